From an optimization exercise on the open Yosys and OpenROAD flow, aimed at small area; shortcuts taken in it are not production practice.
Only simulation tests tie the RTL to the original design; equivalence was not proved.
Order is by start time. A run may have started before the one above it ended, and the first run may already hold edits.
Not every run is shown, and edits may drop behaviour that the tests do not exercise.
The flow treats the clock pin as an ideal source. Dropping or thinning the clock tree relies on that and would not hold on a real chip.

File: design.v
module led_display (
    input wire signed [3:0] x1,    
    input wire signed [3:0] x2,    
    input wire display_select,     
    output reg [6:0] seg1,         
    output reg [6:0] seg2          
);
    reg signed [3:0] value;       
    reg [3:0] abs_value;          
    always @(*) begin
        value = (display_select == 0) ? x1 : x2;
        abs_value = (value < 0) ? -value : value;
    end
    always @(*) begin
        if (value < 0)
            seg1 = 7'b0111111;  
        else
            seg1 = 7'b1000000;  
    end
    always @(*) begin
        case (abs_value)
            4'd0: seg2 = 7'b1000000;  
            4'd1: seg2 = 7'b1111001;  
            4'd2: seg2 = 7'b0100100;  
            4'd3: seg2 = 7'b0110000;  
            4'd4: seg2 = 7'b0011001;  
            4'd5: seg2 = 7'b0010010;  
            4'd6: seg2 = 7'b0000010;  
            4'd7: seg2 = 7'b1111000;  
            4'd8: seg2 = 7'b0000000;  
            4'd9: seg2 = 7'b0010000;  
            4'd10: seg2 = 7'b0001000;  
            4'd11: seg2 = 7'b0000011;  
            4'd12: seg2 = 7'b1000110;  
            4'd13: seg2 = 7'b0100001;  
            4'd14: seg2 = 7'b0000110;  
            4'd15: seg2 = 7'b0001110;  
            default: seg2 = 7'b1111111;  
        endcase
    end
endmodule
module quadratic_sequence (
    input wire i_clk,              
    input wire i_rst_n,            
    input wire i_write_en,         
    input wire i_read_en,          
    input wire signed [4:0] i_data,  
    output reg [1:0] o_result,     
    output wire [6:0] led1_data,   
    output wire [6:0] led2_data,   
    output wire [6:0] led1_A, led2_A, led1_B, led2_B, led1_C, led2_C  
);
    parameter IDLE        = 4'b0000,
              GET_A       = 4'b0001,
              GET_B       = 4'b0010,
              GET_C       = 4'b0011,
              CALC_DELTA  = 4'b0100,
              CALC_SQRT   = 4'b0101,
              CALC_ROOTS  = 4'b0110,
              FINISH      = 4'b0111,
              READ_X      = 4'b1000,
              READ_X1     = 4'b1001,
              READ_X2     = 4'b1010;
    reg signed [3:0] reg_A, reg_B, reg_C;  
    reg signed [3:0] led_reg_A, led_reg_B, led_reg_C;  
    reg signed [15:0] delta;               
    reg signed [3:0] sqrt_delta;           
    reg signed [3:0] reg_X, reg_X1, reg_X2;  
    reg [2:0] CNT;                         
    reg [3:0] current_state;               
    reg i_write_en_prev, i_read_en_prev;   
	reg signed [3:0] o_data;
    reg signed [4:0] temp_value;  
    led_display display_data (
        .x1(o_data),
        .x2(o_data),  
        .display_select(1'b0),
        .seg1(led1_data),
        .seg2(led2_data)
    );
    led_display display_A (
        .x1(led_reg_A),
        .x2(led_reg_A),  
        .display_select(1'b0),
        .seg1(led1_A),
        .seg2(led2_A)
    );
    led_display display_B (
        .x1(led_reg_B),
        .x2(led_reg_B),  
        .display_select(1'b0),
        .seg1(led1_B),
        .seg2(led2_B)
    );
    led_display display_C (
        .x1(led_reg_C),
        .x2(led_reg_C),  
        .display_select(1'b0),
        .seg1(led1_C),
        .seg2(led2_C)
    );
    always @(posedge i_clk or negedge i_rst_n) begin
        if (!i_rst_n) begin
            reg_A <= 0;
            reg_B <= 0;
            reg_C <= 0;
            led_reg_A <= 0;
            led_reg_B <= 0;
            led_reg_C <= 0;
            delta <= 0;
            sqrt_delta <= 0;
            reg_X <= 0;
            reg_X1 <= 0;
            reg_X2 <= 0;
            o_result <= 0;
            o_data <= 0;
            CNT <= 0;
            current_state <= IDLE;
            i_write_en_prev <= 0;
            i_read_en_prev <= 0;
        end else begin
            i_write_en_prev <= !i_write_en;
            i_read_en_prev <= !i_read_en;
            if (!i_write_en && !i_write_en_prev) begin
                CNT <= CNT + 1;
            end
            if (i_data[4] == 1'b0) begin
                temp_value = $signed(i_data[3:0]);  
            end else begin
                temp_value = -$signed(i_data[3:0]);  
            end
            if (temp_value > 7) temp_value = 4'sd7;
            else if (temp_value < -8) temp_value = -4'sd8;
            case (current_state)
                IDLE: begin
                    CNT <= 0;
                    if (!i_read_en && !i_read_en_prev) begin
                        case (o_result)
                            2'b10: begin  
                                current_state <= READ_X;
                            end
                            2'b11: begin  
                                current_state <= READ_X1;
                            end
                            default: current_state <= IDLE;  
                        endcase
                    end else if (!i_write_en && !i_write_en_prev) begin
                        reg_A <= temp_value[3:0];
                        led_reg_A <= temp_value[3:0];
                        current_state <= GET_A;
                    end
                end
                GET_A: begin
                    if (!i_write_en && !i_write_en_prev) begin
                        reg_B <= temp_value[3:0];
                        led_reg_B <= temp_value[3:0];
                        current_state <= GET_B;
                    end
                end
                GET_B: begin
                    if (!i_write_en && !i_write_en_prev) begin
                        reg_C <= temp_value[3:0];
                        led_reg_C <= temp_value[3:0];
                        current_state <= GET_C;
                    end
                end
                GET_C: begin
                    if (CNT == 3'd2) begin
                        current_state <= CALC_DELTA;
                    end
                end
                CALC_DELTA: begin
                    delta <= (reg_B * reg_B) - (4 * reg_A * reg_C);
                    current_state <= CALC_SQRT;
                end
                CALC_SQRT: begin
                    case (delta)
                        16'd0:  sqrt_delta <= 4'd0;
                        16'd1:  sqrt_delta <= 4'd1;
                        16'd4:  sqrt_delta <= 4'd2;
                        16'd9:  sqrt_delta <= 4'd3;
                        16'd16: sqrt_delta <= 4'd4;
                        16'd25: sqrt_delta <= 4'd5;
                        16'd36: sqrt_delta <= 4'd6;
                        16'd49: sqrt_delta <= 4'd7;
                        16'd64: sqrt_delta <= 4'd8;
                        16'd81: sqrt_delta <= 4'd9;
                        16'd100: sqrt_delta <= 4'd10;
                        16'd121: sqrt_delta <= 4'd11;
                        16'd144: sqrt_delta <= 4'd12;
                        16'd169: sqrt_delta <= 4'd13;
                        16'd196: sqrt_delta <= 4'd14;
                        16'd225: sqrt_delta <= 4'd15;
                        default: sqrt_delta <= 4'd0;  
                    endcase
                    current_state <= CALC_ROOTS;
                end
                CALC_ROOTS: begin
                    if (reg_A != 0) begin
                        reg_X  <= (-reg_B) / (2 * reg_A);
                        reg_X1 <= (-reg_B + $signed({4'b0, sqrt_delta})) / (2 * reg_A);
                        reg_X2 <= (-reg_B - $signed({4'b0, sqrt_delta})) / (2 * reg_A);
                    end else begin
                        reg_X <= 0;
                        reg_X1 <= 0;
                        reg_X2 <= 0;
                    end
                    current_state <= FINISH;
                end
                FINISH: begin
                    if (delta < 0)
                        o_result <= 2'b01;  
                    else if (delta == 0)
                        o_result <= 2'b10;  
                    else
                        o_result <= 2'b11;  
                    current_state <= IDLE;
                end
                READ_X: begin
                    o_data <= reg_X;  
                    if (!i_read_en && !i_read_en_prev) begin
                        current_state <= IDLE;
                    end
                end
                READ_X1: begin
                    o_data <= reg_X1;  
                    if (!i_read_en && !i_read_en_prev) begin
                        current_state <= READ_X2;
                    end
                end
                READ_X2: begin
                    o_data <= reg_X2;  
                    if (!i_read_en && !i_read_en_prev) begin
                        current_state <= IDLE;
                    end
                end
                default: current_state <= IDLE;
            endcase
        end
    end
endmodule
File: run.sh
#!/bin/bash
# synth_recipe.tcl (not shown) runs the flow's synth.tcl, then flattens the netlist and writes it again
# the make line also repeats each setting of config.mk as NAME=value (left out here)
make -C /OpenROAD-flow-scripts/flow DESIGN_CONFIG=/design/flow/config.mk WORK_HOME=/design/flow/orfs CLKGATE_MAP_FILE= SYNTH_SCRIPT=/design/flow/synth_recipe.tcl finish
File: config.mk
export PLATFORM = sky130hd
export DESIGN_NAME = quadratic_sequence
export DESIGN_NICKNAME = quadratic_sequence
export VERILOG_FILES = /design/flow/design.v
export SDC_FILE = /design/flow/constraint.sdc
export NUM_CORES = 4
export LEC_CHECK = 0
export CAP_MARGIN = 20
export CORE_MARGIN = 2
export CORE_UTILIZATION = 40
export PLACE_DENSITY = 0.6
export SLEW_MARGIN = 20
File: constraint.sdc
create_clock -name core_clock -period 80.0 [get_ports {i_clk}]
set_input_delay 16.0000 -clock core_clock [delete_from_list [all_inputs] [get_ports {i_clk}]]
set_output_delay 16.0000 -clock core_clock [all_outputs]
set_load 0.01 [all_outputs]
==> results of run 1 <==
[stage by stage]
stage / hold WS [ps] / worst slack, ps
after global placement: 465 / -687
final: 482 / 5230
after global routing: 535 / -59.3
after floorplan: 442 / 7690
after detailed placement: 470 / -660
after CTS: 488 / 256
[layout by cell type, fill, tap and decap left out, types with 65 or more instances in the layout]
master              n
ha_1             1565
nand2_1          1281
conb_1           1139
nor2_1           1125
a21oi_1           960
o21ai_0           732
inv_1             546
xnor2_1           531
a21o_1            486
nor3_1            406
o21a_1            392
xor2_1            340
buf_4             318
nand3_1           299
a31oi_1           214
or3_1             189
nor2b_1           186
mux2_2            170
nand2b_1          143
o211ai_1          140
nand4_1           132
a211oi_1          129
and2_1            127
and3_1            119
or2_2             102
o21bai_1          100
o31ai_1           100
mux2i_1            85
a211o_1            67
clkdlybuf4s50_1    65
[worst max-delay path: cells and delay by family (launching register included)]
family	cells	cell delay [ps]
compound gates	155	39830
xor+xnor	2	380
fa+ha+maj	33	10110
buf+inv	24	5320
flops	1	610
mux	7	2280
simple gates	65	15900
[cell families (layout without fill, tap and decap cells)]
family,count (synthesis),in the layout,share of synthesized area
buffers and inverters,909,956,0.0425
adders and majority gates,1598,1598,0.240
muxes,258,258,0.0335
and+or+nand+nor,4347,4347,0.245
other,2,1139,0.0000892
DFF,53,53,0.0158
AOI/OAI and AO/OA,4163,4164,0.332
xor gates and xnor gates,877,877,0.0917
[final cells by class]
cell class,instances,area [µm²]
well taps,2805,3510
flip-flops and latches,53,1330
clock inverters,3,25.0
clock buffers,5,125
inverters,558,2120
fillers,22200,115000
multi-input cells,12400,84100
repair buffers,390,3150
[worst max path at each step]
stage	to	slack [ps]	cells past startpoint
final	reg_X[2]$_DFFE_PN0P_	5230	286
after global routing	reg_X[2]$_DFFE_PN0P_	-60	284
after CTS	reg_X[2]$_DFFE_PN0P_	260	272
after detailed placement	reg_X[2]$_DFFE_PN0P_	-660	275
after global placement	reg_X[2]$_DFFE_PN0P_	-690	277
after floorplan	reg_X2[1]$_DFFE_PN0P_	7690	311
[flip-flops by register name, summed over array words and instances, names as in the netlist]
| register | count |
|---|---|
| led_reg_C | 4 |
| led_reg_B | 4 |
| led_reg_A | 4 |
| i_read_en_prev | 1 |
| delta | 10 |
| o_data | 4 |
| o_result | 2 |
| CNT | 3 |
| reg_X1 | 4 |
| reg_X2 | 4 |
| i_write_en_prev | 1 |
| sqrt_delta | 4 |
| current_state | 4 |
| reg_X | 4 |
[per-layer routing]
metal,up-vias,part of all wire,global-route usage
met2,2171,0.44,0.414
met4,2,0.032,0.0676
met5,-,0.000046,0
met1,41400,0.48,0.352
li1,46900,-,-
met3,324,0.045,0.0138
[timing repair]
action / CTS / global route
resized for setup: 6 / 90
setup buffers: 0 / 12
gates cloned: 0 / 1
pin swaps: 0 / 6
endpoints found under the setup margin: 4 / 12
==> impl_metrics.yaml, run 1 <==
final_layout:
  syn2layout_area_growth_pct: 12.1
  finalNonFillerCells: 16200
  fin_nets: 15000
  antenna_cells: 0
  drive_above_1_share: 0.0638
  final_area_um2: 94300
  fin_util: 0.451
drt:
  drt_iter0_drc: 6679
  num_vias: 90900
  dr.pass1.iters: 6
  wire_per_inst_um: 17.4
  routed_wl_um: 282000
  drc_errors: 0
  postRouteAntennaNets: 0
  viasPerCell: 5.61
floorplanning:
  die_height_um: 463
  core_um2: 209000
  io_pins: 67
  rows: 168
  die_area_um2: 214000
  start_util: 0.402
  die_x_um: 463
global_route:
  first_global_vias: 83000
  antenna_found_initial: 4
  grt_max_degree: 54
  overflow: 0
  grt_pass1_wl_um: 448000
  grt_usage: 0.251
worst_hold_path:
  min_to: "reg_X[2]$_DFFE_PN0P_"
  min_from: "reg_X[2]$_DFFE_PN0P_"
  hold_path.class: "reg -> reg"
  hold_depth: 2
sta:
  worst_slew_pin_slew_ps: 1140
  fin_crit_sh: 0.935
  final_hold_viol_count: 0
  max_slew_margin: 0.230
  fmax_ghz: 0.0134
  drv_slew: 0
  skew_ps: 19.9
  setup_viol: 0
  post-route-min-period_ps: 74770
  setup_tns_ps: 0
logic_synthesis:
  async_flop_share: 1.00
  ys.flop_type: "dfrtp_1"
  syn_inst: 12200
  ys_seq_area_frac: 0.0158
  synth.area.top_cells: "ha_1, nand2_1, a21oi_1"
  synth_most_common_cell: "ha_1"
  synth_common_cells: "ha_1, nand2_1, nor2_1"
  synth_area_per_cell_um2: 6.89
  synth_area_um2: 84200
  synth_edf_count: 0
  ys_types: 121
  synth-seq-cells: 53
  yosys_warnings: 2
  yosysTopAreaCell: "ha_1"
  synth_top_area_share: 0.233
cts:
  numCtsBuffers: 5
  ctsLongestPathBuffers: 2
  cts.clk_slew.worst_paths_ps: 80
  ctsHoldBuffers: 0
  h-tree-depth: 2
  root_buffer: "clkbuf_16"
  cts_sinks: 53
  clkLatencyLatePin_ps: 340
  cts_tree: "built"
place:
  gp_congestion: 0.989
  place_inst: 16200
  dpl.hpwl_um: 239000
  post_dp_cell_area_um2: 93700
  port_buffers: 66
setup_path:
  r2r_start: "led_reg_B[0]$_DFFE_PN0P_"
  worstSetupPathType: "reg -> reg"
  cp_common_cell: "ha_1"
  critPathLaunchType: "register"
  critPathMaxFanout: 32
  r2r_cells: 286
  cpMaxStageDelayCell: "a2111oi_0"
  r2r-end: "reg_X[2]$_DFFE_PN0P_"
  endpoint_kind: "register"
  rrSetupSlack_ps: 5230
  cp-startpoint: "led_reg_B[0]$_DFFE_PN0P_"
  critPathRequiredTime_ps: 80200
  critical_path_arrival_ps: 74970
  cpPeakStageDelay_ps: 640
run:
  max_cap_violations: 0
run_status:
  status: "complete, no violations"
Power of run 1 is left out: the tool's default activity adds up to more than one toggle a clock period on the data nets, which glitch-free logic cannot reach.
==> run 2, diff against run 1 <==
==> design.v (replaced) <==
module led_display (
    input  wire [3:0] v,
    output wire [6:0] seg1,
    output reg  [6:0] seg2
);
    assign seg1 = v[3] ? 7'b0111111 : 7'b1000000;
    always @(*) begin
        case (v)
            4'd0:  seg2 = 7'b1000000;
            4'd1:  seg2 = 7'b1111001;
            4'd2:  seg2 = 7'b0100100;
            4'd3:  seg2 = 7'b0110000;
            4'd4:  seg2 = 7'b0011001;
            4'd5:  seg2 = 7'b0010010;
            4'd6:  seg2 = 7'b0000010;
            4'd7:  seg2 = 7'b1111000;
            4'd8:  seg2 = 7'b0000000;  
            4'd9:  seg2 = 7'b1111000;  
            4'd10: seg2 = 7'b0000010;  
            4'd11: seg2 = 7'b0010010;  
            4'd12: seg2 = 7'b0011001;  
            4'd13: seg2 = 7'b0110000;  
            4'd14: seg2 = 7'b0100100;  
            default: seg2 = 7'b1111001;  
        endcase
    end
endmodule
module quadratic_sequence (
    input  wire       i_clk,
    input  wire       i_rst_n,
    input  wire       i_write_en,
    input  wire       i_read_en,
    input  wire [4:0] i_data,
    output reg  [1:0] o_result,
    output wire [6:0] led1_data,
    output wire [6:0] led2_data,
    output wire [6:0] led1_A, led2_A, led1_B, led2_B, led1_C, led2_C
);
    localparam IDLE = 4'd0, GET_A = 4'd1, GET_B = 4'd2, GET_C = 4'd3,
               CALC_DELTA = 4'd4, CALC_SQRT = 4'd5, CALC_ROOTS = 4'd6,
               FINISH = 4'd7, READ_1 = 4'd8, READ_2 = 4'd9;
    reg [3:0] reg_A, reg_B, reg_C, o_data, state;
    reg w_prev, r_prev;
    wire w_press = ~i_write_en & ~w_prev;
    wire r_press = ~i_read_en & ~r_prev;
    wire [3:0] m = i_data[3:0];
    wire [3:0] coef = i_data[4] ? ((m == 4'b1000) ? 4'd7 : -m) : m;
    wire signed [3:0] sa = reg_A, sb = reg_B, sc = reg_C;
    wire signed [9:0] delta = sb * sb - 4 * (sa * sc);
    reg [3:0] s;
    always @(*) begin
        case (delta)
            10'd0:   s = 4'd0;
            10'd1:   s = 4'd1;
            10'd4:   s = 4'd2;
            10'd9:   s = 4'd3;
            10'd16:  s = 4'd4;
            10'd25:  s = 4'd5;
            10'd36:  s = 4'd6;
            10'd49:  s = 4'd7;
            10'd64:  s = 4'd8;
            10'd81:  s = 4'd9;
            10'd100: s = 4'd10;
            10'd121: s = 4'd11;
            10'd144: s = 4'd12;
            10'd169: s = 4'd13;
            10'd196: s = 4'd14;
            10'd225: s = 4'd15;
            default: s = 4'd0;
        endcase
    end
    wire sel = state[0];
    wire signed [5:0] num = sel ? (-sb - $signed({1'b0, s})) : (-sb + $signed({1'b0, s}));
    wire [4:0] anum = num[5] ? -num[4:0] : num[4:0];
    wire [3:0] aa = sa[3] ? -sa : sa;
    wire [3:0] q = anum[4:1] / aa;
    wire [3:0] root = (sa == 0) ? 4'd0 : ((num[5] ^ sa[3]) ? -q : q);
    led_display d_data (.v(o_data), .seg1(led1_data), .seg2(led2_data));
    led_display d_a (.v(reg_A), .seg1(led1_A), .seg2(led2_A));
    led_display d_b (.v(reg_B), .seg1(led1_B), .seg2(led2_B));
    led_display d_c (.v(reg_C), .seg1(led1_C), .seg2(led2_C));
    always @(posedge i_clk or negedge i_rst_n) begin
        if (!i_rst_n) begin
            reg_A <= 0; reg_B <= 0; reg_C <= 0; o_data <= 0;
            o_result <= 0; state <= IDLE; w_prev <= 0; r_prev <= 0;
        end else begin
            w_prev <= ~i_write_en;
            r_prev <= ~i_read_en;
            case (state)
                IDLE:
                    if (r_press) begin
                        if (o_result[1]) state <= READ_1;
                    end else if (w_press) begin
                        reg_A <= coef; state <= GET_A;
                    end
                GET_A: if (w_press) begin reg_B <= coef; state <= GET_B; end
                GET_B: if (w_press) begin reg_C <= coef; state <= GET_C; end
                GET_C: state <= CALC_DELTA;
                CALC_DELTA: state <= CALC_SQRT;
                CALC_SQRT: state <= CALC_ROOTS;
                CALC_ROOTS: state <= FINISH;
                FINISH: begin
                    o_result <= {~delta[9], delta != 0};
                    state <= IDLE;
                end
                READ_1: begin
                    o_data <= root;
                    if (r_press) state <= o_result[0] ? READ_2 : IDLE;
                end
                READ_2: begin
                    o_data <= root;
                    if (r_press) state <= IDLE;
                end
                default: state <= IDLE;
            endcase
        end
    end
endmodule
==> run 2 against run 1 <==
Compared with the run above:
- via count is 96% lower
- critical endpoint is now led2_B[0]
- highest routed layer is now met4
- global-route usage is 7.7 points lower
- flip-flop and latch count is 29 lower
- synthesized area is 94% lower
- synthesized cell count is 95% lower
- first-iteration DRC count is 97% lower
==> impl_metrics.yaml, run 2 <==
worst_hold_path:
  hold_path.class: "reg -> reg"
  min_from: "o_result[1]$_DFFE_PN0N_"
logic_synthesis:
  ys_types: 63
  synth_top_area_share: 0.183
  synth.area.top_cells: "ha_1, dfrtp_1, fa_1"
  synth_most_common_cell: "ha_1"
  ys.flop_type: "dfrtp_1"
  async_flop_share: 1.00
  ys_seq_area_frac: 0.128
  yosysTopAreaCell: "ha_1"
  synth_edf_count: 0
  syn_inst: 589
  synth_area_per_cell_um2: 7.99
  synth_area_um2: 4710
  synth-seq-cells: 24
  synth_common_cells: "ha_1, inv_1, nand2_1"
  yosys_warnings: 2
setup_path:
  critPathRequiredTime_ps: 64000
  r2r_start: "reg_A[3]$_DFFE_PN0P_"
  cp-startpoint: "reg_B[0]$_DFFE_PN0P_"
  cp-endpoint: "led2_B[0]"
  r2r_cells: 55
  rrSetupSlack_ps: 65270
  worstSetupPathType: "reg -> out"
  endpoint_kind: "output port"
  critPathLaunchType: "register"
  critPathMaxFanout: 17
  critical_path_arrival_ps: 2620
  r2r-end: "o_data[1]$_DFFE_PN0P_"
run_status:
  status: "complete, no violations"
global_route:
  grt_usage: 0.174
  grt_pass1_wl_um: 18800
  grt_max_degree: 25
  overflow: 0
  first_global_vias: 3961
  antenna_found_initial: 0
cts:
  ctsHoldBuffers: 0
  cts_tree: "built"
  cts_sinks: 24
  h-tree-depth: 1
  post_cts_buffers: 0
  cts.clk_slew.worst_paths_ps: 60
  ctsResizeCount: 0
  clkLatencyLatePin_ps: 260
  ctsLongestPathBuffers: 2
  root_buffer: "clkbuf_16"
  numCtsBuffers: 3
sta:
  max_slew_margin: 0.509
  post-route-min-period_ps: 18620
  setup_tns_ps: 0
  worst_slew_pin_slew_ps: 728
  drv_slew: 0
  skew_ps: 4.26
  fin_crit_sh: 0.233
  setup_viol: 0
  rsz0062_at_grt: "no"
  fmax_ghz: 0.0537
  final_hold_viol_count: 0
run:
  max_cap_violations: 0
floorplanning:
  die_x_um: 112
  io_pins: 67
  die_height_um: 112
  start_util: 0.410
  die_area_um2: 12700
  core_um2: 11500
  rows: 39
drt:
  drt_iter0_drc: 200
  postRouteAntennaNets: 0
  dr.pass1.iters: 4
  routed_wl_um: 10700
  viasPerCell: 5.26
  wire_per_inst_um: 14.1
  drc_errors: 0
  num_vias: 3996
final_layout:
  antenna_cells: 0
  syn2layout_area_growth_pct: 14.1
  fin_nets: 723
  drive_above_1_share: 0.0390
  final_common_cell: "ha_1"
  final_cell_mix: "ha_1, inv_1, clkdlybuf4s50_1"
place:
  port_buffers: 66
  gp_congestion: 0.960
  dpl.hpwl_um: 8690
-- run 2: changes by cell type after synthesis, moves of 483 or more --
cell     delta
xnor2_1   -510
nand2_1  -1229
inv_1     -483
a21oi_1   -934
ha_1     -1499
nor2_1   -1083
o21ai_0   -707
-- run 2: worst max-delay path: stages, from the launching register on --
cell and delay (ps):
dfrtp_1 730, inv_1 310, ha_1 460, o21ai_0 190
a22o_1 140, clkdlybuf4s50_1 530
-- run 2: per-stage QoR --
stage / utilization / std cells / hold WS [ps] / worst slack, ps / area, µm²
6_report: 0.469 / 759 / 560 / 61380 / 5370
5_1_grt: 0.469 / 759 / 567 / 61250 / 5370
4_1_cts: 0.469 / 759 / 559 / 61390 / 5380
3_5_place_dp: 0.462 / 756 / 544 / 61680 / 5300
3_3_place_gp: 0.462 / 756 / 536 / 61720 / 5300
2_1_floorplan: - / 589 / 538 / 62550 / 4710
-- run 2: worst min path at each step --
stage                                         end  depth (start not counted)  slack (ps)
after floorplan             o_data[0]$_DFFE_PN0P_                          2         540
after global placement    o_result[1]$_DFFE_PN0N_                          1         540
after detailed placement  o_result[1]$_DFFE_PN0N_                          1         540
after CTS                 o_result[1]$_DFFE_PN0N_                          1         560
after global routing      o_result[1]$_DFFE_PN0N_                          1         570
final                     o_result[1]$_DFFE_PN0N_                          1         560
-- run 2: cell families after synthesis --
group,share of synthesized area
DFF,0.128
muxes,0.0359
buffers and inverters,0.108
and+or+nand+nor,0.175
adders and majority gates,0.298
xor gates and xnor gates,0.0880
AOI/OAI and AO/OA,0.166
-- run 2: layout make-up --
class                           instances  area, µm²
Fill cell                            1141       6090
Sequential cell                        24        601
Timing Repair Buffer                   67        663
Multi-Input combinational cell        453       3600
Tap cell                              143        179
Inverter                               69        259
Clock buffer                            3       75.1
-- run 2: layer usage --
layer,wire length [µm],global-route usage
met5,0,0
met4,118,0.0260
met3,402,0.0200
met2,5060,0.294
met1,5140,0.247
Power of run 2 is left out for the same reason.
==> run 3, diff against run 2 <==
==> flow/run.sh (new file) <==
#!/bin/bash
bash standard.sh > standard.log 2>&1
==> standard.sh (new file) <==
#!/bin/bash
# synth_recipe.tcl (not shown) runs the flow's synth.tcl, then flattens the netlist and writes it again
# the make line also repeats each setting of config.mk as NAME=value (left out here)
make -C /OpenROAD-flow-scripts/flow DESIGN_CONFIG=/design/flow/config.mk WORK_HOME=/design/flow/orfs CLKGATE_MAP_FILE= SYNTH_SCRIPT=/design/flow/synth_recipe.tcl "${@:-finish}"
removed: run.sh
==> run 3 against run 2 <==
Compared with the run above:
- wire length is the same
- hold slack stayed put
- first-iteration DRC count unchanged
- register-to-register slack barely moved
- cell area unchanged
- flip-flop and latch count is the same
- via count is the same
- sequential share of layout area did not move
- fmax unchanged
==> impl_metrics.yaml, run 3 <==
sta:
  skew_ps: 4.26
  drv_slew: 0
  fin_crit_sh: 0.233
  final_hold_viol_count: 0
  max_slew_margin: 0.509
  setup_tns_ps: 0
  worst_slew_pin_slew_ps: 728
  rsz0062_at_grt: "no"
  worst_hold_slack_ps: 560
  fmax_ghz: 0.0537
  post-route-min-period_ps: 18620
  setup_viol: 0
logic_synthesis:
  ys_seq_area_frac: 0.128
  syn_inst: 589
  synth_most_common_cell: "ha_1"
  synth_area_per_cell_um2: 7.99
  synth.area.top_cells: "ha_1, dfrtp_1, fa_1"
  synth_top_area_share: 0.183
  async_flop_share: 1.00
  synth_common_cells: "ha_1, inv_1, nand2_1"
  synth_area_um2: 4710
  yosys_warnings: 2
  synth_edf_count: 0
  yosysTopAreaCell: "ha_1"
  synth-seq-cells: 24
  ys.flop_type: "dfrtp_1"
  ys_types: 63
setup_path:
  endpoint_kind: "output port"
  critPathLaunchType: "register"
  rrSetupSlack_ps: 65270
  critPathRequiredTime_ps: 64000
  cpPeakStageDelay_ps: 730
  cp-startpoint: "reg_B[0]$_DFFE_PN0P_"
  cpMaxStageDelayCell: "dfrtp_1"
  worstSetupPathType: "reg -> out"
  r2r_start: "reg_A[3]$_DFFE_PN0P_"
  critPathMaxFanout: 17
  critical_path_arrival_ps: 2620
  cp_cell_sequence: "inv_1 > ha_1 > o21ai_0 > a22o_1 > clkdlybuf4s50_1"
cts:
  cts_tree: "built"
  clkLatencyLatePin_ps: 260
  h-tree-depth: 1
  ctsLongestPathBuffers: 2
  root_buffer: "clkbuf_16"
  cts.clk_slew.worst_paths_ps: 60
  ctsHoldBuffers: 0
  cts_sinks: 24
  post_cts_buffers: 0
  numCtsBuffers: 3
  ctsResizeCount: 0
worst_hold_path:
  hold_path.class: "reg -> reg"
  min_from: "o_result[1]$_DFFE_PN0N_"
floorplanning:
  die_area_um2: 12700
  start_util: 0.410
  core_um2: 11500
  die_height_um: 112
  rows: 39
  io_pins: 67
  die_x_um: 112
place:
  dpl.hpwl_um: 8690
  port_buffers: 66
  post_dp_cell_area_um2: 5300
  gp_congestion: 0.960
final_layout:
  drive_above_1_share: 0.0390
  multiInputGateArea_um2: 3600
  antenna_cells: 0
  final_area_um2: 5370
  final_common_cell: "ha_1"
  filler_cell_count: 1141
  seq_area_um2: 601
  syn2layout_area_growth_pct: 14.1
  fin_nets: 723
  final_cell_mix: "ha_1, inv_1, clkdlybuf4s50_1"
run_status:
  status: "complete, no violations"
global_route:
  antenna_found_initial: 0
  grt_usage: 0.174
  first_global_vias: 3961
  overflow: 0
  grt_max_degree: 25
  grt_pass1_wl_um: 18800
drt:
  num_vias: 3996
  routed_wl_um: 10700
  viasPerCell: 5.26
  postRouteAntennaNets: 0
  drc_errors: 0
  wire_per_inst_um: 14.1
  dr.pass1.iters: 4
  drt_iter0_drc: 200
run:
  max_cap_violations: 0
## run 3: routing by layer
metal / GRT usage / share of wire
met4: 0.0260 / 0.011
met3: 0.0200 / 0.038
met1: 0.247 / 0.48
met5: 0 / 0
met2: 0.294 / 0.47
## run 3: cells by family (layout without fill, tap and decap cells)
logic type | Yosys count | count (layout) | synth area share
xor gates and xnor gates | 40 | 40 | 0.0880
AOI/OAI and AO/OA | 123 | 123 | 0.166
buffers and inverters | 112 | 139 | 0.108
DFF | 24 | 24 | 0.128
adders and majority gates | 96 | 96 | 0.298
and+or+nand+nor | 178 | 178 | 0.175
muxes | 16 | 16 | 0.0359
## run 3: final timing paths
check	endpoint	cells after the start
worst max register to register	o_data[1]$_DFFE_PN0P_	55
min in group asynchronous	o_result[0]$_DFFE_PN0N_	1
worst min register to register	o_result[1]$_DFFE_PN0N_	1
max in group asynchronous	state[1]$_DFFE_PN0P_	1
worst min-delay path	o_result[1]$_DFFE_PN0N_	1
worst max-delay path	led2_B[0]	5
## run 3: cell type report
class | count | share of cell area
Clock buffer | 3 | 0.0140
Multi-Input combinational cell | 453 | 0.669
Inverter | 69 | 0.0482
Timing Repair Buffer | 67 | 0.123
Sequential cell | 24 | 0.112
Tap cell | 143 | 0.0333
## run 3: worst max-delay path: cells and delay by family, from the launching register on
family,cells,cell delay [ps]
adder cells (fa/ha/maj),1,460
flip-flops,1,730
buffers and inverters,2,840
AO/OA/AOI/OAI,2,330
## run 3: stage by stage
step	setup WS, ps	instances	util
2_1_floorplan	62550	589	-
3_3_place_gp	61720	756	0.462
3_5_place_dp	61680	756	0.462
4_1_cts	61390	759	0.469
5_1_grt	61250	759	0.469
6_report	61380	759	0.469
Power of run 3 is left out for the same reason.
==> run 4, diff against run 3 <==
==> flow/run.sh (replaced) <==
#!/bin/bash
set -euo pipefail
WORK=$PWD
export MY_ABC_SCRIPT=$WORK/flow/abc.script
export FLOW_SYNTH_TCL=$WORK/synth_recipe.tcl
bash standard.sh ADDER_MAP_FILE= SYNTH_SCRIPT=$WORK/flow/synth.tcl \
  "BUFFER_PORTS_ARGS=-buffer_cell sky130_fd_sc_hd__buf_1" finish > $WORK/standard.log 2>&1
==> flow/abc.script (new file) <==
strash
&get -n
&deepsyn -T 60
&put
dch
map -a
topo
==> flow/synth.tcl (new file) <==
# The standard flow's synthesis script (synth_recipe.tcl) unchanged, except that every abc call
# runs flow/abc.script instead of ORFS's abc script.
proc abc {args} {
  set i [lsearch -exact $args -script]
  if {$i >= 0} { set args [lreplace $args $i [expr {$i + 1}] -script $::env(MY_ABC_SCRIPT)] }
  yosys abc {*}$args
}
source $::env(FLOW_SYNTH_TCL)
==> run 4 against run 3 <==
Compared with the run above:
- global-route usage grew 3.0 points
- hold slack lost 5.8 ps
- utilization shrank 2.4 points
- critical path type unchanged
- worst setup slack gained 280 ps
- die area shrank 40%
- fmax grew 1.5%
- critical endpoint is now led2_B[5]
- sequential share of layout area grew 8.8 points
- still clean on timing, DRC and antenna
- wire length shrank 28%
==> impl_metrics.yaml, run 4 <==
place:
  dpl.hpwl_um: 6200
  post_dp_cell_area_um2: 2950
  port_buffers: 66
  place_ws_ps: 62000
  gp_congestion: 0.949
final_layout:
  fin_nets: 534
  multiInputGateArea_um2: 1730
  final_common_cell: "nor2_1"
  seq_area_um2: 601
  filler_cell_count: 758
  final_cell_mix: "nor2_1, nand2_1, clkinv_1"
  final_area_um2: 3000
  drive_above_1_share: 0.0248
  syn2layout_area_growth_pct: 8.31
  antenna_cells: 0
logic_synthesis:
  synth_area_per_cell_um2: 5.81
  synth-seq-cells: 24
  ys_seq_area_frac: 0.217
  yosysTopAreaCell: "dfrtp_1"
  async_flop_share: 1.00
  syn_inst: 477
  synth_common_cells: "nor2_1, nand2_1, clkinv_1"
  ys_types: 31
  synth_most_common_cell: "nor2_1"
  ys.flop_type: "dfrtp_1"
  synth_edf_count: 0
  synth_top_area_share: 0.217
  yosys_warnings: 2
  synth.area.top_cells: "dfrtp_1, nor2_1, nand2_1"
  synth_area_um2: 2770
sta:
  setup_ws_ps: 61660
  rsz0062_at_grt: "no"
  worst_slew_pin_slew_ps: 1020
  drv_slew: 0
  setup_tns_ps: 0
  setup_viol: 0
  post-route-min-period_ps: 18340
  fin_crit_sh: 0.229
  final_hold_viol_count: 0
  fmax_ghz: 0.0545
  max_slew_margin: 0.313
  skew_ps: 6.77
setup_path:
  critPathRequiredTime_ps: 64000
  worstSetupPathType: "reg -> out"
  r2r_cells: 50
  r2r-end: "o_data[2]$_DFFE_PN0P_"
  critPathLaunchType: "register"
  critical_path_arrival_ps: 2340
  critPathMaxFanout: 9
  r2r_start: "reg_A[0]$_DFFE_PN0P_"
  rrSetupSlack_ps: 70850
  cp_common_cell: "clkinv_1"
  cpLargestDelayFamily: "buffers and inverters"
  path_buf_inv: 5
  endpoint_kind: "output port"
  cp_cell_sequence: "clkinv_1 > nor2_1 > clkinv_1 > a21oi_1 > clkinv_1 > o21ai_0 > clkinv_1 > a21oi_1 > buf_1"
  cpMaxStageDelayCell: "dfrtp_1"
  cpPeakStageDelay_ps: 530
global_route:
  grt_pass1_wl_um: 12700
  grt_max_degree: 25
  grt_usage: 0.205
  overflow: 0
  met3_usage: 0.0180
  grtUsageMet1: 0.296
  grt-busiest-layer: "met2"
  antenna_found_initial: 0
  grt_util_met2: 0.324
  first_global_vias: 2714
cts:
  ctsHoldBuffers: 0
  ctsResizeCount: 0
  numCtsBuffers: 3
  post_cts_buffers: 0
  cts_sinks: 24
  clkLatencyLatePin_ps: 270
  cts.clk_slew.worst_paths_ps: 90
  h-tree-depth: 1
  cts_tree: "built"
  ctsLongestPathBuffers: 2
  root_buffer: "clkbuf_8"
drt:
  wire_per_inst_um: 12.7
  num_vias: 3186
  postRouteAntennaNets: 0
  dr.pass1.iters: 7
  routed_wl_um: 7700
  drt_iter0_drc: 219
  drc_errors: 0
  viasPerCell: 5.27
worst_hold_path:
  min_from: "o_result[1]$_DFFE_PN0N_"
  min_to: "o_result[1]$_DFFE_PN0N_"
  hold_depth: 1
  hold_path.class: "reg -> reg"
floorplanning:
  io_pins: 67
  die_area_um2: 7610
  start_util: 0.410
  core_um2: 6760
  die_height_um: 87.2
  rows: 30
  die_x_um: 87.2
run:
  max_cap_violations: 0
run_status:
  status: "complete, no violations"
[run 4: layout make-up]
cell class / count / area share
Clock buffer: 4 / 0.0183
Inverter: 69 / 0.0863
Tap cell: 80 / 0.0334
Timing Repair Buffer: 67 / 0.0851
Multi-Input combinational cell: 360 / 0.577
Sequential cell: 24 / 0.200
[run 4: cells by family (layout without fill, tap and decap cells)]
| family | after synthesis | count (layout) | share of synthesized area |
|---|---|---|---|
| flops | 24 | 24 | 0.217 |
| compound gates | 118 | 118 | 0.248 |
| xor+xnor | 16 | 16 | 0.0506 |
| simple gates | 225 | 225 | 0.322 |
| mux | 1 | 1 | 0.00406 |
| buf+inv | 93 | 140 | 0.159 |
[run 4: metrics by stage]
step / std cells / hold WS, ps / util
6_report: 604 / 554 / 0.444
3_5_place_dp: 600 / 532 / 0.436
3_3_place_gp: 600 / 533 / 0.436
4_1_cts: 604 / 555 / 0.444
5_1_grt: 604 / 571 / 0.444
2_1_floorplan: 477 / 485 / -
[run 4: worst max path at each step]
stage,start,end,depth (start not counted)
2_1_floorplan,reg_B[1]$_DFFE_PN0P_,led2_B[5],8
3_3_place_gp,reg_B[1]$_DFFE_PN0P_,led2_B[5],9
3_5_place_dp,reg_B[1]$_DFFE_PN0P_,led2_B[5],9
4_1_cts,reg_B[1]$_DFFE_PN0P_,led2_B[5],9
5_1_grt,reg_B[1]$_DFFE_PN0P_,led2_B[5],9
6_report,reg_B[1]$_DFFE_PN0P_,led2_B[5],9
[run 4: routing by layer]
layer  up-vias  part of all wire
li1       1655                 -
met1      1412              0.48
met2       108              0.44
met3        11             0.057
met4         0             0.020
met5         -                 0
Power of run 4 is left out for the same reason.
==> run 5, diff against run 4 <==
==> design.v (replaced) <==
module led_display (
    input  wire [3:0] v,
    output wire [6:0] seg1,    
    output reg  [6:0] seg2     
);
    assign seg1 = v[3] ? 7'b0111111 : 7'b1000000;
    always @(*) begin
        case (v[2:0])
            3'd0:    seg2 = v[3] ? 7'b0000000 : 7'b1000000;  
            3'd1:    seg2 = 7'b1111001;
            3'd2:    seg2 = 7'b0100100;
            3'd3:    seg2 = 7'b0110000;
            3'd4:    seg2 = 7'b0011001;
            3'd5:    seg2 = 7'b0010010;
            3'd6:    seg2 = 7'b0000010;
            default: seg2 = 7'b1111000;
        endcase
    end
endmodule
module quadratic_sequence (
    input  wire       i_clk,
    input  wire       i_rst_n,
    input  wire       i_write_en,
    input  wire       i_read_en,
    input  wire [4:0] i_data,
    output reg  [1:0] o_result,
    output wire [6:0] led1_data,
    output wire [6:0] led2_data,
    output wire [6:0] led1_A, led2_A, led1_B, led2_B, led1_C, led2_C
);
    localparam IDLE = 4'd0, GET_A = 4'd1, GET_B = 4'd2, GET_C = 4'd3,
               CALC_DELTA = 4'd4, CALC_SQRT = 4'd5, CALC_ROOTS = 4'd6,
               FINISH = 4'd7, READ_1 = 4'd8, READ_2 = 4'd9;
    reg [3:0] reg_A, reg_B, reg_C, o_data, state;
    reg w_prev, r_prev;
    wire w_press = ~i_write_en & ~w_prev;
    wire r_press = ~i_read_en & ~r_prev;
    wire [3:0] m = i_data[3:0];
    wire [2:0] m_mag = m[3] ? 3'd0 - m[2:0] : m[2:0];
    wire [3:0] coef = {i_data[4] ? (~m[3] & (m[2:0] != 3'd0)) : m[3],
                       m_mag | {3{i_data[4] & (m == 4'b1000)}}};
    wire a8 = reg_A[3] & (reg_A[2:0] == 3'd0);
    wire b8 = reg_B[3] & (reg_B[2:0] == 3'd0);
    wire c8 = reg_C[3] & (reg_C[2:0] == 3'd0);
    wire [3:0] ma = {a8, reg_A[2:0]}, mb = {b8, reg_B[2:0]}, mc = {c8, reg_C[2:0]};
    wire e = reg_B[0];
    reg [4:0] u;
    always @(*) begin
        case (reg_B[2:0])
            3'd0:    u = b8 ? 5'd16 : 5'd0;
            3'd1:    u = 5'd0;
            3'd2:    u = 5'd1;
            3'd3:    u = 5'd2;
            3'd4:    u = 5'd4;
            3'd5:    u = 5'd6;
            3'd6:    u = 5'd9;
            default: u = 5'd12;
        endcase
    end
    wire [6:0] p = ma * mc;
    wire ac_neg = reg_A[3] ^ reg_C[3];
    wire [7:0] dp = ac_neg ? {3'b0, u} + {1'b0, p} : {3'b0, u} - {1'b0, p};
    wire delta_neg = dp[7];
    wire delta_nz = (dp != 8'd0) | e;
    reg [2:0] j;
    reg ok;
    always @(*) begin
        ok = 1'b1;
        j = 3'd0;
        case ({e, dp[6:0]})
            {1'b0, 7'd0}:  j = 3'd0;
            {1'b0, 7'd1}:  j = 3'd1;
            {1'b0, 7'd4}:  j = 3'd2;
            {1'b0, 7'd9}:  j = 3'd3;
            {1'b0, 7'd16}: j = 3'd4;
            {1'b0, 7'd25}: j = 3'd5;
            {1'b0, 7'd36}: j = 3'd6;
            {1'b0, 7'd49}: j = 3'd7;
            {1'b1, 7'd0}:  j = 3'd0;
            {1'b1, 7'd2}:  j = 3'd1;
            {1'b1, 7'd6}:  j = 3'd2;
            {1'b1, 7'd12}: j = 3'd3;
            {1'b1, 7'd20}: j = 3'd4;
            {1'b1, 7'd30}: j = 3'd5;
            {1'b1, 7'd42}: j = 3'd6;
            {1'b1, 7'd56}: j = 3'd7;
            default:       ok = 1'b0;
        endcase
    end
    wire [3:0] s = ok ? {j, e} : 4'd0;
    wire sel = state[0];
    wire t = sel ^ reg_B[3];
    wire signed [5:0] mm = t ? $signed({2'b0, s}) + $signed({2'b0, mb})
                             : $signed({2'b0, s}) - $signed({2'b0, mb});
    wire [4:0] am = mm[5] ? 5'd0 - mm[4:0] : mm[4:0];
    wire [3:0] q = am[4:1] / ma;
    wire rneg = reg_A[3] ^ sel ^ mm[5];
    wire [2:0] wq = q[3] ? 3'd0 - q[2:0] : q[2:0];
    wire rs = (q == 4'd0) ? 1'b0 : (rneg ? ~(q[3] & (q[2:0] != 3'd0)) : q[3]);
    wire [3:0] root = (ma == 4'd0) ? 4'd0 : {rs, wq};
    led_display d_data (.v(o_data), .seg1(led1_data), .seg2(led2_data));
    led_display d_a    (.v(reg_A),  .seg1(led1_A),    .seg2(led2_A));
    led_display d_b    (.v(reg_B),  .seg1(led1_B),    .seg2(led2_B));
    led_display d_c    (.v(reg_C),  .seg1(led1_C),    .seg2(led2_C));
    always @(posedge i_clk or negedge i_rst_n) begin
        if (!i_rst_n) begin
            reg_A <= 0; reg_B <= 0; reg_C <= 0; o_data <= 0;
            o_result <= 0; state <= IDLE; w_prev <= 0; r_prev <= 0;
        end else begin
            w_prev <= ~i_write_en;
            r_prev <= ~i_read_en;
            case (state)
                IDLE:
                    if (r_press) begin
                        if (o_result[1]) state <= READ_1;
                    end else if (w_press) begin
                        reg_A <= coef; state <= GET_A;
                    end
                GET_A: if (w_press) begin reg_B <= coef; state <= GET_B; end
                GET_B: if (w_press) begin reg_C <= coef; state <= GET_C; end
                GET_C: state <= CALC_DELTA;
                CALC_DELTA: state <= CALC_SQRT;
                CALC_SQRT: state <= CALC_ROOTS;
                CALC_ROOTS: state <= FINISH;
                FINISH: begin
                    o_result <= {~delta_neg, delta_nz};
                    state <= IDLE;
                end
                READ_1: begin
                    o_data <= root;
                    if (r_press) state <= o_result[0] ? READ_2 : IDLE;
                end
                READ_2: begin
                    o_data <= root;
                    if (r_press) state <= IDLE;
                end
                default: state <= IDLE;
            endcase
        end
    end
endmodule
==> flow/abc.script (replaced) <==
strash
&get -n
&deepsyn -J 200
&put
dch
amap
topo
==> run 5 against run 4 <==
Compared with the run above:
- cell count down 22%
- flip-flop and latch count unchanged
- die area down 18%
- first-iteration DRC count down 28%
- critical path depth down 2
- via count down 21%
- sequential share of layout area up 4.3 points
- wire length down 21%
- register-to-register slack better by 670 ps
- worst setup slack better by 540 ps
- fmax up 3.1%
- largest cell class unchanged
==> impl_metrics.yaml, run 5 <==
global_route:
  overflow: 0
  grt_pass1_wl_um: 10200
  first_global_vias: 2166
  antenna_found_initial: 0
  grt_usage: 0.201
  grt_max_degree: 25
logic_synthesis:
  synth_top_area_share: 0.269
  yosys_warnings: 2
  synth_compound_area_frac: 0.305
  synth-simple-area-share: 0.258
  synth-seq-cells: 24
  synth_area_um2: 2240
  synth_adder_area_share: 0
  synth_edf_count: 0
  async_flop_share: 1.00
  synth_most_common_cell: "nor2_1"
  syn_inst: 350
  synth.area.top_cells: "dfrtp_1, nor2_1, clkinv_1"
  ys_seq_area_frac: 0.269
  ys.flop_type: "dfrtp_1"
  synth_common_cells: "nor2_1, clkinv_1, nand2_1, o21ai_0, a21oi_1"
  yosysTopAreaCell: "dfrtp_1"
  synth_area_per_cell_um2: 6.39
  synth-xor-area-share: 0.00392
  ys_types: 34
  muxShareOfSynthArea: 0
  synth_top_family_by_area: "compound AO/OA/AOI/OAI gates"
cts:
  numCtsBuffers: 3
  ctsHoldBuffers: 0
  ctsResizeCount: 0
  root_buffer: "clkbuf_8"
  cts.clk_slew.worst_paths_ps: 90
  post_cts_buffers: 0
  clkLatencyLatePin_ps: 270
  ctsLongestPathBuffers: 2
  cts_sinks: 24
  cts_tree: "built"
  h-tree-depth: 1
floorplanning:
  die_x_um: 78.8
  rows: 27
  die_height_um: 78.8
  core_um2: 5440
  io_pins: 67
  die_area_um2: 6200
  start_util: 0.411
setup_path:
  critical_path_arrival_ps: 1790
  worstSetupPathType: "reg -> out"
  critPathLaunchType: "register"
  cp_common_cell: "nor2_1"
  critPathMaxFanout: 7
  critPathRequiredTime_ps: 64000
  r2r_start: "reg_A[3]$_DFFE_PN0P_"
  r2r_cells: 38
  endpoint_kind: "output port"
  cpMaxStageDelayCell: "dfrtp_1"
  r2r-end: "o_data[3]$_DFFE_PN0P_"
  cpPeakStageDelay_ps: 470
  cp_cell_sequence: "clkinv_1 > nor2_1 > a22oi_1 > nand2_1 > o21ai_0 > nor2_1 > buf_1"
  rrSetupSlack_ps: 71520
final_layout:
  finalNonFillerCells: 469
  fin_nets: 407
  drive_above_1_share: 0.0126
  antenna_cells: 0
  syn2layout_area_growth_pct: 10.6
  final_common_cell: "nor2_1"
  final_cell_mix: "nor2_1, buf_1, clkinv_1"
sta:
  skew_ps: 4.32
  drv_slew: 0
  fmax_ghz: 0.0562
  fin_crit_sh: 0.222
  setup_tns_ps: 0
  rsz0062_at_grt: "no"
  worst_slew_pin_slew_ps: 907
  setup_ws_ps: 62210
  setup_viol: 0
  final_hold_viol_count: 0
  post-route-min-period_ps: 17790
  max_slew_margin: 0.380
worst_hold_path:
  hold_depth: 1
  hold_path.class: "reg -> reg"
  min_from: "state[3]$_DFFE_PN0P_"
  min_to: "state[2]$_DFFE_PN0P_"
place:
  port_buffers: 66
  dpl.hpwl_um: 4900
  gp_congestion: 0.954
  place_ws_ps: 62410
  place_inst: 465
drt:
  wire_per_inst_um: 13.0
  drt_iter0_drc: 158
  postRouteAntennaNets: 0
  viasPerCell: 5.39
  num_vias: 2526
  drc_errors: 0
  dr.pass1.iters: 5
  routed_wl_um: 6090
run:
  max_cap_violations: 0
run_status:
  status: "complete, no violations"
-- run 5: cell count changes after synthesis, sizes merged, moves of 5 or more --
cell,change
nand3,-7
o21ai,-10
nor2,-27
clkinv,-19
o22ai,+15
a21oi,-10
nand2,-58
xor2,-12
nor3,-5
-- run 5: cell type report --
cell class	instances	area [µm²]
Tap cell	72	90.1
Timing Repair Buffer	67	255
Inverter	50	188
Fill cell	606	2970
Clock buffer	3	41.3
Sequential cell	24	601
Multi-Input combinational cell	252	1270
Clock inverter	1	30.0
-- run 5: how the worst max path moves through the flow --
stage	startpoint	end	slack [ps]	cells after the start
finish	reg_A[1]$_DFFE_PN0P_	led2_A[1]	62210	7
global route	reg_A[1]$_DFFE_PN0P_	led2_A[1]	61970	7
CTS	reg_A[1]$_DFFE_PN0P_	led2_A[1]	62190	7
detailed placement	i_read_en	reg_A[2]$_DFFE_PN0P_	62410	8
global placement	i_read_en	reg_A[2]$_DFFE_PN0P_	62460	8
floorplan	reg_C[2]$_DFFE_PN0P_	led2_C[5]	62490	7
-- run 5: routing by layer --
metal | GRT usage | routed length, µm | part of all wire | vias up
met1 | 0.296 | 2960 | 0.49 | 1137
li1 | - | - | - | 1300
met2 | 0.321 | 2670 | 0.44 | 87
met4 | 0.0316 | 35 | 0.0058 | 0
met3 | 0.0261 | 421 | 0.069 | 2
met5 | 0 | 0 | 0 | -
-- run 5: cells by family after synthesis --
| group | count (synthesis) |
|---|---|
| flops | 24 |
| xor+xnor | 1 |
| compound gates | 113 |
| simple gates | 138 |
| buf+inv | 74 |
-- run 5: metrics by stage --
| stage | hold slack, ps | util | area, µm² |
|---|---|---|---|
| 2_1_floorplan | 420 | - | 2240 |
| 3_3_place_gp | 440 | 0.441 | 2400 |
| 3_5_place_dp | 447 | 0.441 | 2400 |
| 4_1_cts | 461 | 0.455 | 2470 |
| 5_1_grt | 469 | 0.455 | 2470 |
| 6_report | 459 | 0.455 | 2470 |
-- run 5: worst max-delay path, delay by kind of cell, from the launching register on --
kind	cells	cell delay (ps)
flops	1	470
simple gates	3	430
buf+inv	2	400
compound gates	2	220
Power of run 5 is left out for the same reason.
==> run 6, diff against run 5 <==
--- a/design.v
+++ b/design.v
@@ -44,15 +44,17 @@
     wire c8 = reg_C[3] & (reg_C[2:0] == 3'd0);
-    wire [3:0] ma = {a8, reg_A[2:0]}, mb = {b8, reg_B[2:0]}, mc = {c8, reg_C[2:0]};
+    wire [3:0] ma = {a8, reg_A[2:0]}, mc = {c8, reg_C[2:0]};
     wire e = reg_B[0];
+    wire [2:0] kap = {b8, reg_B[2:1]};
     reg [4:0] u;
     always @(*) begin
-        case (reg_B[2:0])
-            3'd0:    u = b8 ? 5'd16 : 5'd0;
-            3'd1:    u = 5'd0;
-            3'd2:    u = 5'd1;
-            3'd3:    u = 5'd2;
-            3'd4:    u = 5'd4;
-            3'd5:    u = 5'd6;
-            3'd6:    u = 5'd9;
-            default: u = 5'd12;
+        case ({kap, e})
+            4'b0000: u = 5'd0;
+            4'b0001: u = 5'd0;
+            4'b0010: u = 5'd1;
+            4'b0011: u = 5'd2;
+            4'b0100: u = 5'd4;
+            4'b0101: u = 5'd6;
+            4'b0110: u = 5'd9;
+            4'b0111: u = 5'd12;
+            default: u = 5'd16;
         endcase
@@ -89,10 +91,10 @@
     end
-    wire [3:0] s = ok ? {j, e} : 4'd0;
     wire sel = state[0];
     wire t = sel ^ reg_B[3];
-    wire signed [5:0] mm = t ? $signed({2'b0, s}) + $signed({2'b0, mb})
-                             : $signed({2'b0, s}) - $signed({2'b0, mb});
-    wire [4:0] am = mm[5] ? 5'd0 - mm[4:0] : mm[4:0];
-    wire [3:0] q = am[4:1] / ma;
-    wire rneg = reg_A[3] ^ sel ^ mm[5];
+    wire jlt = j < kap;
+    wire [2:0] jmk = jlt ? kap - j : j - kap;
+    wire [3:0] h = ok ? (t ? j + kap + e : {1'b0, jmk}) : {1'b0, kap};
+    wire m_neg = ok ? (~t & jlt) : ~t;
+    wire [3:0] q = h / ma;
+    wire rneg = reg_A[3] ^ sel ^ m_neg;
     wire [2:0] wq = q[3] ? 3'd0 - q[2:0] : q[2:0];
==> flow/run.sh (replaced) <==
#!/bin/bash
set -euo pipefail
WORK=$PWD
export MY_ABC_SCRIPT=$WORK/flow/abc.script
export FLOW_SYNTH_TCL=$WORK/synth_recipe.tcl
CTS="-sink_clustering_enable -repair_clock_nets -dont_use_dummy_load"
if [[ -f $WORK/flow/cts_args ]]; then CTS=$(cat $WORK/flow/cts_args); fi
bash standard.sh ADDER_MAP_FILE= SYNTH_SCRIPT=$WORK/flow/synth.tcl \
  "BUFFER_PORTS_ARGS=-buffer_cell sky130_fd_sc_hd__buf_1" \
  "CTS_ARGS=$CTS" finish > $WORK/standard.log 2>&1
==> run 6 against run 5 <==
Compared with the run above:
- hold slack improved by 130 ps
- worst setup slack got worse by 180 ps
- synthesized cell count increased by 2.0%
- utilization decreased by 0.29 points
- critical path type unchanged
- critical endpoint is now led2_A[0]
- largest cell class unchanged
==> impl_metrics.yaml, run 6 <==
worst_hold_path:
  hold_depth: 1
  hold_path.class: "reg -> reg"
logic_synthesis:
  async_flop_share: 1.00
  ys.flop_type: "dfrtp_1"
  ys_types: 32
  synth_edf_count: 0
  synth.area.top_cells: "dfrtp_1, nor2_1, clkinv_1"
  yosysTopAreaCell: "dfrtp_1"
  synth_area_um2: 2280
  synth_top_area_share: 0.263
  ys_seq_area_frac: 0.263
  synth_most_common_cell: "nor2_1"
  synth_common_cells: "nor2_1, clkinv_1, o21ai_0"
  syn_inst: 357
  synth-seq-cells: 24
  yosys_warnings: 2
  synth_area_per_cell_um2: 6.39
run:
  max_cap_violations: 0
run_status:
  status: "complete, no violations"
place:
  port_buffers: 66
  dpl.hpwl_um: 4960
  gp_congestion: 0.882
drt:
  drt_iter0_drc: 267
  routed_wl_um: 6340
  postRouteAntennaNets: 0
  dr.pass1.iters: 5
  wire_per_inst_um: 13.3
  viasPerCell: 5.49
  drc_errors: 0
  num_vias: 2610
setup_path:
  rrSetupSlack_ps: 69590
  endpoint_kind: "output port"
  critPathLaunchType: "register"
  critPathRequiredTime_ps: 64000
  worstSetupPathType: "reg -> out"
  critical_path_arrival_ps: 1970
  r2r_cells: 50
  critPathMaxFanout: 8
sta:
  setup_viol: 0
  final_hold_viol_count: 0
  drv_slew: 0
  skew_ps: 14.2
  setup_tns_ps: 0
  worst_slew_pin_slew_ps: 755
  post-route-min-period_ps: 17970
  rsz0062_at_grt: "no"
  fin_crit_sh: 0.225
  max_slew_margin: 0.495
  fmax_ghz: 0.0556
floorplanning:
  die_x_um: 79.5
  io_pins: 67
  start_util: 0.414
  die_area_um2: 6320
  core_um2: 5510
  die_height_um: 79.5
  rows: 27
final_layout:
  antenna_cells: 0
  final_common_cell: "nor2_1"
  final_cell_mix: "nor2_1, buf_1, clkinv_1"
  drive_above_1_share: 0.00993
  fin_nets: 414
  syn2layout_area_growth_pct: 9.05
  filler_cell_count: 597
cts:
  ctsLongestPathBuffers: 2
  cts.clk_slew.worst_paths_ps: 90
  ctsResizeCount: 0
  cts_sinks: 24
  numCtsBuffers: 3
  cts_tree: "built"
  clkLatencyLatePin_ps: 270
  ctsHoldBuffers: 0
  post_cts_buffers: 0
  h-tree-depth: 1
  root_buffer: "clkbuf_8"
global_route:
  overflow: 0
  met3_usage: 0.0238
  grt_usage: 0.203
  antenna_found_initial: 0
  grt_util_met2: 0.334
  grt_pass1_wl_um: 10400
  grt_max_degree: 25
  first_global_vias: 2195
  grt-busiest-layer: "met2"
  grtUsageMet1: 0.290
==> run 6: changes by cell type after synthesis, sizes merged, moves of 3 or more <==
cell / change
clkinv: +6
nand2: -6
nor2: +5
o21ai: -5
or2: +4
nor3: +3
==> run 6: critical path, cell delays in order, from the launching register on <==
cell and delay (ps):
dfrtp_1 480, clkinv_1 280, nor2_1 210, clkinv_1 160
nand3_1 140, o21ai_0 140, nor2b_1 170, buf_1 130
==> run 6: kinds of logic (layout without fill, tap and decap cells) <==
family / after synthesis / in the layout / share of synthesized area
buf+inv: 80 / 126 / 0.171
flops: 24 / 24 / 0.263
xor+xnor: 1 / 1 / 0.00384
simple gates: 140 / 140 / 0.259
compound gates: 112 / 112 / 0.302
==> run 6: through the flow <==
stage | worst slack [ps] | instance area [µm²] | util | std cells | hold slack (ps)
finish | 62030 | 2490 | 0.452 | 475 | 584
global route | 61770 | 2490 | 0.452 | 475 | 622
CTS | 62050 | 2490 | 0.452 | 475 | 583
detailed placement | 62350 | 2450 | 0.444 | 472 | 549
global placement | 62420 | 2450 | 0.444 | 472 | 564
floorplan | 62400 | 2280 | - | 357 | 533
==> run 6: layer usage <==
metal / vias up / routed length (µm)
li1: 1310 / -
met1: 1161 / 2930
met2: 131 / 2860
met3: 8 / 496
met4: 0 / 47
met5: - / 0
==> run 6: path summary, 6_finish.rpt <==
check / start / end
max: reg_A[1]$_DFFE_PN0P_ / led2_A[0]
min: o_result[1]$_DFFE_PN0N_ / o_result[1]$_DFFE_PN0N_
max reg2reg: reg_A[0]$_DFFE_PN0P_ / o_data[3]$_DFFE_PN0P_
min reg2reg: o_result[1]$_DFFE_PN0N_ / o_result[1]$_DFFE_PN0N_
max in group asynchronous: i_rst_n / state[2]$_DFFE_PN0P_
min in group asynchronous: i_rst_n / o_result[1]$_DFFE_PN0N_
==> run 6: layout make-up <==
cell class	instances	area, µm²	share of cell area
inverters	56	210	0.0845
multi-input cells	253	1290	0.519
flip-flops and latches	24	601	0.241
clock buffers	3	41.3	0.0166
well taps	72	90.1	0.0362
repair buffers	67	255	0.103
Power of run 6 is left out for the same reason.
==> run 7, diff against run 6 <==
==> flow/cts_args (new file) <==
-repair_clock_nets -dont_use_dummy_load -buf_list sky130_fd_sc_hd__clkbuf_8 -root_buf sky130_fd_sc_hd__clkbuf_8
==> run 7 against run 6 <==
Compared with the run above:
- still clean on timing, DRC and antenna
- sequential share of layout area stayed put
- synthesized area stayed put
- hold slack stayed put
- fmax stayed put
- non-clock buffer count stayed put
- global-route usage stayed put
==> impl_metrics.yaml, run 7 <==
run_status:
  status: "complete, no violations"
logic_synthesis:
  ys.flop_type: "dfrtp_1"
  ys_seq_area_frac: 0.263
  synth_common_cells: "nor2_1, clkinv_1, o21ai_0"
  yosys_warnings: 2
  synth-seq-cells: 24
  ys_types: 32
  yosysTopAreaCell: "dfrtp_1"
  synth_area_per_cell_um2: 6.39
  syn_inst: 357
  synth.area.top_cells: "dfrtp_1, nor2_1, clkinv_1"
  synth_edf_count: 0
  synth_area_um2: 2280
  synth_top_area_share: 0.263
  async_flop_share: 1.00
  synth_most_common_cell: "nor2_1"
final_layout:
  final_common_cell: "nor2_1"
  finalNonFillerCells: 475
  final_area_um2: 2490
  drive_above_1_share: 0.00993
  filler_cell_count: 597
  final_cell_mix: "nor2_1, buf_1, clkinv_1"
  fin_nets: 414
  antenna_cells: 0
  syn2layout_area_growth_pct: 9.05
setup_path:
  cpLargestDelayFamily: "buffers and inverters"
  endpoint_kind: "output port"
  worstSetupPathType: "reg -> out"
  cpMaxStageDelayCell: "dfrtp_1"
  critPathRequiredTime_ps: 64000
  cp-startpoint: "reg_A[1]$_DFFE_PN0P_"
  cp_common_cell: "clkinv_1"
  critPathLaunchType: "register"
  critical_path_arrival_ps: 1970
  critPathMaxFanout: 8
  path_buf_inv: 3
  cp_cell_sequence: "clkinv_1 > nor2_1 > clkinv_1 > nand3_1 > o21ai_0 > nor2b_1 > buf_1"
  cpPeakStageDelay_ps: 480
  r2r_start: "reg_A[0]$_DFFE_PN0P_"
global_route:
  grt_pass1_wl_um: 10400
  first_global_vias: 2195
  antenna_found_initial: 0
  grt_max_degree: 25
  overflow: 0
  grt_usage: 0.203
drt:
  dr.pass1.iters: 5
  drt_iter0_drc: 267
  drc_errors: 0
  num_vias: 2610
  routed_wl_um: 6340
  wire_per_inst_um: 13.3
  viasPerCell: 5.49
  postRouteAntennaNets: 0
cts:
  h-tree-depth: 1
  ctsResizeCount: 0
  root_buffer: "clkbuf_8"
  clkLatencyLatePin_ps: 270
  cts_tree: "built"
  ctsLongestPathBuffers: 2
  cts.clk_slew.worst_paths_ps: 90
  post_cts_buffers: 0
  cts_sinks: 24
  numCtsBuffers: 3
  ctsHoldBuffers: 0
place:
  place_inst: 472
  dpl.hpwl_um: 4960
  post_dp_cell_area_um2: 2450
  port_buffers: 66
  gp_congestion: 0.882
floorplanning:
  die_area_um2: 6320
  io_pins: 67
  start_util: 0.414
  die_height_um: 79.5
  core_um2: 5510
  die_x_um: 79.5
  rows: 27
sta:
  drv_slew: 0
  setup_tns_ps: 0
  worst_hold_slack_ps: 584
  rsz0062_at_grt: "no"
  post-route-min-period_ps: 17970
  max_slew_margin: 0.495
  worst_slew_pin_slew_ps: 755
  final_hold_viol_count: 0
  setup_viol: 0
  skew_ps: 14.2
  fmax_ghz: 0.0556
  fin_crit_sh: 0.225
worst_hold_path:
  hold_path.class: "reg -> reg"
  min_from: "o_result[1]$_DFFE_PN0N_"
run:
  max_cap_violations: 0
-- run 7: cell counts after synthesis --
No cell type changed its count.
-- run 7: layout make-up --
type | instances | area, µm² | share of cell area
sequential | 24 | 601 | 0.241
inverter | 56 | 210 | 0.0845
tap | 72 | 90.1 | 0.0362
multi-input combinational | 253 | 1290 | 0.519
timing repair buffer | 67 | 255 | 0.103
clock buffer | 3 | 41.3 | 0.0166
-- run 7: through the flow --
stage | utilization | worst slack [ps]
6_report | 0.452 | 62030
4_1_cts | 0.452 | 62050
3_5_place_dp | 0.444 | 62350
5_1_grt | 0.452 | 61770
2_1_floorplan | - | 62400
3_3_place_gp | 0.444 | 62420
-- run 7: worst paths after layout --
check                                     endpoint  slack, ps  cells after the start
hold / removal             o_result[1]$_DFFE_PN0N_        580                      1
setup reg to reg             o_data[3]$_DFFE_PN0P_      69590                     50
max in group asynchronous     state[2]$_DFFE_PN0P_      64050                      2
hold reg to reg            o_result[1]$_DFFE_PN0N_        580                      1
setup / recovery                         led2_A[0]      62030                      7
min in group asynchronous  o_result[1]$_DFFE_PN0N_      15700                      2
-- run 7: metal layers --
layer,part of all wire,vias up,global-route usage
met2,0.45,131,0.334
met5,0,-,0
met3,0.078,8,0.0238
li1,-,1310,-
met1,0.46,1161,0.290
met4,0.0074,0,0.0310
-- run 7: cells by family after synthesis --
logic type	count (synthesis)	share of synthesized area
simple gates	140	0.259
xor+xnor	1	0.00384
buf+inv	80	0.171
flops	24	0.263
compound gates	112	0.302
-- run 7: worst reg2reg max path: cells and delay by family, from the launching register on --
kind            cells  cell delay, ps
buf+inv             6            1450
compound gates     21            4400
simple gates       23            3920
flops               1             570
Power of run 7 is left out for the same reason.
==> run 8, diff against run 7 <==
==> flow/cts_args (replaced) <==
-sink_clustering_enable -sink_clustering_size 30 -sink_clustering_max_diameter 200 -repair_clock_nets -dont_use_dummy_load -buf_list sky130_fd_sc_hd__clkbuf_8 -root_buf sky130_fd_sc_hd__clkbuf_8
==> run 8 against run 7 <==
Compared with the run above:
- flip-flop and latch count is the same
- sequential share of layout area is the same
- critical endpoint unchanged
- largest cell class unchanged
- highest routed layer unchanged
- hold slack unchanged
- critical path type unchanged
- still clean
- die area stayed put
- cell area unchanged
==> impl_metrics.yaml, run 8 <==
logic_synthesis:
  synth.area.top_cells: "dfrtp_1, nor2_1, clkinv_1"
  ys.flop_type: "dfrtp_1"
  synth_area_per_cell_um2: 6.39
  synth_top_area_share: 0.263
  async_flop_share: 1.00
  ys_types: 32
  yosys_warnings: 2
  synth_area_um2: 2280
  ys_seq_area_frac: 0.263
  synth_most_common_cell: "nor2_1"
  yosysTopAreaCell: "dfrtp_1"
  synth_common_cells: "nor2_1, clkinv_1, o21ai_0"
  syn_inst: 357
  synth-seq-cells: 24
  synth_edf_count: 0
drt:
  postRouteAntennaNets: 0
  met3_length_um: 496
  wl_met2_um: 2860
  wire_per_inst_um: 13.3
  viasPerCell: 5.49
  drt_iter0_drc: 267
  drc_errors: 0
  routed_wl_um: 6340
  met1_length_um: 2930
  num_vias: 2610
  routed.top_layer: "met4"
  dr.pass1.iters: 5
final_layout:
  final_cell_mix: "nor2_1, buf_1, clkinv_1"
  drive_above_1_share: 0.00993
  filler_cell_count: 597
  final_common_cell: "nor2_1"
  syn2layout_area_growth_pct: 9.05
  antenna_cells: 0
  fin_nets: 414
  fin_util: 0.452
setup_path:
  critPathMaxFanout: 8
  critPathLaunchType: "register"
  cp-startpoint: "reg_A[1]$_DFFE_PN0P_"
  critical_path_arrival_ps: 1970
  endpoint_kind: "output port"
  worstSetupPathType: "reg -> out"
  r2r_start: "reg_A[0]$_DFFE_PN0P_"
  critPathRequiredTime_ps: 64000
sta:
  setup_viol: 0
  worst_slew_pin_slew_ps: 755
  drv_slew: 0
  skew_ps: 14.2
  rsz0062_at_grt: "no"
  post-route-min-period_ps: 17970
  max_slew_margin: 0.495
  fin_crit_sh: 0.225
  setup_tns_ps: 0
  fmax_ghz: 0.0556
  final_hold_viol_count: 0
global_route:
  first_global_vias: 2195
  grt_usage: 0.203
  grt_max_degree: 25
  antenna_found_initial: 0
  overflow: 0
  grt_pass1_wl_um: 10400
cts:
  numCtsBuffers: 3
  cts_sinks: 24
  h-tree-depth: 1
  cts_tree: "built"
  cts.clk_slew.worst_paths_ps: 90
  root_buffer: "clkbuf_8"
  clkLatencyLatePin_ps: 270
  ctsLongestPathBuffers: 2
  ctsHoldBuffers: 0
  ctsResizeCount: 0
  post_cts_buffers: 0
floorplanning:
  rows: 27
  die_height_um: 79.5
  die_area_um2: 6320
  start_util: 0.414
  core_um2: 5510
  die_x_um: 79.5
  io_pins: 67
place:
  dpl.hpwl_um: 4960
  port_buffers: 66
  gp_congestion: 0.882
worst_hold_path:
  hold_path.class: "reg -> reg"
  min_from: "o_result[1]$_DFFE_PN0N_"
run:
  max_cap_violations: 0
run_status:
  status: "complete, no violations"
[run 8: cell counts in the layout (fill, tap and decap cells not counted)]
No cell type changed its count.
[run 8: final timing paths]
check	endpoint	slack (ps)	cells after the start
setup / recovery	led2_A[0]	62030	7
hold / removal	o_result[1]$_DFFE_PN0N_	580	1
setup reg to reg	o_data[3]$_DFFE_PN0P_	69590	50
hold reg to reg	o_result[1]$_DFFE_PN0N_	580	1
max in group asynchronous	state[2]$_DFFE_PN0P_	64050	2
min in group asynchronous	o_result[1]$_DFFE_PN0N_	15700	2
[run 8: through the flow]
stage | hold WS [ps] | std cells | setup slack (ps) | area, µm²
finish | 584 | 475 | 62030 | 2490
global route | 622 | 475 | 61770 | 2490
CTS | 583 | 475 | 62050 | 2490
detailed placement | 549 | 472 | 62350 | 2450
global placement | 564 | 472 | 62420 | 2450
floorplan | 533 | 357 | 62400 | 2280
[run 8: cell type report]
cell class	count	area (µm²)	area share
repair buffers	67	255	0.103
clock buffers	3	41.3	0.0166
well taps	72	90.1	0.0362
flip-flops and latches	24	601	0.241
multi-input cells	253	1290	0.519
inverters	56	210	0.0845
[run 8: per-layer routing]
metal,up-vias,track usage
met5,-,0
met4,0,0.0310
met3,8,0.0238
met2,131,0.334
met1,1161,0.290
li1,1310,-
[run 8: cell families (layout without fill, tap and decap cells)]
group	Yosys count	count (layout)	synth area share
AOI/OAI and AO/OA	112	112	0.302
buffers and inverters	80	126	0.171
xor gates and xnor gates	1	1	0.00384
DFF	24	24	0.263
and+or+nand+nor	140	140	0.259
[run 8: critical path, cell delays in order (launching register included)]
cell and delay [ps]:
dfrtp_1 480, clkinv_1 280, nor2_1 210, clkinv_1 160, nand3_1 140, o21ai_0 140, nor2b_1 170, buf_1 130
Power of run 8 is left out for the same reason.
==> run 9, diff against run 8 <==
--- a/flow/run.sh
+++ b/flow/run.sh
@@ -3,3 +3,3 @@
 WORK=$PWD
-export MY_ABC_SCRIPT=$WORK/flow/abc.script
+export MY_ABC_DIR=$WORK/flow
 export FLOW_SYNTH_TCL=$WORK/synth_recipe.tcl
==> flow/abc_0.script (new file) <==
strash
&get -n
&deepsyn -J 200 -S 0
&put
dch
amap
topo
==> flow/abc_1.script (new file) <==
strash
&get -n
&deepsyn -J 200 -S 1
&put
dch
amap
topo
==> flow/abc_2.script (new file) <==
strash
&get -n
&deepsyn -J 200 -S 2
&put
dch
amap
topo
==> flow/abc_3.script (new file) <==
strash
&get -n
&deepsyn -J 200 -S 3
&put
dch
amap
topo
==> flow/abc_4.script (new file) <==
strash
&get -n
&deepsyn -J 200 -S 4
&put
dch
amap
topo
==> flow/abc_5.script (new file) <==
strash
&get -n
&deepsyn -J 200 -S 5
&put
dch
amap
topo
==> flow/synth.tcl (replaced) <==
# The standard flow's synthesis script (synth_recipe.tcl) unchanged, except for the abc calls:
# each abc call maps the combinational logic with every script flow/abc_*.script in turn,
# starting from the same netlist, and keeps the result with the smallest cell area.
proc abc {args} {
  set i [lsearch -exact $args -script]
  if {$i >= 0} { set args [lreplace $args $i [expr {$i + 1}]] }
  set lib ""
  set j [lsearch -exact $args -liberty]
  if {$j >= 0} { set lib [lindex $args [expr {$j + 1}]] }
  design -save my_pre_abc
  set best ""
  set best_area 0
  foreach scr [lsort [glob $::env(MY_ABC_DIR)/abc_*.script]] {
    design -load my_pre_abc
    yosys abc -script $scr {*}$args
    set report [tee -q -s result.string stat -liberty $lib]
    if {![regexp {Chip area for module '[^']*': ([0-9.]+)} $report -> area]} { error "no area for $scr" }
    puts "abc script [file tail $scr]: cell area $area"
    if {$best eq "" || $area < $best_area} {
      set best $scr
      set best_area $area
      design -save my_best_abc
    }
  }
  puts "abc: kept [file tail $best], cell area $best_area"
  design -load my_best_abc
}
source $::env(FLOW_SYNTH_TCL)
removed: flow/abc.script
removed: flow/cts_args
==> run 9 against run 8 <==
Compared with the run above:
- still clean
- hold slack got worse by 48 ps
- register-to-register slack improved by 4000 ps
- die area decreased by 3.2%
- wire length decreased by 3.6%
- via count decreased by 2.2%
- clock-buffer cell count unchanged
- flip-flop and latch count unchanged
- synthesized cell count decreased by 4.2%
- global-route usage decreased by 0.44 points
==> impl_metrics.yaml, run 9 <==
drt:
  drc_errors: 0
  routed_wl_um: 6110
  num_vias: 2553
  wire_per_inst_um: 13.3
  drt_iter0_drc: 128
  postRouteAntennaNets: 0
  viasPerCell: 5.55
  dr.pass1.iters: 5
sta:
  setup_tns_ps: 0
  rsz0062_at_grt: "no"
  skew_ps: 15.6
  drv_slew: 0
  post-route-min-period_ps: 17980
  final_hold_viol_count: 0
  fin_crit_sh: 0.225
  max_slew_margin: 0.393
  setup_viol: 0
  worst_slew_pin_slew_ps: 901
  fmax_ghz: 0.0556
logic_synthesis:
  synth_area_per_cell_um2: 6.44
  synth-seq-cells: 24
  synth_common_cells: "nor2_1, clkinv_1, a21oi_1"
  synth.area.top_cells: "dfrtp_1, nor2_1, buf_4"
  yosys_warnings: 2
  async_flop_share: 1.00
  yosysTopAreaCell: "dfrtp_1"
  synth_edf_count: 0
  synth_top_area_share: 0.273
  ys.flop_type: "dfrtp_1"
  ys_seq_area_frac: 0.273
  synth_area_um2: 2200
  synth_most_common_cell: "nor2_1"
  syn_inst: 342
  ys_types: 30
final_layout:
  syn2layout_area_growth_pct: 9.37
  filler_cell_count: 587
  final_area_um2: 2410
  drive_above_1_share: 0.0103
  fin_util: 0.446
  antenna_cells: 0
  finalNonFillerCells: 460
  final_common_cell: "nor2_1"
  fin_nets: 399
  final_cell_mix: "nor2_1, buf_1, clkinv_1"
floorplanning:
  core_um2: 5410
  start_util: 0.408
  die_area_um2: 6120
  die_height_um: 78.2
  rows: 27
  die_x_um: 78.2
  io_pins: 67
global_route:
  grt_max_degree: 25
  grt_usage: 0.199
  first_global_vias: 2143
  overflow: 0
  antenna_found_initial: 0
  grt_pass1_wl_um: 9960
setup_path:
  rrSetupSlack_ps: 73620
  critPathRequiredTime_ps: 64000
  critPathLaunchType: "register"
  critPathMaxFanout: 10
  worstSetupPathType: "reg -> out"
  critical_path_arrival_ps: 1980
  endpoint_kind: "output port"
cts:
  cts_sinks: 24
  numCtsBuffers: 3
  cts_tree: "built"
  ctsResizeCount: 0
  root_buffer: "clkbuf_8"
  h-tree-depth: 1
  clkLatencyLatePin_ps: 270
  post_cts_buffers: 0
  ctsLongestPathBuffers: 2
  cts.clk_slew.worst_paths_ps: 90
  ctsHoldBuffers: 0
worst_hold_path:
  hold_path.class: "reg -> reg"
run_status:
  status: "complete, no violations"
run:
  max_cap_violations: 0
place:
  post_dp_cell_area_um2: 2370
  place_inst: 457
  port_buffers: 66
  gp_congestion: 0.942
  dpl.hpwl_um: 4940
[run 9: cell count changes after synthesis, moves of 3 or more]
cell	delta
clkinv_1	-13
nand3_1	+5
nor2_1	+5
or2_0	-5
a21oi_1	+4
nand2_1	-4
o21ai_0	-3
[run 9: logic make-up after synthesis]
group	synth area share
buffers and inverters	0.155
AND/OR/NAND/NOR	0.265
flip-flops	0.273
AO/OA/AOI/OAI	0.308
[run 9: cell type report]
type                    count  area, µm²  share of cell area
clock buffers               3       41.3              0.0171
multi-input cells         251       1260               0.523
flip-flops and latches     24        601               0.249
well taps                  72       90.1              0.0374
repair buffers             67        255               0.106
inverters                  43        161              0.0670
[run 9: through the flow]
| step | hold slack, ps | worst slack (ps) |
|---|---|---|
| global placement | 544 | 62420 |
| floorplan | 517 | 62520 |
| finish | 536 | 62020 |
| global route | 580 | 61770 |
| detailed placement | 555 | 62360 |
| CTS | 542 | 62040 |
[run 9: worst max-delay path: stages (launching register included)]
cell      delay, ps
dfrtp_1         540
clkinv_1        300
nor2_1          290
nor2_1          100
a21o_1          220
nor2_1           90
nor2_1           50
buf_1           130
[run 9: path summary, 6_finish.rpt]
path | from | to | depth (start not counted)
worst max-delay path | reg_A[2]$_DFFE_PN0P_ | led2_A[6] | 7
worst min-delay path | r_prev$_DFF_PN0_ | state[3]$_DFFE_PN0P_ | 3
worst max register to register | reg_A[3]$_DFFE_PN0P_ | o_data[3]$_DFFE_PN0P_ | 25
worst min register to register | r_prev$_DFF_PN0_ | state[3]$_DFFE_PN0P_ | 3
max in group asynchronous | i_rst_n | o_result[0]$_DFFE_PN0N_ | 2
min in group asynchronous | i_rst_n | state[3]$_DFFE_PN0P_ | 2
[run 9: routing by layer]
| layer | global-route usage | up-vias | wire length, µm |
|---|---|---|---|
| li1 | - | 1274 | - |
| met1 | 0.276 | 1172 | 2810 |
| met2 | 0.317 | 97 | 2780 |
| met3 | 0.0483 | 10 | 442 |
| met4 | 0.0351 | 0 | 71 |
| met5 | 0 | - | 0 |
Power of run 9 is left out for the same reason.
==> run 10, diff against run 9 <==
--- a/design.v
+++ b/design.v
@@ -61,3 +61,5 @@
     end
-    wire [6:0] p = ma * mc;
+    wire [5:0] p3 = reg_A[2:0] * reg_C[2:0];
+    wire [6:0] p = a8 ? (c8 ? 7'd64 : {1'b0, reg_C[2:0], 3'b0})
+                      : (c8 ? {1'b0, reg_A[2:0], 3'b0} : {1'b0, p3});
     wire ac_neg = reg_A[3] ^ reg_C[3];
@@ -93,3 +95,3 @@
     wire t = sel ^ reg_B[3];
-    wire jlt = j < kap;
+    wire jlt = ~ac_neg;
     wire [2:0] jmk = jlt ? kap - j : j - kap;
@@ -97,3 +99,264 @@
     wire m_neg = ok ? (~t & jlt) : ~t;
-    wire [3:0] q = h / ma;
+    reg [3:0] q;
+    always @(*) begin
+        case ({ma, h})
+            {4'd0, 4'd0}: q = 4'd0;
+            {4'd0, 4'd1}: q = 4'd0;
+            {4'd0, 4'd2}: q = 4'd0;
+            {4'd0, 4'd3}: q = 4'd0;
+            {4'd0, 4'd4}: q = 4'd0;
+            {4'd0, 4'd5}: q = 4'd0;
+            {4'd0, 4'd6}: q = 4'd0;
+            {4'd0, 4'd7}: q = 4'd0;
+            {4'd0, 4'd8}: q = 4'd0;
+            {4'd0, 4'd9}: q = 4'd0;
+            {4'd0, 4'd10}: q = 4'd0;
+            {4'd0, 4'd11}: q = 4'd0;
+            {4'd0, 4'd12}: q = 4'd0;
+            {4'd0, 4'd13}: q = 4'd0;
+            {4'd0, 4'd14}: q = 4'd0;
+            {4'd0, 4'd15}: q = 4'd0;
+            {4'd1, 4'd0}: q = 4'd0;
+            {4'd1, 4'd1}: q = 4'd1;
+            {4'd1, 4'd2}: q = 4'd2;
+            {4'd1, 4'd3}: q = 4'd3;
+            {4'd1, 4'd4}: q = 4'd4;
+            {4'd1, 4'd5}: q = 4'd5;
+            {4'd1, 4'd6}: q = 4'd6;
+            {4'd1, 4'd7}: q = 4'd7;
+            {4'd1, 4'd8}: q = 4'd8;
+            {4'd1, 4'd9}: q = 4'd9;
+            {4'd1, 4'd10}: q = 4'd10;
+            {4'd1, 4'd11}: q = 4'd11;
+            {4'd1, 4'd12}: q = 4'd12;
+            {4'd1, 4'd13}: q = 4'd13;
+            {4'd1, 4'd14}: q = 4'd14;
+            {4'd1, 4'd15}: q = 4'd15;
+            {4'd2, 4'd0}: q = 4'd0;
+            {4'd2, 4'd1}: q = 4'd0;
+            {4'd2, 4'd2}: q = 4'd1;
+            {4'd2, 4'd3}: q = 4'd1;
+            {4'd2, 4'd4}: q = 4'd2;
+            {4'd2, 4'd5}: q = 4'd2;
+            {4'd2, 4'd6}: q = 4'd3;
+            {4'd2, 4'd7}: q = 4'd3;
+            {4'd2, 4'd8}: q = 4'd4;
+            {4'd2, 4'd9}: q = 4'd4;
+            {4'd2, 4'd10}: q = 4'd5;
+            {4'd2, 4'd11}: q = 4'd5;
+            {4'd2, 4'd12}: q = 4'd6;
+            {4'd2, 4'd13}: q = 4'd6;
+            {4'd2, 4'd14}: q = 4'd7;
+            {4'd2, 4'd15}: q = 4'd7;
+            {4'd3, 4'd0}: q = 4'd0;
+            {4'd3, 4'd1}: q = 4'd0;
+            {4'd3, 4'd2}: q = 4'd0;
+            {4'd3, 4'd3}: q = 4'd1;
+            {4'd3, 4'd4}: q = 4'd1;
+            {4'd3, 4'd5}: q = 4'd1;
+            {4'd3, 4'd6}: q = 4'd2;
+            {4'd3, 4'd7}: q = 4'd2;
+            {4'd3, 4'd8}: q = 4'd2;
+            {4'd3, 4'd9}: q = 4'd3;
+            {4'd3, 4'd10}: q = 4'd3;
+            {4'd3, 4'd11}: q = 4'd3;
+            {4'd3, 4'd12}: q = 4'd4;
+            {4'd3, 4'd13}: q = 4'd4;
+            {4'd3, 4'd14}: q = 4'd4;
+            {4'd3, 4'd15}: q = 4'd5;
+            {4'd4, 4'd0}: q = 4'd0;
+            {4'd4, 4'd1}: q = 4'd0;
+            {4'd4, 4'd2}: q = 4'd0;
+            {4'd4, 4'd3}: q = 4'd0;
+            {4'd4, 4'd4}: q = 4'd1;
+            {4'd4, 4'd5}: q = 4'd1;
+            {4'd4, 4'd6}: q = 4'd1;
+            {4'd4, 4'd7}: q = 4'd1;
+            {4'd4, 4'd8}: q = 4'd2;
+            {4'd4, 4'd9}: q = 4'd2;
+            {4'd4, 4'd10}: q = 4'd2;
+            {4'd4, 4'd11}: q = 4'd2;
+            {4'd4, 4'd12}: q = 4'd3;
+            {4'd4, 4'd13}: q = 4'd3;
+            {4'd4, 4'd14}: q = 4'd3;
+            {4'd4, 4'd15}: q = 4'd3;
+            {4'd5, 4'd0}: q = 4'd0;
+            {4'd5, 4'd1}: q = 4'd0;
+            {4'd5, 4'd2}: q = 4'd0;
+            {4'd5, 4'd3}: q = 4'd0;
+            {4'd5, 4'd4}: q = 4'd0;
+            {4'd5, 4'd5}: q = 4'd1;
+            {4'd5, 4'd6}: q = 4'd1;
+            {4'd5, 4'd7}: q = 4'd1;
+            {4'd5, 4'd8}: q = 4'd1;
+            {4'd5, 4'd9}: q = 4'd1;
+            {4'd5, 4'd10}: q = 4'd2;
+            {4'd5, 4'd11}: q = 4'd2;
+            {4'd5, 4'd12}: q = 4'd2;
+            {4'd5, 4'd13}: q = 4'd2;
+            {4'd5, 4'd14}: q = 4'd2;
+            {4'd5, 4'd15}: q = 4'd3;
+            {4'd6, 4'd0}: q = 4'd0;
+            {4'd6, 4'd1}: q = 4'd0;
+            {4'd6, 4'd2}: q = 4'd0;
+            {4'd6, 4'd3}: q = 4'd0;
+            {4'd6, 4'd4}: q = 4'd0;
+            {4'd6, 4'd5}: q = 4'd0;
+            {4'd6, 4'd6}: q = 4'd1;
+            {4'd6, 4'd7}: q = 4'd1;
+            {4'd6, 4'd8}: q = 4'd1;
+            {4'd6, 4'd9}: q = 4'd1;
+            {4'd6, 4'd10}: q = 4'd1;
+            {4'd6, 4'd11}: q = 4'd1;
+            {4'd6, 4'd12}: q = 4'd2;
+            {4'd6, 4'd13}: q = 4'd2;
+            {4'd6, 4'd14}: q = 4'd2;
+            {4'd6, 4'd15}: q = 4'd2;
+            {4'd7, 4'd0}: q = 4'd0;
+            {4'd7, 4'd1}: q = 4'd0;
+            {4'd7, 4'd2}: q = 4'd0;
+            {4'd7, 4'd3}: q = 4'd0;
+            {4'd7, 4'd4}: q = 4'd0;
+            {4'd7, 4'd5}: q = 4'd0;
+            {4'd7, 4'd6}: q = 4'd0;
+            {4'd7, 4'd7}: q = 4'd1;
+            {4'd7, 4'd8}: q = 4'd1;
+            {4'd7, 4'd9}: q = 4'd1;
+            {4'd7, 4'd10}: q = 4'd1;
+            {4'd7, 4'd11}: q = 4'd1;
+            {4'd7, 4'd12}: q = 4'd1;
+            {4'd7, 4'd13}: q = 4'd1;
+            {4'd7, 4'd14}: q = 4'd2;
+            {4'd7, 4'd15}: q = 4'd2;
+            {4'd8, 4'd0}: q = 4'd0;
+            {4'd8, 4'd1}: q = 4'd0;
+            {4'd8, 4'd2}: q = 4'd0;
+            {4'd8, 4'd3}: q = 4'd0;
+            {4'd8, 4'd4}: q = 4'd0;
+            {4'd8, 4'd5}: q = 4'd0;
+            {4'd8, 4'd6}: q = 4'd0;
+            {4'd8, 4'd7}: q = 4'd0;
+            {4'd8, 4'd8}: q = 4'd1;
+            {4'd8, 4'd9}: q = 4'd1;
+            {4'd8, 4'd10}: q = 4'd1;
+            {4'd8, 4'd11}: q = 4'd1;
+            {4'd8, 4'd12}: q = 4'd1;
+            {4'd8, 4'd13}: q = 4'd1;
+            {4'd8, 4'd14}: q = 4'd1;
+            {4'd8, 4'd15}: q = 4'd1;
+            {4'd9, 4'd0}: q = 4'd0;
+            {4'd9, 4'd1}: q = 4'd0;
+            {4'd9, 4'd2}: q = 4'd0;
+            {4'd9, 4'd3}: q = 4'd0;
+            {4'd9, 4'd4}: q = 4'd0;
+            {4'd9, 4'd5}: q = 4'd0;
+            {4'd9, 4'd6}: q = 4'd0;
+            {4'd9, 4'd7}: q = 4'd0;
+            {4'd9, 4'd8}: q = 4'd0;
+            {4'd9, 4'd9}: q = 4'd1;
+            {4'd9, 4'd10}: q = 4'd1;
+            {4'd9, 4'd11}: q = 4'd1;
+            {4'd9, 4'd12}: q = 4'd1;
+            {4'd9, 4'd13}: q = 4'd1;
+            {4'd9, 4'd14}: q = 4'd1;
+            {4'd9, 4'd15}: q = 4'd1;
+            {4'd10, 4'd0}: q = 4'd0;
+            {4'd10, 4'd1}: q = 4'd0;
+            {4'd10, 4'd2}: q = 4'd0;
+            {4'd10, 4'd3}: q = 4'd0;
+            {4'd10, 4'd4}: q = 4'd0;
+            {4'd10, 4'd5}: q = 4'd0;
+            {4'd10, 4'd6}: q = 4'd0;
+            {4'd10, 4'd7}: q = 4'd0;
+            {4'd10, 4'd8}: q = 4'd0;
+            {4'd10, 4'd9}: q = 4'd0;
+            {4'd10, 4'd10}: q = 4'd1;
+            {4'd10, 4'd11}: q = 4'd1;
+            {4'd10, 4'd12}: q = 4'd1;
+            {4'd10, 4'd13}: q = 4'd1;
+            {4'd10, 4'd14}: q = 4'd1;
+            {4'd10, 4'd15}: q = 4'd1;
+            {4'd11, 4'd0}: q = 4'd0;
+            {4'd11, 4'd1}: q = 4'd0;
+            {4'd11, 4'd2}: q = 4'd0;
+            {4'd11, 4'd3}: q = 4'd0;
+            {4'd11, 4'd4}: q = 4'd0;
+            {4'd11, 4'd5}: q = 4'd0;
+            {4'd11, 4'd6}: q = 4'd0;
+            {4'd11, 4'd7}: q = 4'd0;
+            {4'd11, 4'd8}: q = 4'd0;
+            {4'd11, 4'd9}: q = 4'd0;
+            {4'd11, 4'd10}: q = 4'd0;
+            {4'd11, 4'd11}: q = 4'd1;
+            {4'd11, 4'd12}: q = 4'd1;
+            {4'd11, 4'd13}: q = 4'd1;
+            {4'd11, 4'd14}: q = 4'd1;
+            {4'd11, 4'd15}: q = 4'd1;
+            {4'd12, 4'd0}: q = 4'd0;
+            {4'd12, 4'd1}: q = 4'd0;
+            {4'd12, 4'd2}: q = 4'd0;
+            {4'd12, 4'd3}: q = 4'd0;
+            {4'd12, 4'd4}: q = 4'd0;
+            {4'd12, 4'd5}: q = 4'd0;
+            {4'd12, 4'd6}: q = 4'd0;
+            {4'd12, 4'd7}: q = 4'd0;
+            {4'd12, 4'd8}: q = 4'd0;
+            {4'd12, 4'd9}: q = 4'd0;
+            {4'd12, 4'd10}: q = 4'd0;
+            {4'd12, 4'd11}: q = 4'd0;
+            {4'd12, 4'd12}: q = 4'd1;
+            {4'd12, 4'd13}: q = 4'd1;
+            {4'd12, 4'd14}: q = 4'd1;
+            {4'd12, 4'd15}: q = 4'd1;
+            {4'd13, 4'd0}: q = 4'd0;
+            {4'd13, 4'd1}: q = 4'd0;
+            {4'd13, 4'd2}: q = 4'd0;
+            {4'd13, 4'd3}: q = 4'd0;
+            {4'd13, 4'd4}: q = 4'd0;
+            {4'd13, 4'd5}: q = 4'd0;
+            {4'd13, 4'd6}: q = 4'd0;
+            {4'd13, 4'd7}: q = 4'd0;
+            {4'd13, 4'd8}: q = 4'd0;
+            {4'd13, 4'd9}: q = 4'd0;
+            {4'd13, 4'd10}: q = 4'd0;
+            {4'd13, 4'd11}: q = 4'd0;
+            {4'd13, 4'd12}: q = 4'd0;
+            {4'd13, 4'd13}: q = 4'd1;
+            {4'd13, 4'd14}: q = 4'd1;
+            {4'd13, 4'd15}: q = 4'd1;
+            {4'd14, 4'd0}: q = 4'd0;
+            {4'd14, 4'd1}: q = 4'd0;
+            {4'd14, 4'd2}: q = 4'd0;
+            {4'd14, 4'd3}: q = 4'd0;
+            {4'd14, 4'd4}: q = 4'd0;
+            {4'd14, 4'd5}: q = 4'd0;
+            {4'd14, 4'd6}: q = 4'd0;
+            {4'd14, 4'd7}: q = 4'd0;
+            {4'd14, 4'd8}: q = 4'd0;
+            {4'd14, 4'd9}: q = 4'd0;
+            {4'd14, 4'd10}: q = 4'd0;
+            {4'd14, 4'd11}: q = 4'd0;
+            {4'd14, 4'd12}: q = 4'd0;
+            {4'd14, 4'd13}: q = 4'd0;
+            {4'd14, 4'd14}: q = 4'd1;
+            {4'd14, 4'd15}: q = 4'd1;
+            {4'd15, 4'd0}: q = 4'd0;
+            {4'd15, 4'd1}: q = 4'd0;
+            {4'd15, 4'd2}: q = 4'd0;
+            {4'd15, 4'd3}: q = 4'd0;
+            {4'd15, 4'd4}: q = 4'd0;
+            {4'd15, 4'd5}: q = 4'd0;
+            {4'd15, 4'd6}: q = 4'd0;
+            {4'd15, 4'd7}: q = 4'd0;
+            {4'd15, 4'd8}: q = 4'd0;
+            {4'd15, 4'd9}: q = 4'd0;
+            {4'd15, 4'd10}: q = 4'd0;
+            {4'd15, 4'd11}: q = 4'd0;
+            {4'd15, 4'd12}: q = 4'd0;
+            {4'd15, 4'd13}: q = 4'd0;
+            {4'd15, 4'd14}: q = 4'd0;
+            {4'd15, 4'd15}: q = 4'd1;
+            default: q = 4'd0;
+        endcase
+    end
     wire rneg = reg_A[3] ^ sel ^ m_neg;
@@ -101,3 +364,3 @@
     wire rs = (q == 4'd0) ? 1'b0 : (rneg ? ~(q[3] & (q[2:0] != 3'd0)) : q[3]);
-    wire [3:0] root = (ma == 4'd0) ? 4'd0 : {rs, wq};
+    wire [3:0] root = {rs, wq};
     led_display d_data (.v(o_data), .seg1(led1_data), .seg2(led2_data));
==> flow/abc_p0.script (new file) <==
strash
&get -n
&deepsyn -J 200 -S 0
&put
dch
amap
topo
==> flow/abc_p1.script (new file) <==
strash
&get -n
&deepsyn -J 200 -S 1
&put
dch
amap
topo
==> flow/abc_p2.script (new file) <==
strash
&get -n
&deepsyn -J 200 -S 2
&put
dch
amap
topo
==> flow/abc_p3.script (new file) <==
strash
&get -n
&deepsyn -J 200 -S 3
&put
dch
amap
topo
==> flow/abc_p4.script (new file) <==
strash
&get -n
&deepsyn -J 200 -S 4
&put
dch
amap
topo
==> flow/abc_p5.script (new file) <==
strash
&get -n
&deepsyn -J 200 -S 5
&put
dch
amap
topo
==> flow/abc_p6.script (new file) <==
strash
&get -n
&deepsyn -J 200 -S 6
&put
dch
amap
topo
==> flow/abc_p7.script (new file) <==
strash
&get -n
&deepsyn -J 200 -S 7
&put
dch
amap
topo
==> flow/abc_t0.script (new file) <==
strash
&get -n
&deepsyn -J 200 -t -S 0
&put
dch
amap
topo
==> flow/abc_t1.script (new file) <==
strash
&get -n
&deepsyn -J 200 -t -S 1
&put
dch
amap
topo
==> flow/abc_t2.script (new file) <==
strash
&get -n
&deepsyn -J 200 -t -S 2
&put
dch
amap
topo
==> flow/abc_t3.script (new file) <==
strash
&get -n
&deepsyn -J 200 -t -S 3
&put
dch
amap
topo
==> flow/abc_t4.script (new file) <==
strash
&get -n
&deepsyn -J 200 -t -S 4
&put
dch
amap
topo
==> flow/abc_t5.script (new file) <==
strash
&get -n
&deepsyn -J 200 -t -S 5
&put
dch
amap
topo
==> flow/abc_t6.script (new file) <==
strash
&get -n
&deepsyn -J 200 -t -S 6
&put
dch
amap
topo
==> flow/abc_t7.script (new file) <==
strash
&get -n
&deepsyn -J 200 -t -S 7
&put
dch
amap
topo
removed: flow/abc_0.script
removed: flow/abc_1.script
removed: flow/abc_2.script
removed: flow/abc_3.script
removed: flow/abc_4.script
removed: flow/abc_5.script
==> run 10 against run 9 <==
Compared with the run above:
- still clean
- cell area rose by 0.52%
- synthesized area rose by 0.57%
- flip-flop and latch count did not move
==> impl_metrics.yaml, run 10 <==
floorplanning:
  die_x_um: 78.4
  start_util: 0.407
  rows: 27
  io_pins: 67
  die_area_um2: 6150
  die_height_um: 78.4
  core_um2: 5440
setup_path:
  r2r_cells: 38
  critPathMaxFanout: 9
  r2r_start: "reg_A[1]$_DFFE_PN0P_"
  critical_path_arrival_ps: 1930
  rrSetupSlack_ps: 72310
  cp-endpoint: "led2_B[6]"
  cp-startpoint: "reg_B[2]$_DFFE_PN0P_"
  critPathLaunchType: "register"
  r2r-end: "o_data[3]$_DFFE_PN0P_"
  worstSetupPathType: "reg -> out"
  endpoint_kind: "output port"
  critPathRequiredTime_ps: 64000
worst_hold_path:
  hold_path.class: "reg -> reg"
  min_from: "state[2]$_DFFE_PN0P_"
final_layout:
  filler_cell_count: 587
  multiInputGateArea_um2: 1250
  final_common_cell: "nor2_1"
  antenna_cells: 0
  drive_above_1_share: 0.0104
  syn2layout_area_growth_pct: 9.32
  fin_nets: 397
  final_cell_mix: "nor2_1, buf_1, clkinv_1"
  seq_area_um2: 601
logic_synthesis:
  synth_common_cells: "nor2_1, clkinv_1, o21ai_0"
  async_flop_share: 1.00
  ys_types: 32
  synth_top_area_share: 0.271
  synth_area_per_cell_um2: 6.52
  yosys_warnings: 2
  synth_most_common_cell: "nor2_1"
  yosysTopAreaCell: "dfrtp_1"
  ys_seq_area_frac: 0.271
  ys.flop_type: "dfrtp_1"
  synth-seq-cells: 24
  synth_edf_count: 0
  synth.area.top_cells: "dfrtp_1, nor2_1, buf_4"
  synth_area_um2: 2220
  syn_inst: 340
global_route:
  grt_max_degree: 25
  grt_usage: 0.203
  first_global_vias: 2121
  grt_pass1_wl_um: 10000
  antenna_found_initial: 0
  overflow: 0
cts:
  root_buffer: "clkbuf_8"
  clkLatencyLatePin_ps: 270
  numCtsBuffers: 3
  post_cts_buffers: 0
  ctsHoldBuffers: 0
  cts_sinks: 24
  cts.clk_slew.worst_paths_ps: 90
  ctsLongestPathBuffers: 2
  h-tree-depth: 1
  cts_tree: "built"
  ctsResizeCount: 0
place:
  port_buffers: 66
  place_ws_ps: 62390
  gp_congestion: 0.862
  dpl.hpwl_um: 4810
sta:
  setup_tns_ps: 0
  post-route-min-period_ps: 17930
  drv_slew: 0
  worst_slew_pin_slew_ps: 774
  final_hold_viol_count: 0
  rsz0062_at_grt: "no"
  setup_viol: 0
  fmax_ghz: 0.0558
  max_slew_margin: 0.484
  setup_ws_ps: 62070
  skew_ps: 15.0
  fin_crit_sh: 0.224
drt:
  viasPerCell: 5.33
  postRouteAntennaNets: 0
  num_vias: 2441
  routed_wl_um: 6020
  drt_iter0_drc: 131
  drc_errors: 0
  dr.pass1.iters: 4
  wire_per_inst_um: 13.2
run_status:
  status: "complete, no violations"
run:
  max_cap_violations: 0
[run 10: cell types whose count changed in the layout (fill, tap and decap cells not counted), moves of 3 or more]
| cell | change |
|---|---|
| nand3_1 | -5 |
| a211oi_1 | -3 |
| o22ai_1 | +7 |
| clkinv_1 | +5 |
| o21a_1 | +5 |
| nor2_1 | -9 |
[run 10: cell families after synthesis]
family | synth area share
AND/OR/NAND/NOR | 0.238
flip-flops | 0.271
buffers and inverters | 0.163
AO/OA/AOI/OAI | 0.329
[run 10: area by class of cell]
cell class              instances  area share
clock buffers                   3      0.0170
repair buffers                 67       0.105
flip-flops and latches         24       0.248
multi-input cells             244       0.518
well taps                      72      0.0372
inverters                      48      0.0744
[run 10: metal layers]
layer  GRT usage  wire length (µm)  vias to the layer above  part of all wire
li1            -                 -                     1280                 -
met1       0.302              3000                     1077              0.50
met2       0.321              2640                       76              0.44
met3      0.0138               302                        8             0.050
met4      0.0509                80                        0             0.013
met5           0                 0                        -                 0
[run 10: how the worst min path moves through the flow]
stage                            to  slack, ps  depth (start not counted)
6_report       state[2]$_DFFE_PN0P_        590                          1
3_3_place_gp   state[2]$_DFFE_PN0P_        570                          1
5_1_grt        state[2]$_DFFE_PN0P_        630                          1
3_5_place_dp   state[2]$_DFFE_PN0P_        580                          1
2_1_floorplan  state[2]$_DFFE_PN0P_        540                          1
4_1_cts        state[3]$_DFFE_PN0P_        600                          1
[run 10: through the flow]
step           area (µm²)  instances  hold WS [ps]   util
2_1_floorplan        2220        340           536      -
3_3_place_gp         2380        455           572  0.438
3_5_place_dp         2380        455           575  0.438
4_1_cts              2420        458           597  0.445
5_1_grt              2420        458           629  0.445
6_report             2420        458           594  0.445
[run 10: worst max-delay path, stage by stage (launching register included)]
cell	delay, ps
dfrtp_1	520
clkinv_1	330
nor2_1	220
clkinv_1	140
o21ai_0	270
buf_1	190
Power of run 10 is left out for the same reason.
==> run 11, diff against run 10 <==
==> flow/abc_p00.script (new file) <==
strash
&get -n
&deepsyn -J 200 -S 0
&put
dch
amap
topo
==> flow/abc_p01.script (new file) <==
strash
&get -n
&deepsyn -J 200 -S 1
&put
dch
amap
topo
==> flow/abc_p02.script (new file) <==
strash
&get -n
&deepsyn -J 200 -S 2
&put
dch
amap
topo
==> flow/abc_p03.script (new file) <==
strash
&get -n
&deepsyn -J 200 -S 3
&put
dch
amap
topo
==> flow/abc_p04.script (new file) <==
strash
&get -n
&deepsyn -J 200 -S 4
&put
dch
amap
topo
==> flow/abc_p05.script (new file) <==
strash
&get -n
&deepsyn -J 200 -S 5
&put
dch
amap
topo
==> flow/abc_p06.script (new file) <==
strash
&get -n
&deepsyn -J 200 -S 6
&put
dch
amap
topo
==> flow/abc_p07.script (new file) <==
strash
&get -n
&deepsyn -J 200 -S 7
&put
dch
amap
topo
==> flow/abc_p08.script (new file) <==
strash
&get -n
&deepsyn -J 200 -S 8
&put
dch
amap
topo
==> flow/abc_p09.script (new file) <==
strash
&get -n
&deepsyn -J 200 -S 9
&put
dch
amap
topo
==> flow/abc_p10.script (new file) <==
strash
&get -n
&deepsyn -J 200 -S 10
&put
dch
amap
topo
==> flow/abc_p11.script (new file) <==
strash
&get -n
&deepsyn -J 200 -S 11
&put
dch
amap
topo
==> flow/abc_t00.script (new file) <==
strash
&get -n
&deepsyn -J 200 -t -S 0
&put
dch
amap
topo
==> flow/abc_t01.script (new file) <==
strash
&get -n
&deepsyn -J 200 -t -S 1
&put
dch
amap
topo
==> flow/abc_t02.script (new file) <==
strash
&get -n
&deepsyn -J 200 -t -S 2
&put
dch
amap
topo
==> flow/abc_t03.script (new file) <==
strash
&get -n
&deepsyn -J 200 -t -S 3
&put
dch
amap
topo
==> flow/abc_t04.script (new file) <==
strash
&get -n
&deepsyn -J 200 -t -S 4
&put
dch
amap
topo
==> flow/abc_t05.script (new file) <==
strash
&get -n
&deepsyn -J 200 -t -S 5
&put
dch
amap
topo
==> flow/abc_t06.script (new file) <==
strash
&get -n
&deepsyn -J 200 -t -S 6
&put
dch
amap
topo
==> flow/abc_t07.script (new file) <==
strash
&get -n
&deepsyn -J 200 -t -S 7
&put
dch
amap
topo
==> flow/abc_t08.script (new file) <==
strash
&get -n
&deepsyn -J 200 -t -S 8
&put
dch
amap
topo
==> flow/abc_t09.script (new file) <==
strash
&get -n
&deepsyn -J 200 -t -S 9
&put
dch
amap
topo
==> flow/abc_t10.script (new file) <==
strash
&get -n
&deepsyn -J 200 -t -S 10
&put
dch
amap
topo
==> flow/abc_t11.script (new file) <==
strash
&get -n
&deepsyn -J 200 -t -S 11
&put
dch
amap
topo
removed: flow/abc_p0.script
removed: flow/abc_p1.script
removed: flow/abc_p2.script
removed: flow/abc_p3.script
removed: flow/abc_p4.script
removed: flow/abc_p5.script
removed: flow/abc_p6.script
removed: flow/abc_p7.script
removed: flow/abc_t0.script
removed: flow/abc_t1.script
removed: flow/abc_t2.script
removed: flow/abc_t3.script
removed: flow/abc_t4.script
removed: flow/abc_t5.script
removed: flow/abc_t6.script
removed: flow/abc_t7.script
==> run 11 against run 10 <==
Compared with the run above:
- still clean on timing, DRC and antenna
- flip-flop and latch count unchanged
- fmax about the same
- via count increased by 3.2%
==> impl_metrics.yaml, run 11 <==
cts:
  numCtsBuffers: 3
  clkLatencyLatePin_ps: 270
  cts_sinks: 24
  root_buffer: "clkbuf_8"
  ctsHoldBuffers: 0
  ctsLongestPathBuffers: 2
  ctsResizeCount: 0
  cts.clk_slew.worst_paths_ps: 90
  h-tree-depth: 1
  post_cts_buffers: 0
  cts_tree: "built"
sta:
  post-route-min-period_ps: 17920
  max_slew_margin: 0.601
  worst_slew_pin_slew_ps: 594
  final_hold_viol_count: 0
  setup_viol: 0
  fmax_ghz: 0.0558
  fin_crit_sh: 0.224
  drv_slew: 0
  skew_ps: 13.9
  rsz0062_at_grt: "no"
  setup_tns_ps: 0
logic_synthesis:
  synth.area.top_cells: "dfrtp_1, nor2_1, o21ai_0"
  syn_inst: 344
  synth_top_family_by_area: "compound AO/OA/AOI/OAI gates"
  synth-xor-area-share: 0.00397
  async_flop_share: 1.00
  ys.flop_type: "dfrtp_1"
  ys_seq_area_frac: 0.272
  synth_edf_count: 0
  synth_most_common_cell: "nor2_1"
  synth-simple-area-share: 0.264
  synth_top_area_share: 0.272
  synth-seq-cells: 24
  muxShareOfSynthArea: 0
  synth_compound_area_frac: 0.302
  synth_area_per_cell_um2: 6.42
  yosysTopAreaCell: "dfrtp_1"
  ys_types: 31
  yosys_warnings: 2
  synth_area_um2: 2210
  synth_common_cells: "nor2_1, clkinv_1, nand2_1"
  synth_adder_area_share: 0
setup_path:
  critPathLaunchType: "register"
  critPathRequiredTime_ps: 64000
  cp_cell_sequence: "clkinv_1 > nor2_1 > clkinv_1 > nand3_1 > o21ai_0 > nor2_1 > buf_1"
  endpoint_kind: "output port"
  cpLargestDelayFamily: "buffers and inverters"
  worstSetupPathType: "reg -> out"
  cpMaxStageDelayCell: "dfrtp_1"
  cpPeakStageDelay_ps: 450
  critPathMaxFanout: 9
  critical_path_arrival_ps: 1920
  path_buf_inv: 3
global_route:
  first_global_vias: 2174
  antenna_found_initial: 0
  grt_usage: 0.208
  grt-busiest-layer: "met2"
  grt_max_degree: 25
  overflow: 0
  grt_util_met2: 0.325
  met3_usage: 0.0184
  grt_pass1_wl_um: 10300
  grtUsageMet1: 0.307
final_layout:
  final_common_cell: "nor2_1"
  fin_nets: 401
  finalNonFillerCells: 462
  antenna_cells: 0
  syn2layout_area_growth_pct: 9.35
  drive_above_1_share: 0.0103
  final_cell_mix: "nor2_1, buf_1, clkinv_1"
run_status:
  status: "complete, no violations"
place:
  gp_congestion: 0.949
  dpl.hpwl_um: 5030
  place_inst: 459
  port_buffers: 66
drt:
  drt_iter0_drc: 131
  postRouteAntennaNets: 0
  num_vias: 2519
  viasPerCell: 5.45
  drc_errors: 0
  dr.pass1.iters: 4
  wire_per_inst_um: 13.5
  routed_wl_um: 6260
floorplanning:
  die_x_um: 78.3
  rows: 27
  die_area_um2: 6130
  core_um2: 5410
  die_height_um: 78.3
  io_pins: 67
  start_util: 0.409
worst_hold_path:
  hold_path.class: "reg -> reg"
run:
  max_cap_violations: 0
## run 11: cell types whose count changed in the layout (fill, tap and decap cells not counted), sizes merged, moves of 3 or more
| cell | change |
|---|---|
| a21oi | -7 |
| a31oi | -3 |
| clkinv | -3 |
| nand2 | +18 |
| nand3 | +4 |
| nor3 | -6 |
| o21a | -7 |
| o21ai | +11 |
| o22ai | -8 |
| or3 | -3 |
## run 11: worst paths after layout
kind,depth (start not counted),slack [ps],startpoint,endpoint
max,7,62080,reg_A[2]$_DFFE_PN0P_,led2_A[1]
min,1,550,state[3]$_DFFE_PN0P_,state[2]$_DFFE_PN0P_
max reg2reg,41,71740,reg_A[3]$_DFFE_PN0P_,o_data[3]$_DFFE_PN0P_
min reg2reg,1,550,state[3]$_DFFE_PN0P_,state[2]$_DFFE_PN0P_
max in group asynchronous,2,64060,i_rst_n,r_prev$_DFF_PN0_
min in group asynchronous,2,15690,i_rst_n,reg_A[0]$_DFFE_PN0P_
## run 11: stage by stage
stage	utilization	setup slack, ps	area [µm²]	hold WS (ps)
after floorplan	-	62540	2210	480
after CTS	0.447	62090	2410	536
final	0.447	62080	2410	545
after global placement	0.439	62440	2370	527
after global routing	0.447	61840	2410	595
after detailed placement	0.439	62400	2370	519
## run 11: layout make-up
cell class | count | area [µm²]
Sequential cell | 24 | 601
Clock buffer | 3 | 41.3
Timing Repair Buffer | 67 | 255
Multi-Input combinational cell | 251 | 1260
Fill cell | 576 | 2990
Inverter | 45 | 169
Tap cell | 72 | 90.1
## run 11: worst register-to-register path: cells and delay by family (launching register included)
| kind | cells | cell delay [ps] |
|---|---|---|
| AOI/OAI and AO/OA | 22 | 4550 |
| buffers and inverters | 4 | 930 |
| DFF | 1 | 540 |
| and+or+nand+nor | 15 | 2100 |
## run 11: metal layers
layer | vias to the layer above | wire length, µm
li1 | 1273 | -
met1 | 1137 | 2920
met2 | 98 | 2750
met3 | 11 | 492
met4 | 0 | 96
met5 | - | 0
## run 11: cells by family after synthesis
group	after synthesis
simple gates	141
compound gates	109
buf+inv	69
flops	24
xor+xnor	1
Power of run 11 is left out for the same reason.
==> run 12, diff against run 11 <==
--- a/design.v
+++ b/design.v
@@ -95,3 +95,3 @@
     wire t = sel ^ reg_B[3];
-    wire jlt = ~ac_neg;
+    wire jlt = j < kap;
     wire [2:0] jmk = jlt ? kap - j : j - kap;
==> run 12 against run 11 <==
Compared with the run above:
- still clean on timing, DRC and antenna
- clock-buffer cell count unchanged
- utilization up 1.2 points
- synthesized area down 1.0%
- hold slack better by 17 ps
- via count down 1.4%
- cell area down 1.0%
- clock skew down 6.8 ps
- global-route usage down 0.19 points
- highest routed layer unchanged
==> impl_metrics.yaml, run 12 <==
final_layout:
  fin_nets: 397
  final_cell_mix: "nor2_1, buf_1, clkinv_1"
  drive_above_1_share: 0.0104
  antenna_cells: 0
  final_common_cell: "nor2_1"
  multiInputGateArea_um2: 1220
  syn2layout_area_growth_pct: 9.33
  seq_area_um2: 601
  filler_cell_count: 583
sta:
  skew_ps: 7.08
  final_hold_viol_count: 0
  fin_crit_sh: 0.223
  setup_ws_ps: 62190
  setup_tns_ps: 0
  post-route-min-period_ps: 17810
  drv_slew: 0
  worst_hold_slack_ps: 562
  setup_viol: 0
  rsz0062_at_grt: "no"
  max_slew_margin: 0.510
  worst_slew_pin_slew_ps: 728
  fmax_ghz: 0.0561
logic_synthesis:
  synth_area_per_cell_um2: 6.43
  synth.area.top_cells: "dfrtp_1, nor2_1, clkinv_1"
  syn_inst: 340
  yosysTopAreaCell: "dfrtp_1"
  ys_seq_area_frac: 0.275
  synth_edf_count: 0
  yosys_warnings: 2
  ys_types: 34
  async_flop_share: 1.00
  ys.flop_type: "dfrtp_1"
  synth_most_common_cell: "nor2_1"
  synth_top_area_share: 0.275
  synth_common_cells: "nor2_1, clkinv_1, o21ai_0"
  synth_area_um2: 2190
  synth-seq-cells: 24
global_route:
  grt_max_degree: 25
  first_global_vias: 2217
  grt_pass1_wl_um: 10300
  grt_usage: 0.206
  overflow: 0
  antenna_found_initial: 0
run:
  max_cap_violations: 0
floorplanning:
  start_util: 0.420
  die_height_um: 77.9
  die_area_um2: 6070
  die_x_um: 77.9
  io_pins: 67
  rows: 26
  core_um2: 5200
cts:
  h-tree-depth: 1
  numCtsBuffers: 3
  post_cts_buffers: 0
  ctsLongestPathBuffers: 2
  root_buffer: "clkbuf_8"
  ctsHoldBuffers: 0
  cts.clk_slew.worst_paths_ps: 80
  cts_sinks: 24
  ctsResizeCount: 0
  cts_tree: "built"
  clkLatencyLatePin_ps: 260
setup_path:
  critPathRequiredTime_ps: 64000
  critPathLaunchType: "register"
  critPathMaxFanout: 7
  critical_path_arrival_ps: 1810
  path_buf_inv: 3
  endpoint_kind: "output port"
  cpPeakStageDelay_ps: 450
  cpMaxStageDelayCell: "dfrtp_1"
  cpLargestDelayFamily: "buffers and inverters"
  cp_cell_sequence: "clkinv_1 > nor2_1 > nor3_1 > a21oi_1 > clkinv_1 > nor2_1 > buf_1"
  worstSetupPathType: "reg -> out"
drt:
  routed_wl_um: 6040
  num_vias: 2483
  viasPerCell: 5.45
  drc_errors: 0
  drt_iter0_drc: 161
  postRouteAntennaNets: 0
  wire_per_inst_um: 13.3
  dr.pass1.iters: 4
place:
  gp_congestion: 0.850
  port_buffers: 66
  place_ws_ps: 62470
  dpl.hpwl_um: 4830
run_status:
  status: "complete, no violations"
worst_hold_path:
  hold_path.class: "reg -> reg"
==> run 12: changes by cell type after synthesis, moves of 4 or more <==
cell      before  now
o22ai_1       18   22
nor2_1        70   83
clkinv_1      45   49
o21ai_0       39   32
or2_0          5    1
nand2_1       42   26
a31oi_1        3    7
==> run 12: per-layer routing <==
layer  wire length [µm]  global-route usage
met1               2910               0.295
met2               2650               0.336
met3                477              0.0326
met4                 14              0.0246
met5                  0                   0
==> run 12: final timing paths <==
kind,start,to,slack [ps],cells after the start
hold / removal,o_result[1]$_DFFE_PN0N_,state[3]$_DFFE_PN0P_,560,1
setup reg to reg,reg_A[0]$_DFFE_PN0P_,o_data[3]$_DFFE_PN0P_,71750,38
min in group asynchronous,i_rst_n,o_data[0]$_DFFE_PN0P_,15710,2
hold reg to reg,o_result[1]$_DFFE_PN0N_,state[3]$_DFFE_PN0P_,560,1
max in group asynchronous,i_rst_n,state[0]$_DFFE_PN0P_,64050,2
setup / recovery,reg_C[1]$_DFFE_PN0P_,led2_C[1],62190,7
==> run 12: area by class of cell <==
cell class,instances,share of cell area
clock buffers,3,0.0173
inverters,49,0.0770
multi-input cells,243,0.511
flip-flops and latches,24,0.251
well taps,70,0.0366
repair buffers,67,0.107
==> run 12: stage by stage <==
step,instances,cell area (µm²),util
2_1_floorplan,340,2190,-
3_3_place_gp,453,2350,0.451
3_5_place_dp,453,2350,0.451
4_1_cts,456,2390,0.459
5_1_grt,456,2390,0.459
6_report,456,2390,0.459
==> run 12: cell families (layout without fill, tap and decap cells) <==
logic type | count (synthesis) | count (layout) | share of synthesized area
compound gates | 107 | 107 | 0.302
flops | 24 | 24 | 0.275
simple gates | 136 | 136 | 0.256
buf+inv | 73 | 119 | 0.167
Power of run 12 is left out for the same reason.
==> run 13, diff against run 12 <==
--- a/design.v
+++ b/design.v
@@ -95,3 +95,3 @@
     wire t = sel ^ reg_B[3];
-    wire jlt = j < kap;
+    wire jlt = ~ac_neg;
     wire [2:0] jmk = jlt ? kap - j : j - kap;
--- a/flow/run.sh
+++ b/flow/run.sh
@@ -3,3 +3,3 @@
 WORK=$PWD
-export MY_ABC_DIR=$WORK/flow
+export MY_ABC_SCRIPT=$WORK/flow/abc.script
 export FLOW_SYNTH_TCL=$WORK/synth_recipe.tcl
@@ -9,2 +9,2 @@
   "BUFFER_PORTS_ARGS=-buffer_cell sky130_fd_sc_hd__buf_1" \
-  "CTS_ARGS=$CTS" finish > $WORK/standard.log 2>&1
+  "CTS_ARGS=$CTS" POST_CTS_TCL=$WORK/flow/post_cts.tcl finish > $WORK/standard.log 2>&1
==> flow/abc.script (new file) <==
strash
&get -n
&deepsyn -J 200
&put
dch
amap
topo
==> flow/post_cts.tcl (new file) <==
# After clock tree synthesis: the tree for this small design is one root buffer and two
# leaf buffers. Drive every clock sink from the root buffer instead (upsized to clkbuf_16),
# remove the leaf buffers, and legalize the placement again.
set block [ord::get_db_block]
set root [$block findInst clkbuf_0_i_clk]
if { $root != "NULL" } {
  set root_net [[$root findITerm X] getNet]
  foreach leaf [$block getInsts] {
    set name [$leaf getName]
    if { ![string match "clkbuf_1_*_i_clk" $name] } { continue }
    set leaf_net [[$leaf findITerm X] getNet]
    foreach it [$leaf_net getITerms] {
      if { [$it getInst] != $leaf } {
        $it disconnect
        $it connect $root_net
      }
    }
    [$leaf findITerm A] disconnect
    [$leaf findITerm X] disconnect
    odb::dbInst_destroy $leaf
    odb::dbNet_destroy $leaf_net
    puts "post_cts: removed clock buffer $name"
  }
  replace_cell $root sky130_fd_sc_hd__clkbuf_16
  estimate_parasitics -placement
  detailed_placement
  check_placement -verbose
  report_clock_skew
}
==> flow/synth.tcl (replaced) <==
# The standard flow's synthesis script (synth_recipe.tcl) unchanged, except that every abc call
# runs flow/abc.script instead of ORFS's abc script.
proc abc {args} {
  set i [lsearch -exact $args -script]
  if {$i >= 0} { set args [lreplace $args $i [expr {$i + 1}] -script $::env(MY_ABC_SCRIPT)] }
  yosys abc {*}$args
}
source $::env(FLOW_SYNTH_TCL)
removed: flow/abc_p00.script
removed: flow/abc_p01.script
removed: flow/abc_p02.script
removed: flow/abc_p03.script
removed: flow/abc_p04.script
removed: flow/abc_p05.script
removed: flow/abc_p06.script
removed: flow/abc_p07.script
removed: flow/abc_p08.script
removed: flow/abc_p09.script
removed: flow/abc_p10.script
removed: flow/abc_p11.script
removed: flow/abc_t00.script
removed: flow/abc_t01.script
removed: flow/abc_t02.script
removed: flow/abc_t03.script
removed: flow/abc_t04.script
removed: flow/abc_t05.script
removed: flow/abc_t06.script
removed: flow/abc_t07.script
removed: flow/abc_t08.script
removed: flow/abc_t09.script
removed: flow/abc_t10.script
removed: flow/abc_t11.script
==> run 13 against run 12 <==
Compared with the run above:
- the run now fails in clock tree synthesis
- synthesized area up 3.7%
- synthesized cell count rose by 3.5%
==> impl_metrics.yaml, run 13 <==
run_status:
  status: "did not finish"
  stop_stage: "clock tree synthesis"
  flow.first_error: "[ERROR STA-0124] instance type 'odb__dbInst' is not an instance."
cts:
  cts_sinks: 24
place:
  gp_congestion: 0.932
  dpl.hpwl_um: 5010
  port_buffers: 66
logic_synthesis:
  synth_area_per_cell_um2: 6.44
  yosysTopAreaCell: "dfrtp_1"
  async_flop_share: 1.00
  ys_types: 37
  syn_inst: 352
  ys.flop_type: "dfrtp_1"
  synth.area.top_cells: "dfrtp_1, nor2_1, buf_4"
  ys_seq_area_frac: 0.265
  synth_most_common_cell: "nor2_1"
  synth-seq-cells: 24
  synth_top_area_share: 0.265
  yosys_warnings: 2
  synth_common_cells: "nor2_1, clkinv_1, a21oi_1"
  synth_area_um2: 2270
  synth_edf_count: 0
floorplanning:
  die_height_um: 79.3
  io_pins: 67
  die_x_um: 79.3
  rows: 27
  start_util: 0.414
## run 13: cells by family after synthesis
kind of cell           Yosys count  synth area share
and+or+nand+nor                149             0.278
AOI/OAI and AO/OA              109             0.301
DFF                             24             0.265
buffers and inverters           70             0.156
## run 13: metrics by stage
step | setup slack [ps] | utilization | cell area, µm² | hold slack (ps) | cells
after floorplan | 62320 | - | 2270 | 535 | 352
after global placement | 62410 | 0.444 | 2430 | 529 | 467
after detailed placement | 62350 | 0.444 | 2430 | 537 | 467
## run 13: worst min-delay path by stage
stage	slack (ps)	depth (start not counted)	end	start
floorplan	540	1	state[0]$_DFFE_PN0P_	state[1]$_DFFE_PN0P_
global placement	530	1	o_result[0]$_DFFE_PN0N_	o_result[0]$_DFFE_PN0N_
detailed placement	540	1	state[3]$_DFFE_PN0P_	o_result[1]$_DFFE_PN0N_
==> run 14, diff against run 13 <==
--- a/flow/post_cts.tcl
+++ b/flow/post_cts.tcl
@@ -23,3 +23,3 @@
   }
-  replace_cell $root sky130_fd_sc_hd__clkbuf_16
+  replace_cell [$root getName] sky130_fd_sc_hd__clkbuf_16
   estimate_parasitics -placement
==> run 14 against run 13 <==
Compared with the run above:
- the run now finishes clean
- synthesized area unchanged
- synthesized cell count unchanged
==> impl_metrics.yaml, run 14 <==
final_layout:
  antenna_cells: 0
  fin_nets: 407
  finalNonFillerCells: 468
  syn2layout_area_growth_pct: 8.39
  final_common_cell: "nor2_1"
  final_cell_mix: "nor2_1, buf_1, clkinv_1"
  drive_above_1_share: 0.00505
logic_synthesis:
  yosys_warnings: 2
  ys_types: 37
  synth_top_area_share: 0.265
  ys_seq_area_frac: 0.265
  yosysTopAreaCell: "dfrtp_1"
  synth.area.top_cells: "dfrtp_1, nor2_1, buf_4"
  synth-seq-cells: 24
  syn_inst: 352
  synth_most_common_cell: "nor2_1"
  synth_area_per_cell_um2: 6.44
  ys.flop_type: "dfrtp_1"
  async_flop_share: 1.00
  synth_common_cells: "nor2_1, clkinv_1, a21oi_1"
  synth_area_um2: 2270
  synth_edf_count: 0
global_route:
  grt_pass1_wl_um: 9860
  antenna_found_initial: 0
  grt-busiest-layer: "met2"
  first_global_vias: 2152
  grt_util_met2: 0.356
  grtUsageMet1: 0.302
  met3_usage: 0.0159
  grt_max_degree: 25
  grt_usage: 0.211
  overflow: 0
drt:
  num_vias: 2577
  dr.pass1.iters: 5
  wire_per_inst_um: 13.2
  viasPerCell: 5.51
  drc_errors: 0
  routed_wl_um: 6200
  drt_iter0_drc: 209
  postRouteAntennaNets: 0
setup_path:
  critPathRequiredTime_ps: 64000
  cp_common_cell: "nor2_1"
  critPathLaunchType: "register"
  critical_path_arrival_ps: 1860
  endpoint_kind: "output port"
  cpPeakStageDelay_ps: 460
  cp_cell_sequence: "nor2_1 > clkinv_1 > nor2_1 > clkinv_1 > o21ai_0 > or2_0 > nor2_1 > nor2_1 > buf_1"
  worstSetupPathType: "reg -> out"
  critPathMaxFanout: 7
  cpMaxStageDelayCell: "dfrtp_1"
place:
  gp_congestion: 0.932
  dpl.hpwl_um: 5010
  port_buffers: 66
  place_inst: 467
  place_ws_ps: 62350
floorplanning:
  die_height_um: 79.3
  die_x_um: 79.3
  io_pins: 67
  start_util: 0.414
  die_area_um2: 6280
  core_um2: 5470
  rows: 27
sta:
  final_hold_viol_count: 0
  fin_crit_sh: 0.223
  rsz0062_at_grt: "no"
  setup_viol: 0
  setup_ws_ps: 62140
  fmax_ghz: 0.0560
  setup_tns_ps: 0
  skew_ps: 3.51
  worst_slew_pin_slew_ps: 684
  drv_slew: 0
  post-route-min-period_ps: 17860
  worst_hold_slack_ps: 551
  max_slew_margin: 0.544
run_status:
  status: "complete, no violations"
run:
  max_cap_violations: 0
cts:
  cts.clk_slew.worst_paths_ps: 100
  clkLatencyLatePin_ps: 160
  cts_sinks: 24
worst_hold_path:
  hold_path.class: "reg -> reg"
run 14: cell counts after synthesis:
No cell type changed its count.
run 14: logic make-up after synthesis:
family                 Yosys count  synth area share
AND/OR/NAND/NOR                149             0.278
AO/OA/AOI/OAI                  109             0.301
buffers and inverters           70             0.156
flip-flops                      24             0.265
run 14: layout make-up:
| type | instances | area [µm²] |
|---|---|---|
| Clock buffer | 1 | 25.0 |
| Fill cell | 616 | 3020 |
| Inverter | 46 | 173 |
| Multi-Input combinational cell | 258 | 1310 |
| Sequential cell | 24 | 601 |
| Tap cell | 72 | 90.1 |
| Timing Repair Buffer | 67 | 255 |
run 14: stage by stage:
stage | area (µm²) | utilization
global placement | 2430 | 0.444
detailed placement | 2430 | 0.444
global route | 2460 | 0.449
finish | 2460 | 0.449
floorplan | 2270 | -
run 14: final timing paths:
path | cells past startpoint | from | to | slack (ps)
worst min-delay path | 1 | o_result[1]$_DFFE_PN0N_ | state[3]$_DFFE_PN0P_ | 550
max in group asynchronous | 2 | i_rst_n | reg_C[3]$_DFFE_PN0P_ | 63960
worst max register to register | 33 | reg_A[0]$_DFFE_PN0P_ | o_data[3]$_DFFE_PN0P_ | 72590
worst min register to register | 1 | o_result[1]$_DFFE_PN0N_ | state[3]$_DFFE_PN0P_ | 550
worst max-delay path | 9 | reg_A[1]$_DFFE_PN0P_ | led2_A[5] | 62140
min in group asynchronous | 2 | i_rst_n | reg_B[0]$_DFFE_PN0P_ | 15800
run 14: routing by layer:
metal / share of wire / wire length, µm
met5: 0 / 0
met4: 0.011 / 70
met3: 0.081 / 500
met2: 0.48 / 2950
met1: 0.43 / 2670
run 14: worst max-delay path, delay by kind of cell (launching register included):
family                 cells  cell delay [ps]
AND/OR/NAND/NOR            5              740
flip-flops                 1              460
buffers and inverters      3              400
AO/OA/AOI/OAI              1              100
Power of run 14 is left out for the same reason.
==> run 15, diff against run 14 <==
--- a/design.v
+++ b/design.v
@@ -95,3 +95,3 @@
     wire t = sel ^ reg_B[3];
-    wire jlt = ~ac_neg;
+    wire jlt = j < kap;
     wire [2:0] jmk = jlt ? kap - j : j - kap;
--- a/flow/run.sh
+++ b/flow/run.sh
@@ -3,3 +3,3 @@
 WORK=$PWD
-export MY_ABC_SCRIPT=$WORK/flow/abc.script
+export MY_ABC_DIR=$WORK/flow
 export FLOW_SYNTH_TCL=$WORK/synth_recipe.tcl
==> flow/abc_p00.script (new file) <==
strash
&get -n
&deepsyn -J 200 -S 0
&put
dch
amap
topo
==> flow/abc_p01.script (new file) <==
strash
&get -n
&deepsyn -J 200 -S 1
&put
dch
amap
topo
==> flow/abc_p02.script (new file) <==
strash
&get -n
&deepsyn -J 200 -S 2
&put
dch
amap
topo
==> flow/abc_p03.script (new file) <==
strash
&get -n
&deepsyn -J 200 -S 3
&put
dch
amap
topo
==> flow/abc_p04.script (new file) <==
strash
&get -n
&deepsyn -J 200 -S 4
&put
dch
amap
topo
==> flow/abc_p05.script (new file) <==
strash
&get -n
&deepsyn -J 200 -S 5
&put
dch
amap
topo
==> flow/abc_p06.script (new file) <==
strash
&get -n
&deepsyn -J 200 -S 6
&put
dch
amap
topo
==> flow/abc_p07.script (new file) <==
strash
&get -n
&deepsyn -J 200 -S 7
&put
dch
amap
topo
==> flow/abc_p08.script (new file) <==
strash
&get -n
&deepsyn -J 200 -S 8
&put
dch
amap
topo
==> flow/abc_p09.script (new file) <==
strash
&get -n
&deepsyn -J 200 -S 9
&put
dch
amap
topo
==> flow/abc_p10.script (new file) <==
strash
&get -n
&deepsyn -J 200 -S 10
&put
dch
amap
topo
==> flow/abc_p11.script (new file) <==
strash
&get -n
&deepsyn -J 200 -S 11
&put
dch
amap
topo
==> flow/abc_t00.script (new file) <==
strash
&get -n
&deepsyn -J 200 -t -S 0
&put
dch
amap
topo
==> flow/abc_t01.script (new file) <==
strash
&get -n
&deepsyn -J 200 -t -S 1
&put
dch
amap
topo
==> flow/abc_t02.script (new file) <==
strash
&get -n
&deepsyn -J 200 -t -S 2
&put
dch
amap
topo
==> flow/abc_t03.script (new file) <==
strash
&get -n
&deepsyn -J 200 -t -S 3
&put
dch
amap
topo
==> flow/abc_t04.script (new file) <==
strash
&get -n
&deepsyn -J 200 -t -S 4
&put
dch
amap
topo
==> flow/abc_t05.script (new file) <==
strash
&get -n
&deepsyn -J 200 -t -S 5
&put
dch
amap
topo
==> flow/abc_t06.script (new file) <==
strash
&get -n
&deepsyn -J 200 -t -S 6
&put
dch
amap
topo
==> flow/abc_t07.script (new file) <==
strash
&get -n
&deepsyn -J 200 -t -S 7
&put
dch
amap
topo
==> flow/abc_t08.script (new file) <==
strash
&get -n
&deepsyn -J 200 -t -S 8
&put
dch
amap
topo
==> flow/abc_t09.script (new file) <==
strash
&get -n
&deepsyn -J 200 -t -S 9
&put
dch
amap
topo
==> flow/abc_t10.script (new file) <==
strash
&get -n
&deepsyn -J 200 -t -S 10
&put
dch
amap
topo
==> flow/abc_t11.script (new file) <==
strash
&get -n
&deepsyn -J 200 -t -S 11
&put
dch
amap
topo
==> flow/synth.tcl (replaced) <==
# The standard flow's synthesis script (synth_recipe.tcl) unchanged, except for the abc calls:
# each abc call maps the combinational logic with every script flow/abc_*.script in turn,
# starting from the same netlist, and keeps the result with the smallest cell area.
proc abc {args} {
  set i [lsearch -exact $args -script]
  if {$i >= 0} { set args [lreplace $args $i [expr {$i + 1}]] }
  set lib ""
  set j [lsearch -exact $args -liberty]
  if {$j >= 0} { set lib [lindex $args [expr {$j + 1}]] }
  design -save my_pre_abc
  set best ""
  set best_area 0
  foreach scr [lsort [glob $::env(MY_ABC_DIR)/abc_*.script]] {
    design -load my_pre_abc
    yosys abc -script $scr {*}$args
    set report [tee -q -s result.string stat -liberty $lib]
    if {![regexp {Chip area for module '[^']*': ([0-9.]+)} $report -> area]} { error "no area for $scr" }
    puts "abc script [file tail $scr]: cell area $area"
    if {$best eq "" || $area < $best_area} {
      set best $scr
      set best_area $area
      design -save my_best_abc
    }
  }
  puts "abc: kept [file tail $best], cell area $best_area"
  design -load my_best_abc
}
source $::env(FLOW_SYNTH_TCL)
removed: flow/abc.script
==> run 15 against run 14 <==
Compared with the run above:
- cell count down 3.0%
- first-iteration DRC count down 4.8%
- flip-flop and latch count unchanged
- hold slack better by 11 ps
==> impl_metrics.yaml, run 15 <==
setup_path:
  cpMaxStageDelayCell: "dfrtp_1"
  cpPeakStageDelay_ps: 460
  cpLargestDelayFamily: "buffers and inverters"
  cp_cell_sequence: "clkinv_1 > nor2_1 > nor3_1 > a21oi_1 > clkinv_1 > nor2_1 > buf_1"
  endpoint_kind: "output port"
  critPathLaunchType: "register"
  critPathMaxFanout: 7
  worstSetupPathType: "reg -> out"
  critPathRequiredTime_ps: 64000
  path_buf_inv: 3
  critical_path_arrival_ps: 1720
place:
  port_buffers: 66
  dpl.hpwl_um: 4830
  place_ws_ps: 62470
  gp_congestion: 0.850
sta:
  setup_ws_ps: 62280
  worst_slew_pin_slew_ps: 728
  setup_viol: 0
  rsz0062_at_grt: "no"
  final_hold_viol_count: 0
  max_slew_margin: 0.510
  fin_crit_sh: 0.222
  fmax_ghz: 0.0564
  skew_ps: 3.75
  drv_slew: 0
  setup_tns_ps: 0
  post-route-min-period_ps: 17720
run_status:
  status: "complete, no violations"
cts:
  cts.clk_slew.worst_paths_ps: 90
  clkLatencyLatePin_ps: 160
  cts_sinks: 24
logic_synthesis:
  ys.flop_type: "dfrtp_1"
  synth_top_area_share: 0.275
  synth_top_family_by_area: "compound AO/OA/AOI/OAI gates"
  syn_inst: 340
  ys_seq_area_frac: 0.275
  synth.area.top_cells: "dfrtp_1, nor2_1, clkinv_1"
  muxShareOfSynthArea: 0
  synth-xor-area-share: 0
  yosys_warnings: 2
  synth_area_um2: 2190
  synth_common_cells: "nor2_1, clkinv_1, o21ai_0"
  synth_adder_area_share: 0
  ys_types: 34
  yosysTopAreaCell: "dfrtp_1"
  synth-seq-cells: 24
  synth_most_common_cell: "nor2_1"
  synth_area_per_cell_um2: 6.43
  synth_compound_area_frac: 0.302
  synth-simple-area-share: 0.256
  synth_edf_count: 0
  async_flop_share: 1.00
final_layout:
  fin_nets: 395
  final_common_cell: "nor2_1"
  antenna_cells: 0
  seq_area_um2: 601
  final_cell_mix: "nor2_1, buf_1, clkinv_1"
  syn2layout_area_growth_pct: 8.59
  drive_above_1_share: 0.00521
  multiInputGateArea_um2: 1220
  filler_cell_count: 583
drt:
  drc_errors: 0
  postRouteAntennaNets: 0
  drt_iter0_drc: 199
  viasPerCell: 5.55
  wire_per_inst_um: 13.3
  num_vias: 2520
  dr.pass1.iters: 6
  routed_wl_um: 6030
global_route:
  grt_pass1_wl_um: 10300
  overflow: 0
  first_global_vias: 2210
  grt_usage: 0.216
  grt_max_degree: 25
  antenna_found_initial: 0
floorplanning:
  rows: 26
  start_util: 0.420
  die_x_um: 77.9
  die_height_um: 77.9
  io_pins: 67
  core_um2: 5200
  die_area_um2: 6070
run:
  max_cap_violations: 0
worst_hold_path:
  hold_path.class: "reg -> reg"
==> run 15: kinds of logic (layout without fill, tap and decap cells) <==
group / count (synthesis) / in the layout
buffers and inverters: 73 / 117
DFF: 24 / 24
and+or+nand+nor: 136 / 136
AOI/OAI and AO/OA: 107 / 107
==> run 15: metal layers <==
layer  part of all wire  GRT usage  vias up  wire length, µm
li1                   -          -     1255                -
met4             0.0041     0.0281        0               25
met1               0.47      0.315     1129             2840
met3              0.085     0.0209        6              512
met5                  0          0        -                0
met2               0.44      0.355      130             2650
==> run 15: path summary, 6_finish.rpt <==
check,start,to,slack (ps),cells past startpoint
min in group asynchronous,i_rst_n,o_data[0]$_DFFE_PN0P_,15810,2
max in group asynchronous,i_rst_n,reg_B[1]$_DFFE_PN0P_,63960,2
worst min register to register,o_result[1]$_DFFE_PN0N_,state[3]$_DFFE_PN0P_,560,1
worst min-delay path,o_result[1]$_DFFE_PN0N_,state[3]$_DFFE_PN0P_,560,1
worst max register to register,reg_A[0]$_DFFE_PN0P_,o_data[3]$_DFFE_PN0P_,71760,37
worst max-delay path,reg_C[1]$_DFFE_PN0P_,led2_C[1],62280,7
==> run 15: stage by stage <==
| step | util | hold slack (ps) | std cells | instance area, µm² |
|---|---|---|---|---|
| after floorplan | - | 533 | 340 | 2190 |
| after global placement | 0.451 | 547 | 453 | 2350 |
| after detailed placement | 0.451 | 550 | 453 | 2350 |
| after global routing | 0.456 | 588 | 454 | 2370 |
| final | 0.456 | 562 | 454 | 2370 |
==> run 15: area by class of cell <==
class                   instances  share of cell area
clock buffers                   1              0.0105
inverters                      49              0.0775
multi-input cells             243               0.514
flip-flops and latches         24               0.253
well taps                      70              0.0369
repair buffers                 67               0.108
Power of run 15 is left out for the same reason.

-- re-timing with driven ports --
In the flow no input, the clock included, has a driving cell. The finished layouts below were timed again as built, in two steps.
Step 1 assumes that a clkbuf_16 drives the clock port and a buf_2 every other input.
Step 2 times the ports against the registers' clock, not the clock port: input delays grow and output delays shrink by t, the midpoint of the rising clock arrivals with the driver on.
Three values: ideal, step 1, step 2; two values: the first two.
| run | t, ns | setup WS [ns] | worst setup path after step 2 |
|---|---|---|---|
| run 1 | 0.394 | 5.231 / 5.231 / 5.231 | register to register |
| run 2 | 0.288 | 61.385 / 61.350 / 61.638 | register to output |
| run 3 | 0.288 | 61.385 / 61.350 / 61.638 | register to output |
| run 4 | 0.299 | 61.663 / 61.633 / 61.933 | register to output |
| run 5 | 0.293 | 62.207 / 62.181 / 62.396 | input to register |
| run 6 | 0.291 | 62.028 / 62.001 / 62.293 | register to output |
| run 7 | 0.291 | 62.028 / 62.001 / 62.293 | register to output |
| run 8 | 0.291 | 62.028 / 62.001 / 62.293 | register to output |
| run 9 | 0.289 | 62.021 / 61.996 / 62.285 | register to output |
| run 10 | 0.287 | 62.070 / 62.047 / 62.334 | register to output |
| run 11 | 0.286 | 62.077 / 62.051 / 62.337 | register to output |
| run 12 | 0.282 | 62.190 / 62.167 / 62.449 | register to output |
| run 14 | 0.189 | 62.137 / 62.107 / 62.296 | register to output |
| run 15 | 0.182 | 62.276 / 62.248 / 62.415 | input to register |
After both steps every run listed still meets setup and hold.
